What follows belongs to an exercise in optimizing a design on an open flow for a short achievable clock period and few clock cycles; a production flow would make more cautious choices. Function was checked by simulation only, so behaviour that the tests miss may differ from the original. The runs stand in the order in which they began. Some may have run side by side, so a run need not build on the results above it, and the first need not be the original design. Some runs may be left out. An edit can pass the tests and still lose a function that they never use.

**flow/design.v**
```verilog
`timescale 1ns / 1ps
module alu(input [31:0]a,input [31:0]b,input [2:0]alu_control, output reg [31:0] result);
	always@(*)
	begin
		case (alu_control)                                    
		3'b000: result = a + b;
		3'b001: result = a - b;
		3'b010: result = a & b;
		3'b011: result = a | b;                               
		3'b100: result = a ^ b;
		3'b101: result = a << b;
		3'b110: result = a >> b;
		default: result = 32'b0;
		endcase
	end
endmodule
`timescale 1ns / 1ps
module control_logic(instr,RegDst,RegWr,ExtOp,ALUSrc,ALUCtr,MemWr,MemtoReg,rs,rt,rd,imm16,branch,jump);
input [31:0] instr;
output reg RegDst,RegWr,ExtOp,ALUSrc,MemWr,MemtoReg,branch,jump;
output reg [15:0] imm16;
output reg [4:0] rs,rt,rd;
output reg [2:0] ALUCtr;
wire [5:0] op;
wire [5:0] func;
assign op = instr[31:26];
assign func = instr[5:0];
always @(*) begin
	branch = 1'b0; jump = 1'b0; RegDst = 1'b0; RegWr = 1'b0;
	ExtOp = 1'b0; ALUSrc = 1'b0; ALUCtr = 3'b000; MemtoReg = 1'b0;
	MemWr = 1'b0;
	rs = instr[25:21]; rt = instr[20:16]; rd = 5'b0; imm16 = instr[15:0];
	case (op)
	6'b000000:begin                                                   
				 RegDst = 1'b1; rd = instr[15:11];
				 case (func)
				 6'b100000: begin RegWr = 1'b1; ALUCtr = 3'b000; end
				 6'b100010: begin RegWr = 1'b1; ALUCtr = 3'b001; end
				 6'b100100: begin RegWr = 1'b1; ALUCtr = 3'b010; end
				 6'b100101: begin RegWr = 1'b1; ALUCtr = 3'b011; end
				 6'b100110: begin RegWr = 1'b1; ALUCtr = 3'b100; end
				 6'b000000: begin RegWr = 1'b1; ALUCtr = 3'b101; end
				 6'b000010: begin RegWr = 1'b1; ALUCtr = 3'b110; end
				 default:   begin RegWr = 1'b0; ALUCtr = 3'b000; end
				 endcase
				 end
	6'b001101:begin                                                   
				RegWr = 1'b1; ExtOp = 1'b0; ALUSrc = 1'b1; ALUCtr = 3'b011;
				end
	6'b100011:begin                                                  
				 RegWr = 1'b1; ExtOp = 1'b1; ALUSrc = 1'b1; ALUCtr = 3'b000; MemtoReg = 1'b1;
				 end
	6'b101011:begin                                                  
				 ExtOp = 1'b1; ALUSrc = 1'b1; ALUCtr = 3'b000; MemWr = 1'b1;
				 end
	6'b000100:begin                                                  
				 branch = 1'b1; ALUCtr = 3'b001;
				 end
	6'b000010:begin                                                  
				 jump = 1'b1; rs = 5'b0; rt = 5'b0;
				 end
	default: ;
	endcase
end
endmodule
`timescale 1ns / 1ps
module regfile(ReadRegister1,ReadRegister2,WriteRegister,WriteData,RegWrite,reset,clk,ReadData1,ReadData2);
input reset,clk,RegWrite;
input [4:0] ReadRegister1,ReadRegister2,WriteRegister;
input [31:0] WriteData;
output [31:0] ReadData1,ReadData2;
reg [31:0] RegArray [0:31];
integer i;
always @(posedge clk or posedge reset) begin
if (reset) begin
	for (i = 0; i < 32; i = i + 1) RegArray[i] <= 32'b0;
end
else begin
	if (RegWrite) RegArray[WriteRegister] <= WriteData;
end
end
assign ReadData1 = (ReadRegister1 == 0) ? 32'b0 : RegArray[ReadRegister1];
assign ReadData2 = (ReadRegister2 == 0) ? 32'b0 : RegArray[ReadRegister2];
endmodule
`timescale 1ns / 1ps
module Mux(a,b,sel,o);
input sel;
input [31:0] a,b;
output [31:0] o;
assign o = (sel == 0) ? a : b;
endmodule
module execute(instr,branch,zero,jump,reset,clk,Ans,StoreData,MemWr,DataOut);
input reset,clk;
input [31:0] instr;
input [31:0] DataOut;
output branch,zero,jump;
output [31:0] Ans,StoreData;
output MemWr;
wire RegDst,RegWr,ExtOp,ALUSrc,MemtoReg;
wire [2:0] ALUCtr;
wire [31:0] Extension;
wire [31:0] W,W1,A,B;
wire [31:0] rt32,rd32,rw32;
wire [15:0] imm16;
wire [4:0] rs,rt,rd,rw;
control_logic CONTROL(instr,RegDst,RegWr,ExtOp,ALUSrc,ALUCtr,MemWr,MemtoReg,
							 rs,rt,rd,imm16,branch,jump);
assign Extension = (ExtOp == 1'b0) ? {16'b0,imm16} : {{16{imm16[15]}},imm16};
assign rt32 = {27'b0,rt};
assign rd32 = {27'b0,rd};
Mux mux1(rt32,rd32,RegDst,rw32);
assign rw = rw32[4:0];
Mux mux2(B,Extension,ALUSrc,W1);
regfile REGISTER(rs,rt,rw,W,RegWr,reset,clk,A,B);
alu ALU(A,W1,ALUCtr,Ans);                             
Mux mux3(Ans,DataOut,MemtoReg,W);
assign StoreData = B;
assign zero = (ALUCtr == 3'b001 && Ans == 32'b0) ? 1'b1 : 1'b0;
endmodule
`timescale 1ns / 1ps
module Fetch(branch,zero,jump,pc,instr,pc_new);
input branch,zero,jump;
input [29:0] pc;
input [31:0] instr;              
output [29:0] pc_new;
wire [29:0] w2,w3,w4,w6,w7,w8;
wire w5;
assign w2 = pc + 30'b1;
assign w4 = {{14{instr[15]}},instr[15:0]};
assign w3 = pc + w4;
assign w5 = branch && zero;
assign w6 = (w5 == 1'b1) ? w3 : w2;
assign w7[29:26] = pc[29:26];
assign w7[25:0] = instr[25:0];
assign w8 = (jump == 1'b1) ? w7 : w6;
assign pc_new = w8;
endmodule
`timescale 1ns / 1ps
module processor(clk,rst,imem_addr,imem_data,dmem_addr,dmem_wdata,dmem_we,dmem_rdata);
input clk,rst;
output [29:0] imem_addr;         
input [31:0] imem_data;          
output [31:0] dmem_addr;         
output [31:0] dmem_wdata;
output dmem_we;
input [31:0] dmem_rdata;         
reg [29:0] pc;
reg [31:0] instruction_new;
wire [29:0] pc_next;
wire branch,zero,jump;
always @(posedge clk or posedge rst) begin
if (rst) begin
	pc <= 30'b0;
	instruction_new <= 32'b0;
end
else begin
	pc <= pc_next;
	instruction_new <= imem_data;
end
end
assign imem_addr = pc;
Fetch fetch (branch,zero,jump,pc,instruction_new,pc_next);
execute Execute (instruction_new,branch,zero,jump,rst,clk,dmem_addr,dmem_wdata,dmem_we,dmem_rdata);
endmodule
```
**flow/run.sh**
```bash
#!/bin/bash
# synth_recipe.tcl (not shown) runs the flow's synth.tcl, then flattens the netlist and writes it again
# the make line also repeats each setting of config.mk as NAME=value (left out here)
make -C /OpenROAD-flow-scripts/flow DESIGN_CONFIG=/design/flow/config.mk WORK_HOME=/design/flow/orfs CLKGATE_MAP_FILE= SYNTH_SCRIPT=/design/flow/synth_recipe.tcl finish
```
**flow/config.mk**
```make
export PLATFORM = sky130hd
export DESIGN_NAME = processor
export DESIGN_NICKNAME = processor
export VERILOG_FILES = /design/flow/design.v
export SDC_FILE = /design/flow/constraint.sdc
export NUM_CORES = 4
export LEC_CHECK = 0
export CAP_MARGIN = 20
export CORE_MARGIN = 2
export CORE_UTILIZATION = 30
export PLACE_DENSITY = 0.5
export SLEW_MARGIN = 20
```
**flow/constraint.sdc**
```tcl
create_clock -name core_clock -period 13.0 [get_ports {clk}]
set_input_delay 2.6000 -clock core_clock [delete_from_list [all_inputs] [get_ports {clk}]]
set_output_delay 2.6000 -clock core_clock [all_outputs]
set_load 0.01 [all_outputs]
```
==> results of run 1 <==
through the flow:
stage	TNS [ns]	instances
after floorplan	-4356.77	7614
after global placement	0	10500
after detailed placement	0	10500
after CTS	0	10700
after global routing	0	10700
final	0	10800
registers in the layout, indices dropped and copies added (netlist names):
register	flops
Execute.REGISTER.RegArray	992
instruction_new	32
pc	30
layout by cell type (no fill, tap or decap), types with 62 or more instances in the layout:
cell,count
a221oi_1,89
a21oi_1,255
a22o_1,88
mux2i_1,300
mux2_2,102
nand3b_1,62
inv_1,113
clkdlybuf4s50_1,160
buf_4,533
ha_1,125
and3_1,79
nand2_1,1260
nand3_1,139
o21ai_0,1144
o22ai_1,64
nor2_1,300
a211oi_1,95
dfrtp_1,1044
clkbuf_16,140
nor3_1,170
a31oi_1,67
a22oi_1,203
path summary, 6_finish.rpt:
check                      cells past startpoint                             start  slack [ns]                           endpoint
min in group asynchronous                      2                               rst        2.27   Execute.REGISTER.RegArray[17][6]
setup / recovery                              29               instruction_new[27]        0.35                      dmem_addr[31]
max in group asynchronous                      5                               rst        8.23  Execute.REGISTER.RegArray[24][24]
hold / removal                                 2  Execute.REGISTER.RegArray[18][5]        0.49   Execute.REGISTER.RegArray[18][5]
hold reg to reg                                2  Execute.REGISTER.RegArray[18][5]        0.49   Execute.REGISTER.RegArray[18][5]
setup reg to reg                              48               instruction_new[27]        0.40                             pc[29]
layer usage:
metal	vias to the layer above	share of wire [%]
met3	1993	12
met4	44	9.3
li1	28500	-
met2	6389	40
met1	37000	38
met5	-	0.052
repair_timing:
item,CTS,global route
resized for setup,0,2
endpoints found under the setup margin,0,4
buffers inserted,0,4
hold buffers,0,0
cell families (layout without fill, tap and decap cells):
group	after synthesis	count (layout)	synth area share, %
DFF	1054	1054	40.3
xor gates and xnor gates	73	73	0.976
muxes	443	443	7.40
buffers and inverters	839	1092	5.46
other	0	54	0
AOI/OAI and AO/OA	2626	2626	25.9
and+or+nand+nor	2452	2452	17.5
adders and majority gates	127	127	2.45
layout make-up:
cell class / count / area [um2]
fill: 22400 / 139000
antenna: 54 / 135
tap: 2854 / 3570
clock inverter: 51 / 602
sequential: 1054 / 26400
timing repair buffer: 726 / 6230
clock buffer: 192 / 3990
multi-input combinational: 5721 / 36700
inverter: 123 / 465
tightest hold or removal path, cell delays in order, from the launching register on:
cell	delay, ns
dfrtp_1	0.35
nand2_1	0.05
o21ai_0	0.06
==> run notes, run 1 <==
After global routing, the most crowded layer is met2. The area of the core region is 217000 um2, and the first-pass GRT wire length is 678 mm. In the global route stage, met2 resource usage came out at 63.5%. The die boundary height is 471 um. The tools report the overall routed net length as 520 mm. The tools report the max-slew headroom at the worst pin as 13.3%. The worst setup path is captured at an output port.

For the H-tree depth reported by CTS, the log shows 4. Yosys instantiated no cell more often than nand2_1. The part of the Yosys area used for sequential elements was 40.3%.

Subtracting the final worst setup slack from the clock period gives 12.65 ns. Summing over every cut layer, the via total after detailed routing is 73900. The number of nets in the synthesized netlist is 7807. The most used cell along the critical path is buf_4.

Cells fill 35.9% of the core in the end. The pin count of the biggest net entering global routing came out at 154. Setup repair after global routing left no endpoint under its margin.

The logs give 374 mm for the final HPWL from detailed placement and 10.05 ns for the arrival time reported for the critical path endpoint. TritonCTS built the clock tree. After synthesis, the cell types taking the most area are dfrtp_1 40%, o21ai_0 8.9%, nand2_1 7.4%. The tools report the number of global-route vias before repair as 67800. The final count of pins violating max slew is 0, and the violation count after the first detailed-route iteration is 12300. The number of enable flip-flop cells after synthesis works out to 0. The area of the mapped netlist is 65500 um2. For the pin with the worst max-slew slack, the measured transition is 1.30 ns. The logs give 1054 for the clock net sink count and 3 for the maximum clock path buffer count. The cell taking the most area after synthesis is dfrtp_1. The average detailed-routed wire length per instance was 48.3 um; the buffers plus inverters on the worst setup path was 6. The tools report the total count of hold-check failures in the final report as 0. For the worst path setup slack after routing, the log shows 0.348 ns. The count of buffers added on input and output ports is 160. The first detailed-routing pass ran for 9 iterations. The worst hold path belongs to the class flip-flop to flip-flop. The flow ran to the end and the layout has no timing, DRC or antenna violations. The count of nets left with antenna violations once routing finished came out at 0. Remaining global-route overflow: 0. The number of remaining DRC errors is 0, and the count of distinct cell types in the synthesized netlist is 111.

The dominant synthesized flop cell was dfrtp_1. The die covers 222000 um2. The post-route netlist has 15.0% of its cells at a drive strength greater than 1.

The later pin in the worst-skew pair is clocked with a latency of 0.84 ns. The mean post-synth cell area was 8.61 um2. The cell with the biggest individual delay on the critical path was or4b_4. Counting flops and latches in the post-synthesis netlist gives 1054. Along the worst path, the maximum fanout reaches 30. Of the available clock period, the critical path in the final layout requires 97.3%. After clock tree synthesis, the clock-pin slew on the worst setup and hold paths is 0.06 ns. Number of antenna violations at the first check in global routing: 79. After floorplanning, the core was divided into 171 placement rows. The routability-driven placement congestion ratio is 1.10.

The tools report the starting density of the core as 30.2%. The logs give 0.0532 ns for the final setup skew and 10.40 ns for the required time of the critical path. The die span in x works out to 471 um. The final count of negative-setup-slack endpoints was 0.

The area growth from synthesis to layout is 19.1%. The tools report the overall global routing resource usage as 45.5%. The clock tree root buffer cell was clkbuf_16. The routing usage on met1 was 56.1%; the number of primary I/O pins was 161. The tools report the cell area after placement as 73200 um2.

Global routing used 17.5% of the available met3 tracks. Max-cap violations in this run came to 0. On the final layout, the worst hold slack is 0.492 ns.

The commonest cells after synthesis are 1288 x nand2_1, 1161 x o21ai_0, 1054 x dfrtp_1. The top cell type by area accounts for 40.3% of the synthesized area. The tools report the highest attainable clock frequency as 79.0 MHz. By startpoint and endpoint, the worst setup path is classified as flip-flop to output port. The largest incremental delay on the critical path is 0.83 ns. In this design, the largest share of critical-path delay is due to compound AO/OA/AOI/OAI gates.

After detailed routing, the number of vias per cell comes to 6.86. The async set-or-reset flop fraction in the synthesized netlist came out at 100%. The final instance area was 78100 um2; the number of nets in the layout was 7954. The cell count after synthesis was 7614; the TritonCTS buffer count was 135. At the placement stage, the worst setup path has a slack of 0.481 ns. The worst setup path is launched from a flip-flop. The total of warnings raised by yosys is 5.
Testbench counts, summed over its fixed seeds: cycles 16,835.
Power of run 1 is not shown: the default activity estimate is doubtful for this run.
==> run 2, diff against run 1 <==
==> flow/design.v (replaced) <==
`timescale 1ns / 1ps
module alu(a,b,op_add,op_sub,op_and,op_or,op_xor,op_sll,op_srl,result);
input [31:0] a,b;
input op_add,op_sub,op_and,op_or,op_xor,op_sll,op_srl;
output [31:0] result;
wire [31:0] s_add = a + b;
wire [31:0] s_sub = a - b;
wire big = |b[31:5];
wire [31:0] s_sll = big ? 32'b0 : (a << b[4:0]);
wire [31:0] s_srl = big ? 32'b0 : (a >> b[4:0]);
assign result = ({32{op_add}} & s_add) | ({32{op_sub}} & s_sub) |
                ({32{op_and}} & (a & b)) | ({32{op_or}} & (a | b)) |
                ({32{op_xor}} & (a ^ b)) | ({32{op_sll}} & s_sll) |
                ({32{op_srl}} & s_srl);
endmodule
`timescale 1ns / 1ps
module control_logic(instr,uses_rs,uses_rt,reg_we,dest,use_imm,imm32,
                     op_add,op_sub,op_and,op_or,op_xor,op_sll,op_srl,
                     is_lw,is_sw,beq_chk,taken);
input [31:0] instr;
output uses_rs,uses_rt,reg_we,use_imm;
output [4:0] dest;
output [31:0] imm32;
output op_add,op_sub,op_and,op_or,op_xor,op_sll,op_srl;
output is_lw,is_sw,beq_chk,taken;
wire [5:0] op = instr[31:26];
wire [5:0] fn = instr[5:0];
wire [4:0] rs = instr[25:21];
wire [4:0] rt = instr[20:16];
wire [4:0] rd = instr[15:11];
wire is_r   = (op == 6'b000000);
wire f_add  = is_r & (fn == 6'b100000);
wire f_sub  = is_r & (fn == 6'b100010);
wire f_and  = is_r & (fn == 6'b100100);
wire f_or   = is_r & (fn == 6'b100101);
wire f_xor  = is_r & (fn == 6'b100110);
wire f_sll  = is_r & (fn == 6'b000000);
wire f_srl  = is_r & (fn == 6'b000010);
wire r_ok   = f_add | f_sub | f_and | f_or | f_xor | f_sll | f_srl;
wire is_ori = (op == 6'b001101);
wire is_beq = (op == 6'b000100);
wire is_j   = (op == 6'b000010);
wire same   = (rs == rt);
assign is_lw   = (op == 6'b100011);
assign is_sw   = (op == 6'b101011);
assign beq_chk = is_beq & ~same;
assign taken   = is_j | (is_beq & same);
assign uses_rs = r_ok | is_ori | is_lw | is_sw | beq_chk;
assign uses_rt = r_ok | is_sw | beq_chk;
assign dest    = r_ok ? rd : rt;
assign reg_we  = (r_ok & (rd != 5'd0)) | ((is_ori | is_lw) & (rt != 5'd0));
assign use_imm = is_ori | is_lw | is_sw;
assign imm32   = {{16{instr[15] & ~is_ori}}, instr[15:0]};
assign op_add  = f_add | is_lw | is_sw;
assign op_sub  = f_sub;
assign op_and  = f_and;
assign op_or   = f_or | is_ori;
assign op_xor  = f_xor;
assign op_sll  = f_sll;
assign op_srl  = f_srl;
endmodule
`timescale 1ns / 1ps
module regfile(ReadRegister1,ReadRegister2,WriteRegister,WriteData,RegWrite,reset,clk,ReadData1,ReadData2);
input reset,clk,RegWrite;
input [4:0] ReadRegister1,ReadRegister2,WriteRegister;
input [31:0] WriteData;
output [31:0] ReadData1,ReadData2;
reg [31:0] RegArray [1:31];
integer i;
always @(posedge clk or posedge reset) begin
if (reset) begin
	for (i = 1; i < 32; i = i + 1) RegArray[i] <= 32'b0;
end
else begin
	if (RegWrite && WriteRegister != 5'd0) RegArray[WriteRegister] <= WriteData;
end
end
wire [31:0] r1 = (ReadRegister1 == 5'd0) ? 32'b0 : RegArray[ReadRegister1];
wire [31:0] r2 = (ReadRegister2 == 5'd0) ? 32'b0 : RegArray[ReadRegister2];
assign ReadData1 = (RegWrite && WriteRegister == ReadRegister1 && ReadRegister1 != 5'd0) ? WriteData : r1;
assign ReadData2 = (RegWrite && WriteRegister == ReadRegister2 && ReadRegister2 != 5'd0) ? WriteData : r2;
endmodule
`timescale 1ns / 1ps
module fwd_mux(sel_em,sel_mw,em,mw,d,o);
input sel_em,sel_mw;
input [31:0] em,mw,d;
output [31:0] o;
assign o = sel_em ? em : (sel_mw ? mw : d);
endmodule
`timescale 1ns / 1ps
module Fetch(pc,d_instr,d_taken,stall,e_redirect,e_target,d_target,pc_new);
input [29:0] pc;
input [31:0] d_instr;            
input d_taken,stall,e_redirect;
input [29:0] e_target;
output [29:0] d_target;          
output [29:0] pc_new;
wire [29:0] br_target = pc + {{14{d_instr[15]}},d_instr[15:0]};
wire [29:0] j_target  = {pc[29:26], d_instr[25:0]};
assign d_target = d_instr[27] ? j_target : br_target;    
assign pc_new = e_redirect ? e_target :
                stall      ? pc :
                d_taken    ? d_target : pc + 30'd1;
endmodule
`timescale 1ns / 1ps
module processor(clk,rst,imem_addr,imem_data,dmem_addr,dmem_wdata,dmem_we,dmem_rdata);
input clk,rst;
output [29:0] imem_addr;         
input [31:0] imem_data;          
output [31:0] dmem_addr;         
output [31:0] dmem_wdata;
output dmem_we;
input [31:0] dmem_rdata;         
reg [29:0] pc;
reg [31:0] d_ir;
reg        e_reg_we, e_lw, e_sw, e_chk;
reg  [4:0] e_dest;
reg        e_add, e_sub, e_and, e_or, e_xor, e_sll, e_srl;
reg        e_fa_em, e_fa_mw, e_fb_em, e_fb_mw, e_fs_em, e_fs_mw;
reg [31:0] e_a, e_b, e_s;
reg [29:0] e_target;
reg        m_reg_we, m_lw, m_sw;
reg  [4:0] m_dest;
reg [31:0] m_res, m_sd;
reg        w_reg_we;
reg  [4:0] w_dest;
reg [31:0] w_res;
wire [4:0] d_rs = d_ir[25:21];
wire [4:0] d_rt = d_ir[20:16];
wire d_uses_rs, d_uses_rt, d_reg_we, d_use_imm;
wire [4:0] d_dest;
wire [31:0] d_imm;
wire d_add, d_sub, d_and, d_or, d_xor, d_sll, d_srl;
wire d_lw, d_sw, d_chk, d_taken;
control_logic CONTROL(d_ir, d_uses_rs, d_uses_rt, d_reg_we, d_dest, d_use_imm, d_imm,
                      d_add, d_sub, d_and, d_or, d_xor, d_sll, d_srl,
                      d_lw, d_sw, d_chk, d_taken);
wire [31:0] rf_a, rf_b;
regfile REGISTER(d_rs, d_rt, w_dest, w_res, w_reg_we, rst, clk, rf_a, rf_b);
wire a_em = e_reg_we & (e_dest == d_rs);
wire a_mw = m_reg_we & (m_dest == d_rs);
wire b_em = e_reg_we & (e_dest == d_rt);
wire b_mw = m_reg_we & (m_dest == d_rt);
wire stall = e_lw & ((d_uses_rs & a_em) | (d_uses_rt & b_em));
wire [31:0] op_a, op_b, op_s, alu_res;
fwd_mux FA(e_fa_em, e_fa_mw, m_res, w_res, e_a, op_a);
fwd_mux FB(e_fb_em, e_fb_mw, m_res, w_res, e_b, op_b);
fwd_mux FS(e_fs_em, e_fs_mw, m_res, w_res, e_s, op_s);
alu ALU(op_a, op_b, e_add, e_sub, e_and, e_or, e_xor, e_sll, e_srl, alu_res);
wire e_redirect = e_chk & (op_a == op_b);
wire [29:0] pc_next, d_target;
Fetch fetch(pc, d_ir, d_taken, stall, e_redirect, e_target, d_target, pc_next);
always @(posedge clk or posedge rst) begin
if (rst) begin
	pc <= 30'b0;
	d_ir <= 32'b0;
	e_reg_we <= 1'b0; e_lw <= 1'b0; e_sw <= 1'b0; e_chk <= 1'b0;
	m_reg_we <= 1'b0; m_lw <= 1'b0; m_sw <= 1'b0;
	w_reg_we <= 1'b0;
end
else begin
	pc <= pc_next;
	if (e_redirect) d_ir <= 32'b0;             
	else if (!stall) d_ir <= imem_data;
	if (stall) begin
		e_reg_we <= 1'b0; e_lw <= 1'b0; e_sw <= 1'b0; e_chk <= 1'b0;
	end else begin
		e_reg_we <= d_reg_we; e_lw <= d_lw; e_sw <= d_sw; e_chk <= d_chk;
	end
	m_reg_we <= e_reg_we; m_lw <= e_lw; m_sw <= e_sw;
	w_reg_we <= m_reg_we;
end
end
always @(posedge clk) begin
	e_dest <= d_dest;
	e_add <= d_add; e_sub <= d_sub; e_and <= d_and; e_or <= d_or;
	e_xor <= d_xor; e_sll <= d_sll; e_srl <= d_srl;
	e_fa_em <= a_em;
	e_fa_mw <= a_mw;
	e_fb_em <= b_em & ~d_use_imm;
	e_fb_mw <= b_mw & ~d_use_imm;
	e_fs_em <= b_em;
	e_fs_mw <= b_mw;
	e_a <= rf_a;
	e_b <= d_use_imm ? d_imm : rf_b;
	e_s <= rf_b;
	e_target <= d_target;
	m_dest <= e_dest;
	m_res <= alu_res;
	m_sd <= op_s;
	w_dest <= m_dest;
	w_res <= m_lw ? dmem_rdata : m_res;
end
assign imem_addr  = pc;
assign dmem_addr  = m_res;
assign dmem_wdata = m_sd;
assign dmem_we    = m_sw;
endmodule
--- a/flow/config.mk
+++ b/flow/config.mk
@@ -5,8 +5,10 @@
 export SDC_FILE = /design/flow/constraint.sdc
 export NUM_CORES = 4
 export LEC_CHECK = 0
+export ABC_CLOCK_PERIOD_IN_PS = 3000
 export CAP_MARGIN = 20
 export CORE_MARGIN = 2
 export CORE_UTILIZATION = 30
 export PLACE_DENSITY = 0.5
+export SETUP_SLACK_MARGIN = 5
 export SLEW_MARGIN = 20
==> run 2 against run 1 <==
  * Clock skew is 0.0047 ns higher
  * Still clean on timing, DRC and antenna
  * Hold slack got worse by 0.12 ns
  * Critical path type is now flip-flop to flip-flop
  * Maximum frequency up 120%
==> run notes, run 2 <==
The run finished with no timing, DRC or antenna violations. The worst setup path is of the flip-flop to flip-flop kind. The worst register-to-register path begins at e_fb_mw. The number of instances on the worst hold path was 0 (-2); the number of antenna violations at the first check in global routing was 22 (-72%). The mean post-synth cell area is 10.5 um2 (+22%), and the clock-pin slew on the worst setup and hold paths is 0.06 ns (about the same). The maximum clock path buffer count is 3 (unchanged), and the mux share of post-synthesis cell area is 20.3% (+13 points).

The TritonCTS buffer count came out at 150 (+11%). The tools report the final count of pins violating max slew as 0 (unchanged). The min-delay analysis places its worst path in the category flip-flop to flip-flop. The post-cts repair resize count was 0 (unchanged). STA classifies the critical path endpoint as a flip-flop. The final setup skew was 0.0580 ns (+0.00474 ns).

The cell count after synthesis was 6812 (-11%). The number of placement rows was 178 (+4.1%); the max-slew headroom at the worst pin was 15.8% (+2.4 points). The routability-driven placement congestion ratio is 0.956 (-13%). The die span in x came out at 492 um (+4.3%). The number of hold buffers added after cts was 0 (unchanged). From synthesis to final layout, the design area changed by 14.9%. The cell taking the most area after synthesis is dfrtp_1.

Async set-or-reset flop fraction in the synthesized netlist: 80.9% (-19 points). The number of vias per cell after detailed routing works out to 6.40 (-6.7%). The overall global routing resource usage was 29.2% (-16 points); the flip-flop count of the largest register after layout was 992 (unchanged). Setup repair after global routing left no endpoint under its margin.

The source of the critical timing path was e_fb_mw. Adder and majority cell fraction of the synthesized area: 2.45% (+0.0052 points). In this run the most critical hold path is launched from e_sw. The xor and xnor fraction of the mapped netlist area is 0.921% (-0.055 points).

The share of cells above drive strength 1 was 25.3% (+10 points). By instance count, the leading cell after synthesis is mux2_2. The tools report the total of warnings raised by yosys as 3 (-2). The die boundary height came out at 492 um (+4.3%). The worst setup path is launched from a flip-flop. The run gives 7016 (-10%) as the total nets after synthesis. Minimum setup slack among reg-to-reg paths: 7.22 ns (+6.82 ns).

The basic-gate share of the synthesized area counting and, or, nand and nor cells was 8.73% (-8.8 points); the register bit count reported by yosys was 1312 (+24%). The final count of negative-setup-slack endpoints was 0 (unchanged); the required time of the critical path was 13.70 ns (+3.30 ns). The endpoint identified for the worst register-to-register timing path is pc[16].

The final HPWL from detailed placement is 221 mm (-41%). By count the netlist is led by 1091 x mux2_2, 1062 x dfrtp_1, 492 x a22oi_1. The violation count after the first detailed-route iteration was 9282 (-24%); the average detailed-routed wire length per instance was 36.7 um (-24%).

The number of maximum-capacitance violations came out at 0 (unchanged). The tools report the post-CTS setup buffer count as 0 (unchanged). The area of the core region was 236000 um2 (+8.6%); the via count was 63800 (-14%).

The source-to-sink clock delay at the later pin of the worst-skew pair was 0.87 ns (+0.03 ns); the filler cell count was 23600 (+5.5%). Area of the die: 242000 um2 (+8.7%). For the remaining antenna violation count after routing, the log shows 0 (unchanged). The run gives 6.73 ns (+6.25 ns) as the worst slack after detailed placement.

Number of enable flip-flop cells after synthesis: 0 (unchanged). The cell area after placement came out at 76600 um2 (+4.6%). The library cell used most frequently in the layout, excluding fill and tap cells, is mux2_2. The logs give 0 (unchanged) for the remaining global-route overflow and 94 (-15%) for the count of distinct cell types in the synthesized netlist. TritonCTS built the clock tree. The number of remaining DRC errors was 0 (unchanged). The number of nets in the layout was 6899 (-13%); the count of input and output buffers was 160 (unchanged).

For the H-tree depth reported by CTS, the log shows 4 (unchanged). The part of the Yosys area used for sequential elements is 44.3% (+4.0 points), and the maximum net fanout on the critical path is 59 (+97%). The worst-case hold path end point was m_sw. The ratio of final minimum period to clock period is 44.5% (-53 points).

The logic depth of the worst register-to-register path was 12 (-75%). The area of the mapped netlist came out at 71300 um2 (+8.8%). The number of primary I/O pins came out at 161 (unchanged). The final instance area is 81900 um2 (+4.9%), and the number of iterations in the first detailed-routing pass is 11 (+2). The number of global-route vias before repair came out at 61600 (-9.1%). Leaving out fill and tap cells, the most frequent cells in the layout are 1091 x mux2_2, 1059 x dfrtp_1, 492 x a22oi_1, 450 x nand2_1, 301 x a21oi_1. The main combinational cell family by area after synthesis was multiplexers.

The first-pass GRT wire length came out at 505 mm (-26%). The compound-gate portion of the synthesized area is 19.0% (-6.9 points). For the final core area utilization, the log shows 34.7% (-1.2 points). The final critical delay including setup and external delays came out at 5.78 ns (-6.87 ns). The arrival time reported for the critical path endpoint came out at 6.48 ns (-3.57 ns). The total count of hold-check failures in the final report is 0 (unchanged), and the worst-margin pin slew is 1.25 ns (-0.0437 ns). In the post-synthesis netlist, the biggest area contributors are dfrtp_1 37%, mux2_2 17%, dfxtp_1 7.0%. The root buffer cell chosen for the clock tree is clkbuf_16. Highest attainable clock frequency: 173 MHz (+120%). The logs give 7.22 ns (+6.87 ns) for the worst path setup slack after routing and 30.2% (+0.059 points) for the starting density of the core. The proportion of netlist area held by the largest area contributor is 37.3% (-3.0 points), and the clock net sink count is 1312 (+24%). The dominant synthesized flop cell was dfrtp_1. Ranked by flip-flop count, first place goes to REGISTER.RegArray. The pin count of the biggest net entering global routing came out at 159 (+3.2%). The overall routed net length was 366 mm (-30%).
-- run 2: worst max-delay path, cell delays in order, from the launching register on --
cell      delay, ns
dfxtp_2        0.31
buf_4          0.42
mux2_1         0.38
mux2i_1        0.64
ha_1           0.59
nor3_1         0.57
nand4_1        0.32
nor3_1         0.88
and2_2         0.52
buf_4          0.63
a211oi_1       0.09
o21ai_0        0.10
o21ai_0        0.09
-- run 2: kinds of logic (layout without fill, tap and decap cells) --
family / Yosys count / count (layout)
AO/OA/AOI/OAI: 1887 / 1887
AND/OR/NAND/NOR: 1330 / 1330
flip-flops: 1312 / 1312
multiplexers: 1307 / 1307
buffers and inverters: 763 / 771
adder cells (fa/ha/maj): 138 / 138
XOR/XNOR: 75 / 75
other: 0 / 5
-- run 2: metal layers --
metal | wire length [um] | global-route usage (%) | up-vias
met5 | 145 | 0 | -
met4 | 24700 | 16.1 | 10
met3 | 43000 | 9.12 | 1370
met2 | 154000 | 43.3 | 4510
met1 | 144000 | 37.7 | 32400
li1 | - | - | 25500
-- run 2: worst max path at each step --
stage                                            to  slack [ns]
after floorplan            REGISTER.RegArray[10][0]       -4.25
after global placement    REGISTER.RegArray[17][19]        6.81
after detailed placement  REGISTER.RegArray[29][19]        6.73
after CTS                                 m_res[30]        7.35
after global routing                         pc[16]        7.10
final                                        pc[16]        7.22
-- run 2: final cells by class --
cell class	instances	area, um2	share of cell area, %
Antenna cell	5	12.5	0.0153
Tap cell	3150	3940	4.81
Inverter	115	435	0.532
Multi-Input combinational cell	4737	37400	45.6
Clock inverter	53	856	1.04
Clock buffer	224	4360	5.33
Sequential cell	1312	31600	38.6
Timing Repair Buffer	379	3310	4.04
-- run 2: metrics by stage --
step	setup TNS [ns]	std cells	hold WS, ns
finish	0	9975	0.369
global route	0	9972	0.377
CTS	0	9970	0.372
detailed placement	0	9693	0.356
global placement	0	9691	0.340
floorplan	-4508.68	6812	0.331
Testbench counts for the RTL of run 2, summed over its fixed seeds: cycles 17,082.
Power of run 2 is not shown: the default activity estimate is doubtful for this run.
==> run 3, diff against run 2 <==
==> flow/flow/run.sh (new file) <==
#!/bin/bash
# Standard synthesis and layout; the timing repair steps aim for a slack
# margin well above zero so the layout runs faster than the 13 ns target.
set -euo pipefail
MARGIN=${MARGIN:-9.5}
bash standard.sh synth > log_synth.txt 2>&1
bash standard.sh SETUP_SLACK_MARGIN=$MARGIN finish > log_layout.txt 2>&1
==> flow/standard.sh (new file) <==
#!/bin/bash
# synth_recipe.tcl (not shown) runs the flow's synth.tcl, then flattens the netlist and writes it again
# the make line also repeats each setting of config.mk as NAME=value (left out here)
make -C /OpenROAD-flow-scripts/flow DESIGN_CONFIG=/design/flow/config.mk WORK_HOME=/design/flow/orfs CLKGATE_MAP_FILE= SYNTH_SCRIPT=/design/flow/synth_recipe.tcl "${@:-finish}"
--- a/flow/config.mk
+++ b/flow/config.mk
@@ -10,5 +10,4 @@
 export CORE_MARGIN = 2
 export CORE_UTILIZATION = 30
 export PLACE_DENSITY = 0.5
-export SETUP_SLACK_MARGIN = 5
 export SLEW_MARGIN = 20
removed: flow/run.sh
==> run 3 against run 2 <==
  * Utilization rose by 3.1 points
  * Die area unchanged
  * Sequential share of layout area is 3.0 points lower
  * First-iteration DRC count up 8.7%
  * Count of clock-buffer cells in the layout increased by 3
==> run notes, run 3 <==
The run finished with no timing, DRC or antenna violations. The mean post-synth cell area works out to 10.5 um2 (unchanged). Clock net sink count: 1312 (unchanged). Yosys attributes the largest share of cell area to dfrtp_1 37%, mux2_2 17%, dfxtp_1 7.0%. Leaving out fill and tap cells, the most frequent cell in the layout is mux2_2. The worst register-to-register path ends at m_res[30]. For the final count of pins violating max slew, the log shows 0 (unchanged). Worst hold-check path type: flip-flop to flip-flop.

The register bit count reported by yosys works out to 1312 (unchanged). By count the netlist is led by 1091 x mux2_2, 1062 x dfrtp_1, 492 x a22oi_1. The library cell with the highest instance count after synthesis was mux2_2. The logs give 0 (unchanged) for the number of maximum-capacitance violations and 4.80 ns (-1.68 ns) for the arrival time reported for the critical path endpoint. The maximum net fanout on the critical path is 14 (-76%), and the proportion of netlist area held by the largest area contributor is 37.3% (unchanged). For the minimum setup slack among reg-to-reg paths, the log shows 8.92 ns (+1.70 ns). The logs give 13.72 ns (+0.02 ns) for the required time of the critical path and 67400 (+5.6%) for the via count. Async set-or-reset flop fraction in the synthesized netlist: 80.9% (unchanged).

The final count of negative-setup-slack endpoints was 0 (unchanged). The clock-pin slew on the worst setup and hold paths is 0.07 ns (about the same), and the logic depth of the worst register-to-register path is 16 (+4). The violation count after the first detailed-route iteration was 10100 (+8.7%). The number of placement rows came out at 178 (unchanged). The worst setup path is captured at a flip-flop. The run gives 161 (unchanged) as the number of primary I/O pins. The number of placed cells counting well taps is 9687 (-0.062%), and the die boundary height is 492 um (unchanged). For the first-pass GRT wire length, the log shows 525 mm (+4.0%). Part of the Yosys area used for sequential elements: 44.3% (unchanged). The final instance area is 89300 um2 (+9.1%). The worst setup path is of the flip-flop to flip-flop kind.

The tools report the remaining global-route overflow as 0 (unchanged). The total of warnings raised by yosys is 3 (unchanged). The flip-flop count of the largest register after layout works out to 992 (unchanged). The logs give 64300 (+4.3%) for the number of global-route vias before repair and 7291 (+5.7%) for the number of nets in the layout.

The H-tree depth reported by CTS was 4 (unchanged); the die span in x was 492 um (unchanged). Mux share of post-synthesis cell area: 20.3% (unchanged). The final non-filler cell total is 10400 (+3.9%). Final core area utilization: 37.9% (+3.1 points).

The number of instances on the worst hold path is 0 (unchanged), and the share of cells above drive strength 1 is 36.2% (+11 points). The average detailed-routed wire length per instance is 37.0 um (+0.93%). The register name with the most flops is REGISTER.RegArray. Setup repair after global routing could not meet its margin everywhere. The worst-margin pin slew was 1.31 ns (+0.0579 ns); the number of hold buffers added after cts was 0 (unchanged). Among all flip-flop cells after synthesis, the most frequent one is dfrtp_1.

The highest attainable clock frequency is 245 MHz (+42%), and the max-slew headroom at the worst pin is 12.7% (-3.1 points). For the maximum clock path buffer count, the log shows 3 (unchanged). The worst setup path is launched from a flip-flop. For the number of remaining DRC errors, the log shows 0 (unchanged). The basic-gate share of the synthesized area counting and, or, nand and nor cells works out to 8.73% (unchanged). The ratio of final minimum period to clock period was 31.4% (-13 points). The number of enable flip-flop cells after synthesis works out to 0 (unchanged).

The number of vias per cell after detailed routing was 6.50 (+1.6%); the starting density of the core was 30.2% (unchanged). The tree is rooted in a clkbuf_16. The number of iterations in the first detailed-routing pass is 13 (+2), and the routability-driven placement congestion ratio is 0.981 (+2.6%). The final critical delay including setup and external delays was 4.08 ns (-1.70 ns). The run gives 30.4% (+1.2 points) as the overall global routing resource usage. Compound-gate portion of the synthesized area: 19.0% (unchanged). TritonCTS built the clock tree.

The number of antenna violations at the first check in global routing was 15 (-32%); the area of the core region was 236000 um2 (unchanged). Final setup skew: 0.0409 ns (-0.0171 ns). The total count of hold-check failures in the final report was 0 (unchanged). The final hold slack came out at 0.364 ns (-0.00482 ns).

In this run the critical register-to-register path is launched from e_fa_mw. The adder and majority cell fraction of the synthesized area was 2.45% (unchanged); the remaining antenna violation count after routing was 0 (unchanged). The most critical setup path has its startpoint at e_fa_mw. The tools report the hold path startpoint as e_sw. The TritonCTS buffer count is 149 (-0.67%), and the xor and xnor fraction of the mapped netlist area is 0.921% (unchanged).

For the area of the die, the log shows 242000 um2 (unchanged). The pin count of the biggest net entering global routing was 86 (-46%); the area of the mapped netlist was 71300 um2 (unchanged). For the count of distinct cell types in the synthesized netlist, the log shows 94 (unchanged). The worst hold path terminates at m_sw.

The filler cell count came out at 22900 (-2.7%). Relative to the synthesized area, the layout overhead comes to 25.3%. The logs give 7016 (unchanged) for the total nets after synthesis and 76700 um2 (about the same) for the cell area after placement. Count of input and output buffers: 160 (unchanged). After synthesis, the largest family of logic cells by area is multiplexers. Of all cell types, the one taking the most synthesized area is dfrtp_1. Final HPWL from detailed placement: 214 mm (-3.4%). The tools report the source-to-sink clock delay at the later pin of the worst-skew pair as 0.86 ns (about the same). Leaving out fill and tap cells, the most frequent cells in the layout are 1083 x mux2_2, 1025 x dfrtp_1, 492 x a22oi_1, 442 x nand2_1, 438 x buf_4. The overall routed net length was 384 mm (+4.9%).

The run gives 6812 (unchanged) as the cell count after synthesis.
[run 3: repair_timing]
item,4_1_cts,5_1_grt
resized for setup,1162,178
hold endpoints to repair,0,0
setup endpoints to repair,1199,739
gates cloned,34,4
pin swaps,127,99
setup buffers,268,92
[run 3: kinds of logic (layout without fill, tap and decap cells)]
logic type / count (synthesis) / count (layout)
AND/OR/NAND/NOR: 1330 / 1330
XOR/XNOR: 75 / 75
adder cells (fa/ha/maj): 138 / 138
buffers and inverters: 763 / 1158
AO/OA/AOI/OAI: 1887 / 1892
flip-flops: 1312 / 1312
other: 0 / 5
multiplexers: 1307 / 1307
[run 3: layout make-up]
cell class | count | area [um2] | share of cell area [%]
clock buffer | 227 | 4500 | 5.03
tap | 3150 | 3940 | 4.41
clock inverter | 49 | 627 | 0.702
multi-input combinational | 4742 | 40000 | 44.8
sequential | 1312 | 31800 | 35.6
antenna | 5 | 12.5 | 0.0140
inverter | 115 | 465 | 0.521
timing repair buffer | 764 | 7930 | 8.88
timing repair inverter | 3 | 22.5 | 0.0252
[run 3: routing by layer]
layer	global-route usage [%]	wire, um	vias up
met5	0.218	260	-
met4	19.3	30700	22
met3	10.9	48000	1690
met2	44.2	159000	5345
met1	38.2	146000	34000
li1	-	-	26400
[run 3: how the worst max path moves through the flow]
stage / end / slack (ns) / depth (start not counted)
6_report: m_res[30] / 8.92 / 16
5_1_grt: m_res[31] / 8.88 / 18
4_1_cts: imem_addr[21] / 8.92 / 1
3_5_place_dp: REGISTER.RegArray[30][18] / 6.88 / 5
3_3_place_gp: REGISTER.RegArray[13][18] / 6.98 / 5
2_1_floorplan: REGISTER.RegArray[10][0] / -4.25 / 1
[run 3: critical path, cell delays in order (launching register included)]
cell and delay, ns:
dfxtp_4 0.42, buf_12 0.18, mux2i_1 0.21, o21a_2 0.23, buf_4 0.16, ha_4 0.13, inv_2 0.04, fa_2 0.34
a221o_1 0.42, a211oi_4 0.37, o21ai_4 0.14, o31ai_4 0.27, o21a_2 0.22, o21ai_4 0.09, a211oi_2 0.27, mux2i_1 0.10
or3_1 0.36
[run 3: metrics by stage]
step / setup TNS [ns] / setup slack (ns)
floorplan: -4508.68 / -4.25
global route: 0 / 8.88
global placement: 0 / 6.98
detailed placement: 0 / 6.88
CTS: 0 / 8.92
finish: 0 / 8.92
Power of run 3 is not shown: the default activity estimate is doubtful for this run.
==> run 4, diff against run 3 <==
==> flow/design.v (replaced) <==
`timescale 1ns / 1ps
module alu(a,b,op_add,op_sub,op_and,op_or,op_xor,op_sll,op_srl,result);
input [31:0] a,b;
input op_add,op_sub,op_and,op_or,op_xor,op_sll,op_srl;
output [31:0] result;
wire [31:0] s_add = a + b;
wire [31:0] s_sub = a - b;
wire big = |b[31:5];
wire [31:0] s_sll = a << b[4:0];
wire [31:0] s_srl = a >> b[4:0];
assign result = ({32{op_add}} & s_add) | ({32{op_sub}} & s_sub) |
                ({32{op_and}} & (a & b)) | ({32{op_or}} & (a | b)) |
                ({32{op_xor}} & (a ^ b)) | ({32{op_sll & ~big}} & s_sll) |
                ({32{op_srl & ~big}} & s_srl);
endmodule
`timescale 1ns / 1ps
module control_logic(instr,uses_rs,uses_rt,reg_we,dest,use_imm,imm32,
                     op_add,op_sub,op_and,op_or,op_xor,op_sll,op_srl,
                     is_lw,is_sw,beq_chk,taken);
input [31:0] instr;
output uses_rs,uses_rt,reg_we,use_imm;
output [4:0] dest;
output [31:0] imm32;
output op_add,op_sub,op_and,op_or,op_xor,op_sll,op_srl;
output is_lw,is_sw,beq_chk,taken;
wire [5:0] op = instr[31:26];
wire [5:0] fn = instr[5:0];
wire [4:0] rs = instr[25:21];
wire [4:0] rt = instr[20:16];
wire [4:0] rd = instr[15:11];
wire is_r   = (op == 6'b000000);
wire f_add  = is_r & (fn == 6'b100000);
wire f_sub  = is_r & (fn == 6'b100010);
wire f_and  = is_r & (fn == 6'b100100);
wire f_or   = is_r & (fn == 6'b100101);
wire f_xor  = is_r & (fn == 6'b100110);
wire f_sll  = is_r & (fn == 6'b000000);
wire f_srl  = is_r & (fn == 6'b000010);
wire r_ok   = f_add | f_sub | f_and | f_or | f_xor | f_sll | f_srl;
wire is_ori = (op == 6'b001101);
wire is_beq = (op == 6'b000100);
wire is_j   = (op == 6'b000010);
wire same   = (rs == rt);
assign is_lw   = (op == 6'b100011);
assign is_sw   = (op == 6'b101011);
assign beq_chk = is_beq & ~same;
assign taken   = is_j | (is_beq & same);
assign uses_rs = r_ok | is_ori | is_lw | is_sw | beq_chk;
assign uses_rt = r_ok | is_sw | beq_chk;
assign dest    = r_ok ? rd : rt;
assign reg_we  = (r_ok & (rd != 5'd0)) | ((is_ori | is_lw) & (rt != 5'd0));
assign use_imm = is_ori | is_lw | is_sw;
assign imm32   = {{16{instr[15] & ~is_ori}}, instr[15:0]};
assign op_add  = f_add | is_lw | is_sw;
assign op_sub  = f_sub;
assign op_and  = f_and;
assign op_or   = f_or | is_ori;
assign op_xor  = f_xor;
assign op_sll  = f_sll;
assign op_srl  = f_srl;
endmodule
`timescale 1ns / 1ps
module regfile(sel1,sel2,WriteRegister,WriteData,RegWrite,reset,clk,ReadData1,ReadData2);
input reset,clk,RegWrite;
input [31:0] sel1,sel2;
input [4:0] WriteRegister;
input [31:0] WriteData;
output reg [31:0] ReadData1,ReadData2;
reg [31:0] RegArray [1:31];
integer i;
always @(posedge clk or posedge reset) begin
if (reset) begin
	for (i = 1; i < 32; i = i + 1) RegArray[i] <= 32'b0;
end
else begin
	if (RegWrite && WriteRegister != 5'd0) RegArray[WriteRegister] <= WriteData;
end
end
always @(*) begin
	ReadData1 = 32'b0;
	ReadData2 = 32'b0;
	for (i = 1; i < 32; i = i + 1) begin
		ReadData1 = ReadData1 | ({32{sel1[i]}} & RegArray[i]);
		ReadData2 = ReadData2 | ({32{sel2[i]}} & RegArray[i]);
	end
end
endmodule
`timescale 1ns / 1ps
module reg_decode(r,oh);
input [4:0] r;
output [31:0] oh;
assign oh = 32'b1 << r;
endmodule
`timescale 1ns / 1ps
module Fetch(pc,d_instr,d_taken,stall,e_redirect,e_target,d_target,pc_new);
input [29:0] pc;
input [31:0] d_instr;            
input d_taken,stall,e_redirect;
input [29:0] e_target;
output [29:0] d_target;          
output [29:0] pc_new;
wire [29:0] br_target = pc + {{14{d_instr[15]}},d_instr[15:0]};
wire [29:0] j_target  = {pc[29:26], d_instr[25:0]};
assign d_target = d_instr[27] ? j_target : br_target;    
assign pc_new = e_redirect ? e_target :
                stall      ? pc :
                d_taken    ? d_target : pc + 30'd1;
endmodule
`timescale 1ns / 1ps
module processor(clk,rst,imem_addr,imem_data,dmem_addr,dmem_wdata,dmem_we,dmem_rdata);
input clk,rst;
output [29:0] imem_addr;         
input [31:0] imem_data;          
output [31:0] dmem_addr;         
output [31:0] dmem_wdata;
output dmem_we;
input [31:0] dmem_rdata;         
reg [29:0] pc;                   
reg [29:0] pc_out;               
reg [31:0] d_ir;
reg [31:0] d_rs_oh, d_rt_oh;     
reg        d_kill;               
reg        e_reg_we, e_lw, e_sw, e_chk;
reg  [4:0] e_dest;
reg        e_add, e_sub, e_and, e_or, e_xor, e_sll, e_srl;
reg [31:0] e_a, e_b, e_s;
reg [29:0] e_target;
reg        m_reg_we, m_lw;
reg  [4:0] m_dest;
reg [31:0] m_res;                
reg [31:0] m_addr;               
reg [31:0] m_sd;
reg        m_sw;
wire [31:0] f_rs_oh, f_rt_oh;
reg_decode DRS(imem_data[25:21], f_rs_oh);
reg_decode DRT(imem_data[20:16], f_rt_oh);
wire [4:0] d_rs = d_ir[25:21];
wire [4:0] d_rt = d_ir[20:16];
wire c_uses_rs, c_uses_rt, c_reg_we, d_use_imm;
wire [4:0] d_dest;
wire [31:0] d_imm;
wire d_add, d_sub, d_and, d_or, d_xor, d_sll, d_srl;
wire c_lw, c_sw, c_chk, c_taken;
control_logic CONTROL(d_ir, c_uses_rs, c_uses_rt, c_reg_we, d_dest, d_use_imm, d_imm,
                      d_add, d_sub, d_and, d_or, d_xor, d_sll, d_srl,
                      c_lw, c_sw, c_chk, c_taken);
wire d_uses_rs = c_uses_rs & ~d_kill;
wire d_uses_rt = c_uses_rt & ~d_kill;
wire d_reg_we  = c_reg_we & ~d_kill;
wire d_lw      = c_lw & ~d_kill;
wire d_sw      = c_sw & ~d_kill;
wire d_chk     = c_chk & ~d_kill;
wire d_taken   = c_taken & ~d_kill;
wire [31:0] wb = m_lw ? dmem_rdata : m_res;
wire [31:0] rf_a, rf_b;
regfile REGISTER(d_rs_oh, d_rt_oh, m_dest, wb, m_reg_we, rst, clk, rf_a, rf_b);
wire a_em = e_reg_we & (e_dest == d_rs);
wire b_em = e_reg_we & (e_dest == d_rt);
wire a_m  = m_reg_we & (m_dest == d_rs);
wire b_m  = m_reg_we & (m_dest == d_rt);
wire stall = e_lw & ((d_uses_rs & a_em) | (d_uses_rt & b_em));
wire [31:0] d_a = a_m ? wb : rf_a;
wire [31:0] d_b = b_m ? wb : rf_b;
wire [31:0] alu_res;
alu ALU(e_a, e_b, e_add, e_sub, e_and, e_or, e_xor, e_sll, e_srl, alu_res);
wire e_redirect = e_chk & (e_a == e_b);
wire [29:0] pc_next, d_target;
Fetch fetch(pc, d_ir, d_taken, stall, e_redirect, e_target, d_target, pc_next);
always @(posedge clk or posedge rst) begin
if (rst) begin
	pc <= 30'b0;
	d_ir <= 32'b0;
	d_rs_oh <= 32'b1;
	d_rt_oh <= 32'b1;
	d_kill <= 1'b0;
	e_reg_we <= 1'b0; e_lw <= 1'b0; e_sw <= 1'b0; e_chk <= 1'b0;
	m_reg_we <= 1'b0; m_lw <= 1'b0;
	m_res <= 32'b0;
end
else begin
	pc <= pc_next;
	if (!stall) begin
		d_ir <= imem_data;
		d_rs_oh <= f_rs_oh;
		d_rt_oh <= f_rt_oh;
	end
	d_kill <= e_redirect;              
	if (stall) begin
		e_reg_we <= 1'b0; e_lw <= 1'b0; e_sw <= 1'b0; e_chk <= 1'b0;
	end else begin
		e_reg_we <= d_reg_we; e_lw <= d_lw; e_sw <= d_sw; e_chk <= d_chk;
	end
	m_reg_we <= e_reg_we; m_lw <= e_lw;
	m_res <= alu_res;
end
end
always @(posedge clk) begin
	pc_out <= rst ? 30'b0 : pc_next;
end
always @(posedge clk) begin
	e_dest <= d_dest;
	e_add <= d_add; e_sub <= d_sub; e_and <= d_and; e_or <= d_or;
	e_xor <= d_xor; e_sll <= d_sll; e_srl <= d_srl;
	e_a <= a_em ? alu_res : d_a;
	e_b <= d_use_imm ? d_imm : (b_em ? alu_res : d_b);
	e_s <= b_em ? alu_res : d_b;
	e_target <= d_target;
	m_dest <= e_dest;
	m_addr <= alu_res;
	m_sd <= e_s;
	m_sw <= e_sw;                      
end
assign imem_addr  = pc_out;
assign dmem_addr  = m_addr;
assign dmem_wdata = m_sd;
assign dmem_we    = m_sw;
endmodule
--- a/flow/config.mk
+++ b/flow/config.mk
@@ -8,6 +8,8 @@
 export ABC_CLOCK_PERIOD_IN_PS = 3000
 export CAP_MARGIN = 20
 export CORE_MARGIN = 2
-export CORE_UTILIZATION = 30
-export PLACE_DENSITY = 0.5
+export CORE_UTILIZATION = 80
+export CTS_CLUSTER_DIAMETER = 100
+export CTS_CLUSTER_SIZE = 40
+export PLACE_DENSITY = 0.9
 export SLEW_MARGIN = 20
==> run 4 against run 3 <==
  * The flow now stops in 5_1_grt
  * Synthesized cell count grew 10%
  * Synthesized area fell by 2.5%
==> run notes, run 4 <==
For the number of placement rows, the log shows 108 (-39%). Die boundary height: 299 um (-39%). The cell area after placement is 71800 um2 (-6.4%). It got as far as 5_1_grt and failed there. The async set-or-reset flop fraction in the synthesized netlist works out to 82.9% (+2.0 points). Number of primary I/O pins: 161 (unchanged). The count of distinct cell types in the synthesized netlist was 93 (-1.1%); the cell count after synthesis was 7497 (+10%).

The logs give 1393 (+6.2%) for the clock net sink count and 2 (-2) for the H-tree depth reported by CTS. The run gives 3 (unchanged) as the total of warnings raised by yosys. For this run, the leading register cell type out of synthesis is dfrtp_1.

The clock tree root buffer cell is clkbuf_16. The run gives 80.4% (+50 points) as the starting density of the core. The final HPWL from detailed placement came out at 178 mm (-17%). Mean post-synth cell area: 9.28 um2 (-11%). The tool reported: "[ERROR GRT-0232] Routing congestion too high. Check the congestion heatmap in the GUI". The run gives 1.15 (+17%) as the routability-driven placement congestion ratio. For the maximum clock path buffer count, the log shows 3 (unchanged). Register bit count reported by yosys: 1393 (+6.2%). The run gives 48.4% (+4.1 points) as the part of the Yosys area used for sequential elements. The total nets after synthesis came out at 7692 (+9.6%). The library cell with the highest instance count after synthesis was dfrtp_1.

The remaining global-route overflow was 8; the die span in x was 299 um (-39%). The number of enable flip-flop cells after synthesis is 0 (unchanged). Of all cell types, the one taking the most synthesized area is dfrtp_1. The overall global routing resource usage was 84.7%; the pin count of the biggest net entering global routing was 104. After synthesis, the most frequently instantiated cells are 1155 x dfrtp_1, 772 x nor2_1, 762 x nand2_1. The TritonCTS buffer count is 43 (-71%), and the proportion of netlist area held by the largest area contributor is 41.6% (+4.3 points). The count of input and output buffers came out at 160 (unchanged). The run stopped with a tool error.

After synthesis, the cell types taking the most area are dfrtp_1 42%, dfxtp_1 6.9%, a21oi_1 5.2%. The tools report the area of the mapped netlist as 69500 um2 (-2.5%).
## run 4: cell types whose count changed after synthesis, moves of 198 or more
cell     before  now
a21oi_1     301  722
a22oi_1     492  294
mux2_2     1091   71
nand2_1     464  762
nor2_1      318  772
o21ai_0     246  634
## run 4: worst min-delay path by stage
stage,from,end,slack [ns],cells past startpoint
after CTS,e_s[29],m_sd[29],0.34,0
after detailed placement,e_s[22],m_sd[22],0.31,0
after global placement,e_s[22],m_sd[22],0.31,0
after floorplan,e_s[0],m_sd[0],0.31,0
## run 4: per-layer routing
metal | GRT usage (%) | GRT overflow
met1 | 85.9 | 0
met2 | 93.7 | 4
met3 | 77.6 | 1
met4 | 79.6 | 3
met5 | 59.5 | 0
## run 4: cell families after synthesis
kind of cell             synth area share [%]
AND/OR/NAND/NOR                          13.1
flip-flops                               48.4
adder cells (fa/ha/maj)                  2.35
AO/OA/AOI/OAI                            26.8
multiplexers                             4.10
buffers and inverters                    4.52
XOR/XNOR                                0.705
## run 4: stage by stage
step           util [%]  setup WS, ns  hold slack [ns]  cells
2_1_floorplan         -          6.44            0.310   7497
3_5_place_dp       83.0          6.54            0.312   8307
4_1_cts            87.5          9.20            0.336   8472
3_3_place_gp       83.0          6.65            0.312   8307
## run 4: repair_timing
| action | in CTS |
|---|---|
| setup buffers | 62 |
| hold buffers | 0 |
| pin swaps | 24 |
| gates cloned | 35 |
| hold endpoints to repair | 0 |
| resized for setup | 757 |
| endpoints found under the setup margin | 1734 |
Testbench counts for the RTL of run 4, summed over its fixed seeds: cycles 17,082.
==> run 5, diff against run 4 <==
--- a/flow/design.v
+++ b/flow/design.v
@@ -144,26 +144,28 @@
 control_logic CONTROL(d_ir, c_uses_rs, c_uses_rt, c_reg_we, d_dest, d_use_imm, d_imm,
                       d_add, d_sub, d_and, d_or, d_xor, d_sll, d_srl,
                       c_lw, c_sw, c_chk, c_taken);
+wire a_em = e_reg_we & (e_dest == d_rs);
+wire b_em = e_reg_we & (e_dest == d_rt);
+wire a_m  = m_reg_we & (m_dest == d_rs);
+wire b_m  = m_reg_we & (m_dest == d_rt);
+wire e_eq = (e_a == e_b);
+wire fuse = c_chk & (e_sub | e_xor) & ((a_em & (d_rt == 5'd0)) | (b_em & (d_rs == 5'd0)));
 wire d_uses_rs = c_uses_rs & ~d_kill;
 wire d_uses_rt = c_uses_rt & ~d_kill;
 wire d_reg_we  = c_reg_we & ~d_kill;
 wire d_lw      = c_lw & ~d_kill;
 wire d_sw      = c_sw & ~d_kill;
-wire d_chk     = c_chk & ~d_kill;
-wire d_taken   = c_taken & ~d_kill;
+wire d_chk     = c_chk & ~fuse & ~d_kill;
+wire d_taken   = (c_taken | (fuse & e_eq)) & ~d_kill;
 wire [31:0] wb = m_lw ? dmem_rdata : m_res;
 wire [31:0] rf_a, rf_b;
 regfile REGISTER(d_rs_oh, d_rt_oh, m_dest, wb, m_reg_we, rst, clk, rf_a, rf_b);
-wire a_em = e_reg_we & (e_dest == d_rs);
-wire b_em = e_reg_we & (e_dest == d_rt);
-wire a_m  = m_reg_we & (m_dest == d_rs);
-wire b_m  = m_reg_we & (m_dest == d_rt);
 wire stall = e_lw & ((d_uses_rs & a_em) | (d_uses_rt & b_em));
 wire [31:0] d_a = a_m ? wb : rf_a;
 wire [31:0] d_b = b_m ? wb : rf_b;
 wire [31:0] alu_res;
 alu ALU(e_a, e_b, e_add, e_sub, e_and, e_or, e_xor, e_sll, e_srl, alu_res);
-wire e_redirect = e_chk & (e_a == e_b);
+wire e_redirect = e_chk & e_eq;
 wire [29:0] pc_next, d_target;
 Fetch fetch(pc, d_ir, d_taken, stall, e_redirect, e_target, d_target, pc_next);
 always @(posedge clk or posedge rst) begin
--- a/flow/config.mk
+++ b/flow/config.mk
@@ -8,8 +8,6 @@
 export ABC_CLOCK_PERIOD_IN_PS = 3000
 export CAP_MARGIN = 20
 export CORE_MARGIN = 2
-export CORE_UTILIZATION = 80
-export CTS_CLUSTER_DIAMETER = 100
-export CTS_CLUSTER_SIZE = 40
-export PLACE_DENSITY = 0.9
+export CORE_UTILIZATION = 40
+export PLACE_DENSITY = 0.55
 export SLEW_MARGIN = 20
==> run 5 against run 4 <==
  * The run now finishes clean
  * Synthesized area grew 1.1%
  * Synthesized cell count increased by 2.0%
==> run notes, run 5 <==
The run finished with no timing, DRC or antenna violations. The total of warnings raised by yosys was 3 (unchanged); the number of placed cells counting well taps was 9643 (+16%). TritonCTS built the clock tree. For the total nets after synthesis, the log shows 7841 (+1.9%). The worst hold-check path type is flip-flop to flip-flop. The tools report the number of hold buffers added after cts as 0 (unchanged).

Clock tree root buffer cell: clkbuf_16. The logs give 40.4% (-40 points) for the starting density of the core and 0.85 ns for the source-to-sink clock delay at the later pin of the worst-skew pair. The tools report the area of the mapped netlist as 70300 um2 (+1.1%). The TritonCTS buffer count came out at 157 (+270%). For this run the aggregate overflow at the end of global routing stands at 0. The core region is 174000 um2. For this block, the routed nets add up to 387 mm of wire. The die span in x was 423 um (+42%); the met2 global-route usage was 57.1%.

In the final design database the tool counted 7864 nets. By area the synthesized netlist is led by dfrtp_1 41%, dfxtp_1 6.8%, a21oi_1 5.3%. For this run, the top clock speed supported by timing is 255 MHz. The critical path is of the flip-flop to output port type.

The final critical path takes up 30.2% of the cycle. The basic-gate share of the synthesized area counting and, or, nand and nor cells came out at 13.7% (+0.53 points). The global routing's busiest layer is met2. The mean post-synth cell area is 9.20 um2 (-0.87%), and the average detailed-routed wire length per instance is 38.2 um. The filler cells instantiated in the layout total 16200. The worst-margin pin slew works out to 1.37 ns. The part of the Yosys area used for sequential elements came out at 47.9% (-0.53 points). The number of global-route vias before repair is 66200, and the async set-or-reset flop fraction in the synthesized netlist is 82.9% (unchanged). The tools report the number of antenna violations at the first check in global routing as 27. After clock tree synthesis, the clock-pin slew on the worst setup and hold paths is 0.06 ns.

The area of the die came out at 179000 um2. The compound-gate portion of the synthesized area was 26.7% (-0.059 points); the routing usage on met1 was 53.4%. Register bit count reported by yosys: 1393 (unchanged). Among all stages on the critical path, the largest delay is contributed by dfxtp_4. The logs give 7.70% for the max-slew headroom at the worst pin and 7646 (+2.0%) for the cell count after synthesis. Die boundary height: 423 um (+42%).

The xor and xnor fraction of the mapped netlist area was 0.573% (-0.13 points); the violation count after the first detailed-route iteration was 12700. STA classifies the critical path startpoint as a flip-flop. The arrival time reported for the critical path endpoint was 1.32 ns. Dominant synthesized flop cell: dfrtp_1. Across the run, the number of max-cap violations was 0.

The share of cells above drive strength 1 came out at 18.0%. The worst register-to-register path has a setup slack of 9.31 ns. The logs give 0 for the final count of pins violating max slew and 41.5% for the overall global routing resource usage.

The number of primary I/O pins is 161 (unchanged), and the H-tree depth reported by CTS is 4 (+2). Setup violations remaining at the end of the flow were counted as 0. By area, the combinational part of the netlist is dominated by compound AO/OA/AOI/OAI gates. Setup repair after global routing could not meet its margin everywhere. The first-pass GRT wire length is 529 mm, and the global routing met3 resource utilization is 16.0%.

The adder and majority cell fraction of the synthesized area was 2.33% (-0.026 points); the remaining antenna violation count after routing was 0. The maximum clock path buffer count was 3 (unchanged). Traced cell by cell, the critical path runs through buf_6.

Summing all multi-input logic gate instances after layout gives 35900 um2. The proportion of netlist area held by the largest area contributor was 41.1% (-0.45 points). The dominant delay contributor by cell family on the critical path was flip-flops. The number of placement rows is 153 (+42%). The library cell with the highest instance count after synthesis was dfrtp_1.

The final non-filler cell total came out at 10100. The total count of hold-check failures in the final report was 0; the number of remaining DRC errors was 0. In this design, the stage delay of the slowest critical-path cell is 0.36 ns. Dividing the detail-routed via count by the number of cells gives 7.03. The tools report the routability-driven placement congestion ratio as 0.988 (-14%). The worst setup path is captured at an output port. The final HPWL from detailed placement is 220 mm (+23%), and the count of input and output buffers is 160 (unchanged). Area overhead of the layout relative to synthesis: 21.2%. In the synthesized netlist, the cells that appear most often are 1155 x dfrtp_1, 846 x nand2_1, 745 x a21oi_1.

The tools report the number of iterations in the first detailed-routing pass as 14. Summed over all instances, the cell type with the most area after synthesis is dfrtp_1. The clock arrives with 0.0600 ns of skew. The mux share of post-synthesis cell area was 4.06% (-0.048 points). The library cell used most frequently in the layout, excluding fill and tap cells, is dfrtp_1.

In the layout the commonest cells are 1086 x dfrtp_1, 832 x nand2_1, 710 x nor2_1, 709 x a21oi_1, 619 x o21ai_0. The aggregate negative setup slack is 0 ns, and the required time of the critical path is 10.40 ns. Registers take 34000 um2.

Ranked by flip-flop count, first place goes to REGISTER.RegArray. The register with the most flip-flops in the layout has 992 of them. The buffers plus inverters on the worst setup path works out to 1. The pin count of the biggest net entering global routing is 99. Via count: 71300. The clock net sink count was 1393 (unchanged); the number of enable flip-flop cells after synthesis was 0 (unchanged). The maximum net fanout on the critical path came out at 1. The smallest clock period supported by the final layout is computed as 3.92 ns.

The count of distinct cell types in the synthesized netlist was 97 (+4.3%).
==> run 5: final cells by class <==
type                    instances  share of cell area (%)
well taps                    2325                    3.41
inverters                     162                   0.743
diodes                         19                  0.0558
repair inverters                1                 0.00881
clock buffers                 234                    5.56
multi-input cells            5406                    42.1
flip-flops and latches       1393                    39.9
repair buffers                548                    7.40
clock inverters                58                   0.811
==> run 5: worst paths after layout <==
kind	start	end	depth (start not counted)
max	m_addr[19]	dmem_addr[19]	1
min	e_s[6]	m_sd[6]	0
max reg2reg	d_rs_oh[17]	e_a[21]	8
min reg2reg	e_s[6]	m_sd[6]	0
max in group asynchronous	rst	REGISTER.RegArray[12][3]	6
min in group asynchronous	rst	pc[17]	4
==> run 5: per-layer routing <==
metal  vias up  share of wire [%]
li1      28400                  -
met1     35000                 37
met2      6125                 40
met3      1790                 14
met4        31                9.0
met5         -              0.090
==> run 5: repair_timing <==
item,CTS,global route
resized for setup,825,282
buffers inserted,88,47
endpoints found under the setup margin,1385,1107
pin swaps,80,112
cloned,42,15
==> run 5: cells by family after synthesis <==
kind of cell | Yosys count
compound gates | 2818
buf+inv | 859
xor+xnor | 46
simple gates | 2183
flops | 1393
mux | 218
fa+ha+maj | 129
==> run 5: through the flow <==
| step | cell area [um2] | setup slack, ns | hold slack (ns) | util (%) |
|---|---|---|---|---|
| 2_1_floorplan | 70400 | 6.45 | 0.310 | - |
| 3_3_place_gp | 74400 | 7.27 | 0.311 | 42.7 |
| 3_5_place_dp | 74600 | 7.24 | 0.312 | 42.8 |
| 4_1_cts | 83100 | 9.05 | 0.321 | 47.7 |
| 5_1_grt | 85200 | 9.06 | 0.332 | 48.9 |
| 6_report | 85200 | 9.08 | 0.321 | 48.9 |
Testbench counts for the RTL of run 5, summed over its fixed seeds: cycles 16,976.
Power of run 5 is not shown: the default activity estimate is doubtful for this run.
==> run 6, diff against run 5 <==
--- a/flow/config.mk
+++ b/flow/config.mk
@@ -8,6 +8,6 @@
 export ABC_CLOCK_PERIOD_IN_PS = 3000
 export CAP_MARGIN = 20
 export CORE_MARGIN = 2
-export CORE_UTILIZATION = 40
-export PLACE_DENSITY = 0.55
+export CORE_UTILIZATION = 30
+export PLACE_DENSITY = 0.5
 export SLEW_MARGIN = 20
==> run 6 against run 5 <==
  * Clock skew decreased by 0.014 ns
  * Maximum frequency decreased by 1.4%
  * Synthesized area unchanged
  * Critical endpoint is now dmem_addr[23]
  * Register-to-register slack got worse by 0.05 ns
  * Hold slack improved by 0.0077 ns
  * Flip-flop and latch count unchanged
  * Global-route usage decreased by 9.2 points
  * Synthesized cell count unchanged
  * Count of clock-buffer cells in the layout decreased by 10
  * Still clean on timing, DRC and antenna
  * Via count decreased by 0.80%
  * First-iteration DRC count decreased by 14%
  * Setup slack got worse by 0.056 ns
  * Critical path type unchanged
==> run notes, run 6 <==
The run finished with no timing, DRC or antenna violations. The TritonCTS buffer count was 157 (unchanged); the pin count of the biggest net entering global routing was 91 (-8.1%). The average detailed-routed wire length per instance is 36.5 um (-4.3%). The commonest cells after synthesis are 1155 x dfrtp_1, 846 x nand2_1, 745 x a21oi_1. The final HPWL from detailed placement was 232 mm (+5.5%); the number of maximum-capacitance violations was 0 (unchanged). The number of cells on the critical path was 1 (unchanged). For the remaining global-route overflow, the log shows 0 (unchanged). Arrival time reported for the critical path endpoint: 1.38 ns (+0.06 ns). The final hold slack is 0.329 ns (+0.00772 ns). The ratio of final minimum period to clock period was 30.6% (+0.43 points). In the post-synthesis netlist, the biggest area contributors are dfrtp_1 41%, dfxtp_1 6.8%, a21oi_1 5.3%. The startpoint identified for the worst hold timing path is e_s[1]. The logic depth of the worst register-to-register path works out to 13 (+5). The uppermost signal routing layer after detailed routing is met5. The count of input and output buffers came out at 160 (unchanged). The dominant synthesized flop cell is dfrtp_1.

The number of antenna violations at the first check in global routing is 36 (+33%). The number of nets in the layout came out at 7883 (+0.24%). Worst-margin pin slew: 1.28 ns (-0.0913 ns).

The total nets after synthesis is 7841 (unchanged). The clock tree root buffer cell was clkbuf_16. The dominant delay contributor by cell family on the critical path was flip-flops.

The highest attainable clock frequency was 251 MHz (-1.4%); the async set-or-reset flop fraction in the synthesized netlist was 82.9% (unchanged). For the number of primary I/O pins, the log shows 161 (unchanged). The met3 layer wire length in the routed design is 54.6 mm (-1.6%), and the register bit count reported by yosys is 1393 (unchanged). The total of warnings raised by yosys is 3 (unchanged), and the clock-pin slew on the worst setup and hold paths is 0.06 ns (about the same). The overall global routing resource usage was 32.3% (-9.2 points). The maximum net fanout on the critical path is 1 (unchanged), and the starting density of the core is 30.2% (-10 points). The filler cell count came out at 23300 (+44%). The flip-flop count of the largest register after layout is 992 (unchanged), and the number of iterations in the first detailed-routing pass is 10 (-4).

The mean post-synth cell area was 9.20 um2 (unchanged). For the violation count after the first detailed-route iteration, the log shows 10900 (-14%). The maximum clock path buffer count was 3 (unchanged).

The aggregate negative setup slack was 0 ns (unchanged); the final critical delay including setup and external delays was 3.98 ns (+0.0564 ns). The logs give 0.86 ns (about the same) for the source-to-sink clock delay at the later pin of the worst-skew pair and 70300 um2 (unchanged) for the area of the mapped netlist. The area growth from synthesis to layout is 22.9%.

The number of instances on the worst hold path is 0 (unchanged), and the via count is 70800 (-0.80%). Ranked by flip-flop count, first place goes to REGISTER.RegArray. The die boundary height was 488 um (+15%). The largest incremental delay on the critical path works out to 0.41 ns (+0.05 ns). The worst hold path belongs to the class flip-flop to flip-flop.

Minimum setup slack among reg-to-reg paths: 9.26 ns (-0.05 ns). The H-tree depth reported by CTS came out at 4 (unchanged). The final count of pins violating max slew came out at 0 (unchanged).

Setup repair after global routing could not meet its margin everywhere. The library cell used most frequently in the layout, excluding fill and tap cells, is dfrtp_1. The final setup skew was 0.0457 ns (-0.0143 ns).

The first-pass GRT wire length came out at 543 mm (+2.7%). The multi-input logic area was 35900 um2 (about the same). The tools report the area occupied by registers as 34000 um2 (about the same). The buffers plus inverters on the worst setup path came out at 1 (unchanged).

The worst setup path is captured at an output port. Count of distinct cell types in the synthesized netlist: 97 (unchanged). The number of global-route vias before repair was 66300 (+0.042%).

The cell count after synthesis was 7646 (unchanged); the die span in x was 488 um (+15%). The proportion of netlist area held by the largest area contributor works out to 41.1% (unchanged). The run gives 0 (unchanged) as the number of remaining DRC errors. For this design, the slowest cell found on the critical path is dfxtp_4. In the layout the commonest cells are 1083 x dfrtp_1, 832 x nand2_1, 709 x nor2_1, 709 x a21oi_1, 613 x o21ai_0. The share of cells above drive strength 1 is 18.0% (+0.021 points), and the number of hold buffers added after cts is 0 (unchanged). The detailed-routing wirelength on met1 is 155 mm (+8.6%).

Area of the die: 238000 um2 (+33%). Number of enable flip-flop cells after synthesis: 0 (unchanged). The remaining antenna violation count after routing was 0 (unchanged).

Source of the critical timing path: m_addr[23]. TritonCTS built the clock tree. The number of placement rows was 177 (+16%); the clock net sink count was 1393 (unchanged). The library cell with the highest instance count after synthesis was dfrtp_1. The number of vias per cell after detailed routing was 6.45 (-8.3%). The overall routed net length was 401 mm (+3.5%); the required time of the critical path was 10.40 ns (about the same). Final count of negative-setup-slack endpoints: 0 (unchanged). The total count of hold-check failures in the final report is 0 (unchanged), and the routability-driven placement congestion ratio is 0.972 (-1.7%). The category of the most critical setup path was flip-flop to output port.

The wire length on met2 was 161 mm (+4.5%). The max-slew headroom at the worst pin was 14.5% (+6.8 points); the part of the Yosys area used for sequential elements was 47.9% (unchanged). The cell taking the most area after synthesis was dfrtp_1. The critical path goes through buf_6. Area of the core region: 233000 um2 (+34%). The worst setup path is launched from a flip-flop.

The start of the worst register-to-register path was e_b[1].
## run 6: area by class of cell
cell class	count	area share [%]
clock buffers	224	5.32
repair buffers	569	7.47
inverters	162	0.734
flip-flops and latches	1393	39.3
diodes	24	0.0695
well taps	3132	4.54
repair inverters	1	0.00869
multi-input cells	5404	41.6
clock inverters	62	0.955
## run 6: per-stage QoR
stage / setup slack (ns) / std cells / instance area [um2] / utilization, %
after global placement: 6.96 / 10500 / 75600 / 32.5
final: 9.02 / 11000 / 86400 / 37.1
after detailed placement: 6.92 / 10500 / 75700 / 32.5
after floorplan: 6.45 / 7646 / 70400 / -
after CTS: 8.99 / 10900 / 83800 / 36.0
after global routing: 9.01 / 11000 / 86300 / 37.1
## run 6: per-layer routing
| metal | global-route usage (%) | up-vias |
|---|---|---|
| met2 | 44.9 | 5661 |
| met3 | 11.7 | 1457 |
| li1 | - | 28400 |
| met4 | 19.1 | 18 |
| met5 | 0.796 | - |
| met1 | 42.6 | 35200 |
## run 6: repair_timing
item	CTS	global route
resized for setup	787	337
buffers inserted	73	62
setup endpoints to repair	1570	967
pin swaps	39	121
gates cloned	38	21
## run 6: logic make-up (layout without fill, tap and decap cells)
logic type,count (synthesis),count (layout),synth area share [%]
XOR/XNOR,46,46,0.573
multiplexers,218,225,4.06
AND/OR/NAND/NOR,2183,2186,13.7
AO/OA/AOI/OAI,2818,2818,26.7
other,0,24,0
adder cells (fa/ha/maj),129,129,2.33
flip-flops,1393,1393,47.9
buffers and inverters,859,1018,4.78
## run 6: worst paths after layout
check / to
max in group asynchronous: REGISTER.RegArray[16][25]
max: dmem_addr[23]
min in group asynchronous: d_ir[0]
min reg2reg: m_sd[1]
min: m_sd[1]
max reg2reg: pc_out[7]
Power of run 6 is not shown: the default activity estimate is doubtful for this run.

[port drivers added, routing unchanged]
How much do the figures lean on ideal ports? The routed layouts below were timed once more, with nothing changed but the port constraints. Step 1 assumes that a clkbuf_16 drives the clock port and a buf_2 every other input. Step 2 adds t to the input delays and takes it off the output delays; t is the mean of the earliest and latest rising clock arrival at the registers after step 1. Input paths then give back, and output paths get back, about the clock's delay inside the block. Three values: ideal, step 1, step 2; two values: the first two.
run | t (ns) | setup slack, ns | worst setup path after step 2 | clock arrival spread, ns | worst register clock-pin slew, ns
run 1 | 0.912 | 0.348 / 0.252 / 0.404 | register to register | 0.054 / 0.053 | 0.07 / 0.07
run 2 | 0.927 | 7.216 / 7.216 / 6.865 | input, reset recovery | 0.061 / 0.062 | 0.07 / 0.07
run 3 | 0.935 | 8.919 / 8.869 / 8.717 | input, reset recovery | 0.044 / 0.044 | 0.08 / 0.08
run 5 | 0.917 | 9.075 / 8.977 / 8.584 | input to register | 0.067 / 0.067 | 0.07 / 0.07
run 6 | 0.930 | 9.019 / 8.926 / 8.473 | input to register | 0.046 / 0.046 | 0.07 / 0.07
After both steps setup and hold are still met in every run listed. For run 6, which loses most, drivers alone change the setup slack by -0.093 ns; drivers and shift together by -0.546 ns. The worst setup slack also covers recovery checks on asynchronous resets.
